This design comes from an exercise in tuning for small area, a short achievable clock period and few clock cycles per item on the open sky130 flow, not from production work. RTL that was checked went through simulation tests only; none was proved equivalent to the original. Order is by start time. A run may have started before the one above it ended, and the first run may already hold edits. Some runs may be left out. An edit can pass the tests and still lose a function that they never use. Function not checked in runs 2 and 3: the RTL went through the layout flow alone.

--- design/flow/run.sh ---
#!/bin/bash
# synth_recipe.tcl (not shown) runs the flow's synth.tcl, then flattens the netlist and writes it again
# the make line also repeats each setting of config.mk as NAME=value (left out here)
make -C /OpenROAD-flow-scripts/flow DESIGN_CONFIG=/design/flow/config.mk WORK_HOME=/design/flow/orfs CLKGATE_MAP_FILE= SYNTH_SCRIPT=/design/flow/synth_recipe.tcl finish
--- design/flow/config.mk ---
export PLATFORM = sky130hd
export DESIGN_NAME = conv_top
export DESIGN_NICKNAME = conv_top
export VERILOG_FILES = /design/flow/design.v
export SDC_FILE = /design/flow/constraint.sdc
export NUM_CORES = 4
export LEC_CHECK = 0
export CAP_MARGIN = 20
export CORE_MARGIN = 2
export CORE_UTILIZATION = 40
export SLEW_MARGIN = 20
--- design/flow/constraint.sdc ---
create_clock -name core_clock -period 7.0 [get_ports {clk}]
set_input_delay 1.4000 -clock core_clock [delete_from_list [all_inputs] [get_ports {clk}]]
set_output_delay 1.4000 -clock core_clock [all_outputs]
set_load 0.01 [all_outputs]
--- design/flow/design.v ---
module and_gate (a, b, out); 
	input a, b;
	output out;
	assign out = a && b;
endmodule
module full_adder_module (a, b, cin, sum, cout);
	input a, b, cin;
	output sum, cout;
	reg sum, cout;
	always@(a or b or cin)
	begin
		{cout, sum} <= a + b + cin;
	end
endmodule
module d_flip_flop_module (d, clk, rst, q, q_bar);
	input d;
	input clk;  
	input rst;
	output q, q_bar;
	reg q, q_bar;	
	always@(posedge clk)
	begin
		if(rst == 1'b1)
		begin
		   q <= 1'b0;
	       q_bar <= 1'b1;
		end
		else
		begin
			q <= d;
			q_bar <= !d;		
		end
	end
endmodule
module pe_module(a, b, clk, rst, out, out_a, out_b);
	input [7:0] a, b;
	input clk;
	input rst;
	output [7:0] out, out_a, out_b;
	wire [35:0] and_out;
	wire [35:0] fa_out;
	wire [35:0] cout;
	wire [23:0] q_bar;	
	and_gate and_module_1(.a(a[0]), .b(b[0]), .out(and_out[0]));
	and_gate and_module_2(.a(a[1]), .b(b[0]), .out(and_out[1]));
	and_gate and_module_3(.a(a[2]), .b(b[0]), .out(and_out[2]));
	and_gate and_module_4(.a(a[3]), .b(b[0]), .out(and_out[3]));
	and_gate and_module_5(.a(a[4]), .b(b[0]), .out(and_out[4]));
	and_gate and_module_6(.a(a[5]), .b(b[0]), .out(and_out[5]));
	and_gate and_module_7(.a(a[6]), .b(b[0]), .out(and_out[6]));
	and_gate and_module_8(.a(a[7]), .b(b[0]), .out(and_out[7]));
	and_gate and_module_9(.a(a[0]), .b(b[1]), .out(and_out[8]));
	and_gate and_module_10(.a(a[1]), .b(b[1]), .out(and_out[9]));
	and_gate and_module_11(.a(a[2]), .b(b[1]), .out(and_out[10]));
	and_gate and_module_12(.a(a[3]), .b(b[1]), .out(and_out[11]));
	and_gate and_module_13(.a(a[4]), .b(b[1]), .out(and_out[12]));
	and_gate and_module_14(.a(a[5]), .b(b[1]), .out(and_out[13]));
	and_gate and_module_15(.a(a[6]), .b(b[1]), .out(and_out[14]));
	and_gate and_module_16(.a(a[0]), .b(b[2]), .out(and_out[15]));
	and_gate and_module_17(.a(a[1]), .b(b[2]), .out(and_out[16]));
	and_gate and_module_18(.a(a[2]), .b(b[2]), .out(and_out[17]));
	and_gate and_module_19(.a(a[3]), .b(b[2]), .out(and_out[18]));
	and_gate and_module_20(.a(a[4]), .b(b[2]), .out(and_out[19]));
	and_gate and_module_21(.a(a[5]), .b(b[2]), .out(and_out[20]));
	and_gate and_module_22(.a(a[0]), .b(b[3]), .out(and_out[21]));
	and_gate and_module_23(.a(a[1]), .b(b[3]), .out(and_out[22]));
	and_gate and_module_24(.a(a[2]), .b(b[3]), .out(and_out[23]));
	and_gate and_module_25(.a(a[3]), .b(b[3]), .out(and_out[24]));
	and_gate and_module_26(.a(a[4]), .b(b[3]), .out(and_out[25]));
	and_gate and_module_27(.a(a[0]), .b(b[4]), .out(and_out[26]));
	and_gate and_module_28(.a(a[1]), .b(b[4]), .out(and_out[27]));
	and_gate and_module_29(.a(a[2]), .b(b[4]), .out(and_out[28]));
	and_gate and_module_30(.a(a[3]), .b(b[4]), .out(and_out[29]));
	and_gate and_module_31(.a(a[0]), .b(b[5]), .out(and_out[30]));
	and_gate and_module_32(.a(a[1]), .b(b[5]), .out(and_out[31]));
	and_gate and_module_33(.a(a[2]), .b(b[5]), .out(and_out[32]));
	and_gate and_module_34(.a(a[0]), .b(b[6]), .out(and_out[33]));
	and_gate and_module_35(.a(a[1]), .b(b[6]), .out(and_out[34]));
	and_gate and_module_36(.a(a[0]), .b(b[7]), .out(and_out[35]));
	full_adder_module fa1(.a(and_out[1]), .b(and_out[8]), .cin(1'b0), .sum(fa_out[0]), .cout(cout[0]));  
	full_adder_module fa2(.a(and_out[2]), .b(and_out[9]), .cin(cout[0]), .sum(fa_out[1]), .cout(cout[1]));
	full_adder_module fa3(.a(and_out[3]), .b(and_out[10]), .cin(cout[1]), .sum(fa_out[2]), .cout(cout[2]));
	full_adder_module fa4(.a(and_out[4]), .b(and_out[11]), .cin(cout[2]), .sum(fa_out[3]), .cout(cout[3]));
	full_adder_module fa5(.a(and_out[5]), .b(and_out[12]), .cin(cout[3]), .sum(fa_out[4]), .cout(cout[4]));
	full_adder_module fa6(.a(and_out[6]), .b(and_out[13]), .cin(cout[4]), .sum(fa_out[5]), .cout(cout[5]));
	full_adder_module fa7(.a(and_out[7]), .b(and_out[14]), .cin(cout[5]), .sum(fa_out[6]), .cout(cout[6]));
	full_adder_module fa8(.a(fa_out[1]), .b(and_out[15]), .cin(1'b0), .sum(fa_out[7]), .cout(cout[7]));  
	full_adder_module fa9(.a(fa_out[2]), .b(and_out[16]), .cin(cout[7]), .sum(fa_out[8]), .cout(cout[8]));
	full_adder_module fa10(.a(fa_out[3]), .b(and_out[17]), .cin(cout[8]), .sum(fa_out[9]), .cout(cout[9]));
	full_adder_module fa11(.a(fa_out[4]), .b(and_out[18]), .cin(cout[9]), .sum(fa_out[10]), .cout(cout[10]));
	full_adder_module fa12(.a(fa_out[5]), .b(and_out[19]), .cin(cout[10]), .sum(fa_out[11]), .cout(cout[11]));
	full_adder_module fa13(.a(fa_out[6]), .b(and_out[20]), .cin(cout[11]), .sum(fa_out[12]), .cout(cout[12]));
	full_adder_module fa14(.a(fa_out[8]), .b(and_out[21]), .cin(1'b0), .sum(fa_out[13]), .cout(cout[13]));  
	full_adder_module fa15(.a(fa_out[9]), .b(and_out[22]), .cin(cout[13]), .sum(fa_out[14]), .cout(cout[14]));
	full_adder_module fa16(.a(fa_out[10]), .b(and_out[23]), .cin(cout[14]), .sum(fa_out[15]), .cout(cout[15]));
	full_adder_module fa17(.a(fa_out[11]), .b(and_out[24]), .cin(cout[15]), .sum(fa_out[16]), .cout(cout[16]));
	full_adder_module fa18(.a(fa_out[12]), .b(and_out[25]), .cin(cout[16]), .sum(fa_out[17]), .cout(cout[17]));
	full_adder_module fa19(.a(fa_out[14]), .b(and_out[26]), .cin(1'b0), .sum(fa_out[18]), .cout(cout[18]));  
	full_adder_module fa20(.a(fa_out[15]), .b(and_out[27]), .cin(cout[18]), .sum(fa_out[19]), .cout(cout[19]));
	full_adder_module fa21(.a(fa_out[16]), .b(and_out[28]), .cin(cout[19]), .sum(fa_out[20]), .cout(cout[20]));
	full_adder_module fa22(.a(fa_out[17]), .b(and_out[29]), .cin(cout[20]), .sum(fa_out[21]), .cout(cout[21]));
	full_adder_module fa23(.a(fa_out[19]), .b(and_out[30]), .cin(1'b0), .sum(fa_out[22]), .cout(cout[22]));  
	full_adder_module fa24(.a(fa_out[20]), .b(and_out[31]), .cin(cout[22]), .sum(fa_out[23]), .cout(cout[23]));
	full_adder_module fa25(.a(fa_out[21]), .b(and_out[32]), .cin(cout[23]), .sum(fa_out[24]), .cout(cout[24]));
	full_adder_module fa26(.a(fa_out[23]), .b(and_out[33]), .cin(1'b0), .sum(fa_out[25]), .cout(cout[25]));  
	full_adder_module fa27(.a(fa_out[24]), .b(and_out[34]), .cin(cout[25]), .sum(fa_out[26]), .cout(cout[26]));
	full_adder_module fa28(.a(fa_out[26]), .b(and_out[35]), .cin(1'b0), .sum(fa_out[27]), .cout(cout[27]));  
	full_adder_module fa29(.a(and_out[0]), .b(out[0]), .cin(1'b0), .sum(fa_out[28]), .cout(cout[28]));
	full_adder_module fa30(.a(fa_out[0]), .b(out[1]), .cin(cout[28]), .sum(fa_out[29]), .cout(cout[29]));
	full_adder_module fa31(.a(fa_out[7]), .b(out[2]), .cin(cout[29]), .sum(fa_out[30]), .cout(cout[30]));
	full_adder_module fa32(.a(fa_out[13]), .b(out[3]), .cin(cout[30]), .sum(fa_out[31]), .cout(cout[31]));
	full_adder_module fa33(.a(fa_out[18]), .b(out[4]), .cin(cout[31]), .sum(fa_out[32]), .cout(cout[32]));
	full_adder_module fa34(.a(fa_out[22]), .b(out[5]), .cin(cout[32]), .sum(fa_out[33]), .cout(cout[33]));
	full_adder_module fa35(.a(fa_out[25]), .b(out[6]), .cin(cout[33]), .sum(fa_out[34]), .cout(cout[34]));
	full_adder_module fa36(.a(fa_out[27]), .b(out[7]), .cin(cout[34]), .sum(fa_out[35]), .cout(cout[35]));
	d_flip_flop_module out_1(.d(fa_out[28]), .clk(clk), .rst(rst), .q(out[0]), .q_bar(q_bar[0]));	
	d_flip_flop_module out_2(.d(fa_out[29]), .clk(clk), .rst(rst), .q(out[1]), .q_bar(q_bar[1]));
	d_flip_flop_module out_3(.d(fa_out[30]), .clk(clk), .rst(rst), .q(out[2]), .q_bar(q_bar[2]));
	d_flip_flop_module out_4(.d(fa_out[31]), .clk(clk), .rst(rst), .q(out[3]), .q_bar(q_bar[3]));
	d_flip_flop_module out_5(.d(fa_out[32]), .clk(clk), .rst(rst), .q(out[4]), .q_bar(q_bar[4]));
	d_flip_flop_module out_6(.d(fa_out[33]), .clk(clk), .rst(rst), .q(out[5]), .q_bar(q_bar[5]));
	d_flip_flop_module out_7(.d(fa_out[34]), .clk(clk), .rst(rst), .q(out[6]), .q_bar(q_bar[6]));
	d_flip_flop_module out_8(.d(fa_out[35]), .clk(clk), .rst(rst), .q(out[7]), .q_bar(q_bar[7]));
	d_flip_flop_module out_a_9(.d(a[0]), .clk(clk), .rst(rst), .q(out_a[0]), .q_bar(q_bar[8]));	
	d_flip_flop_module out_a_10(.d(a[1]), .clk(clk), .rst(rst), .q(out_a[1]), .q_bar(q_bar[9]));
	d_flip_flop_module out_a_11(.d(a[2]), .clk(clk), .rst(rst), .q(out_a[2]), .q_bar(q_bar[10]));
	d_flip_flop_module out_a_12(.d(a[3]), .clk(clk), .rst(rst), .q(out_a[3]), .q_bar(q_bar[11]));
	d_flip_flop_module out_a_13(.d(a[4]), .clk(clk), .rst(rst), .q(out_a[4]), .q_bar(q_bar[12]));
	d_flip_flop_module out_a_14(.d(a[5]), .clk(clk), .rst(rst), .q(out_a[5]), .q_bar(q_bar[13]));
	d_flip_flop_module out_a_15(.d(a[6]), .clk(clk), .rst(rst), .q(out_a[6]), .q_bar(q_bar[14]));
	d_flip_flop_module out_a_16(.d(a[7]), .clk(clk), .rst(rst), .q(out_a[7]), .q_bar(q_bar[15]));
	d_flip_flop_module out_b_17(.d(b[0]), .clk(clk), .rst(rst), .q(out_b[0]), .q_bar(q_bar[16]));	
	d_flip_flop_module out_b_18(.d(b[1]), .clk(clk), .rst(rst), .q(out_b[1]), .q_bar(q_bar[17]));
	d_flip_flop_module out_b_19(.d(b[2]), .clk(clk), .rst(rst), .q(out_b[2]), .q_bar(q_bar[18]));
	d_flip_flop_module out_b_20(.d(b[3]), .clk(clk), .rst(rst), .q(out_b[3]), .q_bar(q_bar[19]));
	d_flip_flop_module out_b_21(.d(b[4]), .clk(clk), .rst(rst), .q(out_b[4]), .q_bar(q_bar[20]));
	d_flip_flop_module out_b_22(.d(b[5]), .clk(clk), .rst(rst), .q(out_b[5]), .q_bar(q_bar[21]));
	d_flip_flop_module out_b_23(.d(b[6]), .clk(clk), .rst(rst), .q(out_b[6]), .q_bar(q_bar[22]));
	d_flip_flop_module out_b_24(.d(b[7]), .clk(clk), .rst(rst), .q(out_b[7]), .q_bar(q_bar[23]));
endmodule 
module memory_module(input clk, input rst, input load, input control, 
                     input [7:0] arr_in0, arr_in1, arr_in2, arr_in3,
                     arr_in4, arr_in5, arr_in6, arr_in7,
                     arr_in8, arr_in9, arr_in10, arr_in11,
                     arr_in12, arr_in13, arr_in14, arr_in15,
                     output reg [7:0] arr_out0, arr_out1, arr_out2, arr_out3,
                     arr_out4, arr_out5, arr_out6, arr_out7,
                     arr_out8, arr_out9, arr_out10, arr_out11,
                     arr_out12, arr_out13, arr_out14, arr_out15);
  integer i;  
  reg [7:0] storage[15:0];
  reg [7:0] matrix[15:0];
  reg [7:0] filter[8:0];
  always @(posedge clk)
  begin  
    {storage[0], storage[1], storage[2], storage[3],
    storage[4], storage[5], storage[6], storage[7], 
    storage[8], storage[9], storage[10], storage[11], 
    storage[12], storage[13], storage[14], storage[15]} =  {arr_in0, arr_in1, arr_in2, arr_in3,
                                                            arr_in4, arr_in5, arr_in6, arr_in7,
                                                            arr_in8, arr_in9, arr_in10, arr_in11,
                                                            arr_in12, arr_in13, arr_in14, arr_in15}; 
    case (rst)
    1'b0:
    begin
      if (load)
      begin
        if(!control)         
        begin
          for (i = 0; i < 9; i = i + 1)
          begin
            filter[i] = storage[i];
          end
          {arr_out0, arr_out1, arr_out2, arr_out3} = {filter[0], filter[1], filter[2], filter[3]};
          {arr_out4, arr_out5, arr_out6, arr_out7} = {filter[4], filter[5], filter[6], filter[7]};
          {arr_out8, arr_out9, arr_out10, arr_out11} = {filter[8], 8'd0, 8'd0, 8'd0};
          {arr_out12, arr_out13, arr_out14, arr_out15} = {8'd0, 8'd0, 8'd0, 8'd0};
        end
        else
        begin
          for (i = 0; i < 16; i = i + 1)
          begin
            matrix[i] = storage[i];
          end
          {arr_out0, arr_out1, arr_out2, arr_out3} = {matrix[0], matrix[1], matrix[2], matrix[3]};
          {arr_out4, arr_out5, arr_out6, arr_out7} = {matrix[4], matrix[5], matrix[6], matrix[7]};
          {arr_out8, arr_out9, arr_out10, arr_out11} = {matrix[8], matrix[9], matrix[10], matrix[11]};
          {arr_out12, arr_out13, arr_out14, arr_out15} = {matrix[12], matrix[13], matrix[14], matrix[15]};
        end
      end
    end
    1'b1: 
    begin
      for (i = 0; i < 16; i = i + 1) 
      begin
        if (i < 9)
        begin           
          filter[i] = 8'd0;
        end
        matrix[i] = 8'd0;
      end
      {arr_out0, arr_out1, arr_out2, arr_out3} = {8'd0, 8'd0, 8'd0, 8'd0};
      {arr_out4, arr_out5, arr_out6, arr_out7} = {8'd0, 8'd0, 8'd0, 8'd0};
      {arr_out8, arr_out9, arr_out10, arr_out11} = {8'd0, 8'd0, 8'd0, 8'd0};
      {arr_out12, arr_out13, arr_out14, arr_out15} = {8'd0, 8'd0, 8'd0, 8'd0};
    end
   endcase
  end
endmodule
module systolic_three_by_three_module(
  input [7:0] input11, input12, input13, input14, input21, input22, input23,
  input24, input31, input32, input33, input34, input41, input42, input43, input44,
  input [7:0] filter11, filter12, filter13, filter21, filter22, filter23, filter31, filter32, filter33,
  input clk, rst, 
  output reg [7:0] result11, result12, result21, result22
  );
  parameter ZERO = 8'd0;  
  parameter NEEDED_CYCLES = 4'd11;  
  wire [7:0] in1[0:11], in2[0:11], in3[0:11], fil1[0:11], fil2[0:11], fil3[0:11];  
  reg [7:0] row_a, row_b, row_c, col_a, col_b, col_c;  
  wire [7:0] res_pe1, res_pe2, res_pe3, res_pe4;  
  wire [7:0] temp_row11, temp_row12, temp_row21, temp_row22, temp_row31, temp_row32, temp_col11, temp_col12, temp_col13, temp_col21, temp_col22, temp_col23;  
  reg [4:0] cnt;  
  assign in1[0] = input11; assign in1[1] = input12; assign in1[2] = input13; assign in1[3] = input21;
  assign in1[4] = input22; assign in1[5] = input23; assign in1[6] = input31; assign in1[7] = input32;
  assign in1[8] = input33; assign in1[9] = ZERO; assign in1[10] = ZERO; assign in1[11] = ZERO;
  assign in2[0] = ZERO; assign in2[1] = input12; assign in2[2] = input13; assign in2[3] = input14;
  assign in2[4] = input22; assign in2[5] = input23; assign in2[6] = input24; assign in2[7] = input32;
  assign in2[8] = input33; assign in2[9] = input34; assign in2[10] = ZERO; assign in2[11] = ZERO;
  assign in3[0] = ZERO; assign in3[1] = filter33; assign in3[2] = filter32; assign in3[3] = filter31;
  assign in3[4] = filter23; assign in3[5] = filter22; assign in3[6] = filter21; assign in3[7] = filter13;
  assign in3[8] = filter12; assign in3[9] = filter11; assign in3[10] = ZERO; assign in3[11] = ZERO;
  assign fil1[0] = filter33; assign fil1[1] = filter32; assign fil1[2] = filter31; assign fil1[3] = filter23;
  assign fil1[4] = filter22; assign fil1[5] = filter21; assign fil1[6] = filter13; assign fil1[7] = filter12;
  assign fil1[8] = filter11; assign fil1[9] = ZERO; assign fil1[10] = ZERO; assign fil1[11] = ZERO;
  assign fil2[0] = input21; assign fil2[1] = input22; assign fil2[2] = input23; assign fil2[3] = input31;
  assign fil2[4] = input32; assign fil2[5] = input33; assign fil2[6] = input41; assign fil2[7] = input42;
  assign fil2[8] = input43; assign fil2[9] = ZERO; assign fil2[10] = ZERO; assign fil2[11] = ZERO;
  assign fil3[0] = ZERO; assign fil3[1] = input22; assign fil3[2] = input23; assign fil3[3] = input24;
  assign fil3[4] = input32; assign fil3[5] = input33; assign fil3[6] = input34; assign fil3[7] = input42;
  assign fil3[8] = input43; assign fil3[9] = input44; assign fil3[10] = ZERO; assign fil3[11] = ZERO;
  pe_module PE1(.a(row_a), .b(col_a), .clk(clk), .rst(rst), .out(res_pe1), .out_a(temp_row11), .out_b(temp_col11));
  pe_module PE2(.a(temp_row11), .b(col_b), .clk(clk), .rst(rst), .out(), .out_a(temp_row12), .out_b(temp_col12));
  pe_module PE3(.a(temp_row12), .b(col_c), .clk(clk), .rst(rst), .out(), .out_a(), .out_b(temp_col13));
  pe_module PE4(.a(row_b), .b(temp_col11), .clk(clk), .rst(rst), .out(res_pe2), .out_a(temp_row21), .out_b(temp_col21));
  pe_module PE5(.a(temp_row21), .b(temp_col12), .clk(clk), .rst(rst), .out(), .out_a(temp_row22), .out_b(temp_col22));
  pe_module PE6(.a(temp_row22), .b(temp_col13), .clk(clk), .rst(rst), .out(), .out_a(), .out_b(temp_col23));
  pe_module PE7(.a(row_c), .b(temp_col21), .clk(clk), .rst(rst), .out(), .out_a(temp_row31), .out_b());
  pe_module PE8(.a(temp_row31), .b(temp_col22), .clk(clk), .rst(rst), .out(res_pe3), .out_a(temp_row32), .out_b());
  pe_module PE9(.a(temp_row32), .b(temp_col23), .clk(clk), .rst(rst), .out(res_pe4), .out_a(), .out_b());
  always @(posedge clk)
  begin
    if(rst)
      begin
        cnt <= ZERO;
        row_a <= ZERO;
        row_b <= ZERO;
        row_c <= ZERO;
        col_a <= ZERO;
        col_b <= ZERO;
        col_c <= ZERO;
      end
    else
    begin
      if (cnt <= NEEDED_CYCLES)
        begin
        cnt <= cnt + 1;
        row_a <= in1[cnt];
        row_b <= in2[cnt];
        row_c <= in3[cnt]; 
        col_a <= fil1[cnt];
        col_b <= fil2[cnt];
        col_c <= fil3[cnt];
        end
      else
        begin
        row_a <= ZERO;
        row_b <= ZERO;
        row_c <= ZERO;
        col_a <= ZERO;
        col_b <= ZERO;
        col_c <= ZERO;
        end
     end
  end
  always @(rst or res_pe1 or res_pe2 or res_pe3 or res_pe4)
  begin
    if(rst)
      begin
        result11 <= ZERO;
        result12 <= ZERO;
        result21<= ZERO;
        result22<= ZERO;
      end
    else
      begin
        result11 <= res_pe1;
        result12 <= res_pe2;
        result21 <= res_pe3;
        result22 <= res_pe4;
      end
  end
endmodule
module controller_module(input clk, input rst, input start,
output ready, output enable_memory, output enable_compute);
  reg state;
  reg [3:0] cnt;
  parameter IDLE = 1'b0, S1 = 1'b1;
  parameter COMPUTE_CYCLES = 4'd13;
  wire accept = start & (state == IDLE);
  assign ready = (state == IDLE);
  assign enable_memory = accept;
  assign enable_compute = accept;
  always @ (posedge clk)
  begin
    if(rst)
    begin
      state <= IDLE;
      cnt <= 4'd0;
    end
    else
    begin
      case(state)
        IDLE:
        begin
          cnt <= 4'd0;
          if (start)
            state <= S1;
        end
        S1:
        begin
          cnt <= cnt + 4'd1;
          if (cnt == COMPUTE_CYCLES - 4'd1)
            state <= IDLE;
        end
      endcase
    end
  end
endmodule
module conv_top(clk, rst, start, image, filter, ready, result);
  input clk, rst, start;
  input [127:0] image;
  input [71:0] filter;
  output ready;
  output [31:0] result;
  wire enable_memory;
  wire enable_compute;
  wire [7:0] a_mem[0:15];
  wire [7:0] f_mem[0:8];
  controller_module controller(.clk(clk), .rst(rst), .start(start), .ready(ready),
  .enable_memory(enable_memory), .enable_compute(enable_compute));
  memory_module memory_matrix(.clk(clk), .rst(rst), .load(enable_memory), .control(1'b1),
  .arr_in0(image[7:0]), .arr_in1(image[15:8]), .arr_in2(image[23:16]), .arr_in3(image[31:24]),
  .arr_in4(image[39:32]), .arr_in5(image[47:40]), .arr_in6(image[55:48]), .arr_in7(image[63:56]),
  .arr_in8(image[71:64]), .arr_in9(image[79:72]), .arr_in10(image[87:80]), .arr_in11(image[95:88]),
  .arr_in12(image[103:96]), .arr_in13(image[111:104]), .arr_in14(image[119:112]), .arr_in15(image[127:120]),
  .arr_out0(a_mem[0]), .arr_out1(a_mem[1]), .arr_out2(a_mem[2]), .arr_out3(a_mem[3]),
  .arr_out4(a_mem[4]), .arr_out5(a_mem[5]), .arr_out6(a_mem[6]), .arr_out7(a_mem[7]),
  .arr_out8(a_mem[8]), .arr_out9(a_mem[9]), .arr_out10(a_mem[10]), .arr_out11(a_mem[11]),
  .arr_out12(a_mem[12]), .arr_out13(a_mem[13]), .arr_out14(a_mem[14]), .arr_out15(a_mem[15]));
  memory_module memory_filter(.clk(clk), .rst(rst), .load(enable_memory), .control(1'b0),
  .arr_in0(filter[7:0]), .arr_in1(filter[15:8]), .arr_in2(filter[23:16]),
  .arr_in3(filter[31:24]), .arr_in4(filter[39:32]), .arr_in5(filter[47:40]),
  .arr_in6(filter[55:48]), .arr_in7(filter[63:56]), .arr_in8(filter[71:64]),
  .arr_in9(8'd0), .arr_in10(8'd0), .arr_in11(8'd0),
  .arr_in12(8'd0), .arr_in13(8'd0), .arr_in14(8'd0), .arr_in15(8'd0),
  .arr_out0(f_mem[0]), .arr_out1(f_mem[1]), .arr_out2(f_mem[2]),
  .arr_out3(f_mem[3]), .arr_out4(f_mem[4]), .arr_out5(f_mem[5]),
  .arr_out6(f_mem[6]), .arr_out7(f_mem[7]), .arr_out8(f_mem[8]),
  .arr_out9(), .arr_out10(), .arr_out11(),
  .arr_out12(), .arr_out13(), .arr_out14(),
  .arr_out15());
  systolic_three_by_three_module Systolic_3by3(
  .input11(a_mem[0]), .input12(a_mem[1]), .input13(a_mem[2]), .input14(a_mem[3]),
  .input21(a_mem[4]), .input22(a_mem[5]), .input23(a_mem[6]), .input24(a_mem[7]),
  .input31(a_mem[8]), .input32(a_mem[9]), .input33(a_mem[10]), .input34(a_mem[11]),
  .input41(a_mem[12]), .input42(a_mem[13]), .input43(a_mem[14]), .input44(a_mem[15]),
  .filter11(f_mem[0]), .filter12(f_mem[1]), .filter13(f_mem[2]),
  .filter21(f_mem[3]), .filter22(f_mem[4]), .filter23(f_mem[5]),
  .filter31(f_mem[6]), .filter32(f_mem[7]), .filter33(f_mem[8]),
  .clk(clk), .rst(rst | enable_compute),
  .result11(result[7:0]), .result12(result[15:8]), .result21(result[23:16]), .result22(result[31:24]));
endmodule
==> results by group, run 1 <==
Placed design
  – Cell Area, Placed: between 0.02 and 0.025 sq mm
  – Placed cell count: 2,309
  – PortBufs: 235
  – DPL Wire Length: 32.9 mm
  – Routability cong.: 0.870

Yosys
  – Most frequently used flop master after synthesis: edfxtp_1
  – Asr flop ratio synth: 0
  – Main combinational cell family by area after synthesis: simple AND/OR/NAND/NOR gates
  – XOR/XNOR share of the synthesized area: 0.0319
  – Synth top area cells: edfxtp_1 (34%), dfxtp_1 (17%), fa_1 (9.5%), nor2b_1 (7.4%), and2_1 (6.1%)
  – Post-synthesis sequential area ratio: 0.506
  – Syn avg cell area: 11.3 sq um
  – Post-synth EDFFs: 200
  – Synth Cell Area: 0.0176 sq mm
  – Total of warnings raised by yosys: 9
  – Area leader, netlist: edfxtp_1
  – Synth Area in Adders: 0.119
  – Syn Inst Count: roughly 1,600
  – Compound-Gate Fraction of Synth Area: 0.103
  – Fraction of synthesized area in multiplexers: 0.00184
  – Register bit total from synthesis: 346
  – Distinct cell type count of the synthesized netlist: 54
  – Post-synthesis simple-gate area fraction: 0.196
  – Share of Yosys cell area claimed by the top area cell type: 0.341
  – Syn nets: approximately 1,900

Drt
  – Final wirelength: around 45 mm
  – DRT iter0 DRCs: 1,046
  – Vias per cell: 5.09
  – TritonRoute pass-1 iters: 8
  – Antenna-violating nets left: 0
  – DRC Markers: 0
  – Routed wire per std cell: approximately 19 um
  – Via count: 12,100

Critical path
  – Critical Path Source Type: flip-flop
  – Critical Path RT: 7.48 ns
  – Critical path arrival: 7.14 ns
  – Setup CP Type: flip-flop to flip-flop
  – CP max FO: 9
  – Crit Reg-Reg Startpoint: Systolic_3by3.col_a[0]
  – CP startpoint: Systolic_3by3.col_a[0]
  – Crit path capture type: flip-flop

Finish
  – Fillers: 3,875
  – Final Cell Area: 0.0218 sq mm
  – Layout cells sized above 1: 0.0535
  – Nets: 2,086
  – Finished Layout Cells: between 2,000 and 2,500
  – Diodes inserted: 0
  – Layout area overhead: 23.5%

STA
  – Final setup vio count: 0
  – Tmin final: 6.65 ns
  – Max-slew headroom: 0.284
  – Max frequency: 0.150 GHz
  – Setup TNS: 0 ns
  – Period utilization: 0.951
  – RSZ-0062 raised after global routing: no
  – Clock skew: around 0.021 ns
  – Final slew viol count: 0
  – Hold Fails Final Rpt: 0
  – Worst Tran Pin Value: approximately 1.0 ns

Die
  – Die Wd: 214 um
  – Die area: 0.0458 sq mm
  – Die span in y: 214 um
  – CORE AREA: 0.0433 sq mm
  – Initial core utilization: 0.408
  – Io pins: roughly 240
  – Row count: 76

Global routing
  – First-pass GRT wire length: 71.0 mm
  – GR Overflow Total: 0
  – Tot GR Track Use: 0.198
  – Vias in the first global route: 12,500
  – Initial antenna violation count: 0
  – Largest net degree at the start of global routing: 146

CTS
  – Worst-path clk slew: 0.06 ns
  – Cts bufs inserted: 39
  – CTS Sinks: 346
  – Post-CTS setup buffers: 0
  – Post-CTS Resized: 0
  – Cts hold-fix bufs: 0
  – Max H-tree Level: 2
  – Later-pin clock latency in the skew report: 0.55 ns
  – CTS tree: built
  – Root buffer cell: clkbuf_16
  – CTS max path bufs: 3

Run
  – Maxcap violations: 0

Min path
  – HP Class: flip-flop to flip-flop
  – Min-delay src: Systolic_3by3.row_c[6]

Run status
  – Status: complete, no violations
==> worst paths after layout <==
path | endpoint | slack, ns | cells after the start
hold / removal | Systolic_3by3.PE7.out_a_15.q | 0.42 | 1
setup reg to reg | Systolic_3by3.PE1.out_8.q | 0.35 | 22
hold reg to reg | Systolic_3by3.PE7.out_a_15.q | 0.42 | 1
setup / recovery | Systolic_3by3.PE1.out_8.q | 0.35 | 22
==> cell families after synthesis <==
kind of cell             count (synthesis)
AO/OA/AOI/OAI                          220
XOR/XNOR                                58
adder cells (fa/ha/maj)                118
buffers and inverters                  180
flip-flops                             346
multiplexers                             3
AND/OR/NAND/NOR                        641
==> layout make-up <==
class	instances	area, sq um	area share
clock buffer	55	1080	0.0495
clock inverter	17	196	0.00902
inverter	85	327	0.0150
multi-input combinational	1040	8020	0.368
sequential	346	8930	0.410
tap	585	732	0.0336
timing repair buffer	253	2500	0.115
==> Yosys cell counts (all sizes together), types with 34 or more instances <==
master   number
nor2b       208
edfxtp      200
and2        175
dfxtp       146
nor2        114
inv          85
fa           84
nand2        82
clkbuf       62
a22oi        46
xnor2        45
nor3         42
a22o         39
a2111oi      36
ha           34
==> critical path, stage by stage (launching register included) <==
cell,delay [ns]
dfxtp_1,0.44
and2_1,0.17
ha_1,0.14
inv_1,0.05
fa_1,0.39
inv_1,0.08
fa_1,0.43
fa_1,0.44
fa_1,0.45
inv_1,0.09
fa_1,0.41
fa_1,0.51
inv_1,0.05
fa_1,0.42
fa_1,0.59
fa_1,0.43
ha_1,0.31
fa_1,0.40
xor2_1,0.16
xnor2_1,0.18
xnor2_1,0.15
xnor3_1,0.22
nor2_1,0.08
==> layout by cell type, fill, tap and decap left out, types with 39 or more instances in the layout <==
cell type	n
a22o_1	39
a22oi_1	46
and2_1	173
clkbuf_16	40
clkdlybuf4s50_1	234
dfxtp_1	145
edfxtp_1	200
fa_1	84
inv_1	84
nand2_1	82
nor2_1	114
nor2b_1	207
nor3_1	42
xnor2_1	45
==> metal layers <==
metal  share of wire  wire length, um  up-vias  global-route usage
li1                -                -     5772                   -
met1            0.45            20200     5851               0.273
met2            0.47            21200      422               0.322
met3           0.055             2490       77              0.0264
met4           0.025             1150        0              0.0690
met5               0                0        -                   0
==> through the flow <==
step	setup slack, ns	utilization	hold slack [ns]
floorplan	0.629	-	0.406
global placement	0.443	0.474	0.412
detailed placement	0.295	0.474	0.410
CTS	0.282	0.503	0.419
global route	0.00507	0.503	0.435
finish	0.345	0.503	0.419
Testbench counts, summed over its fixed seeds: cycles 14,336, items 1,024.
Power of run 1 is not shown: the default activity estimate is doubtful for this run.
==> run 2: changes to the inputs <==
==> design/flow/design.v (replaced) <==
module conv_top(clk, rst, start, image, filter, ready, result);
  input clk, rst, start;
  input [127:0] image;
  input [71:0] filter;
  output ready;
  output [31:0] result;
  reg [31:0] res_q;
  reg [7:0] acc [0:3];
  integer r, c, j, k;
  always @* begin
    for (r = 0; r < 2; r = r + 1)
      for (c = 0; c < 2; c = c + 1) begin
        acc[2*r+c] = 8'd0;
        for (j = 0; j < 3; j = j + 1)
          for (k = 0; k < 3; k = k + 1)
            acc[2*r+c] = acc[2*r+c] + image[8*((r+j)*4 + c + k) +: 8] * filter[8*((2-j)*3 + (2-k)) +: 8];
      end
  end
  always @(posedge clk)
    if (start && !rst)
      res_q <= {acc[3], acc[2], acc[1], acc[0]};
  assign ready = 1'b1;
  assign result = res_q;
endmodule
==> run 2 against run 1 <==
Compared with the run above: the layout now fails its checks (negative setup slack); utilization grew 3.2 points; first-iteration DRC count grew to 3.1 times the previous value; die area grew 110%; via count grew to 2.7 times the previous value; final cell count grew to 2.7 times the previous value; maximum frequency fell by 21%; critical path depth down 1; non-clock buffer count increased by 734; clock-buffer cell count down 48; hold slack improved by 1.6 ns; sequential share of layout area decreased by 39 points; critical path type is now input pin to flip-flop.
==> results by group, run 2 <==
Run status
  – Status: finished with violations (was complete, no violations)
  – Layout Check Fails: negative setup slack

Yosys
  – Share of Yosys cell area claimed by the top area cell type: 0.364 (was 0.341)
  – Distinct cell type count of the synthesized netlist: 19 (was 54)
  – Synth cell count leaders: inv_1 (946), fa_1 (688), nand2_1 (673), and2_1 (623), ha_1 (572) (was nor2b_1 (208), edfxtp_1 (200), and2_1 (173), dfxtp_1 (146), nor2_1 (114))
  – Synth Cell Area: 0.0379 sq mm (was 0.0176 sq mm)
  – Syn Inst Count: 4,308 (was 1,566)
  – Post-synth EDFFs: 32 (was 200)
  – Syn nets: 5,771 (was 1,887)
  – Register bit total from synthesis: 32 (was 346)
  – Synth top area cells: fa_1 (36%), ha_1 (19%), xnor2_1 (10%), and2_1 (10%), inv_1 (9.4%) (was edfxtp_1 (34%), dfxtp_1 (17%), fa_1 (9.5%), nor2b_1 (7.4%), and2_1 (6.1%))
  – Asr flop ratio synth: 0 (unchanged)
  – Area leader, netlist: fa_1 (was edfxtp_1)
  – Most frequently used flop master after synthesis: edfxtp_1 (unchanged)
  – Total of warnings raised by yosys: 2 (was 9)
  – Syn avg cell area: 8.79 sq um (was 11.3 sq um)
  – Most frequent cell after synthesis: inv_1 (was nor2b_1)
  – Post-synthesis sequential area ratio: 0.0254 (was 0.506)

Die
  – Io pins: 236 (unchanged)
  – Row count: 112 (was 76)
  – Die span in y: 312 um (was 214 um)
  – CORE AREA: 0.0936 sq mm (was 0.0433 sq mm)
  – Die Wd: 312 um (was 214 um)
  – Die area: 0.0972 sq mm (was 0.0458 sq mm)
  – Initial core utilization: 0.405 (was 0.408)

Critical path
  – Critical Path Source Type: input pin (was flip-flop)
  – CP max FO: 2 (was 9)
  – Crit path capture type: flip-flop (unchanged)
  – Crit-path cells: dlygate4sd2_1 > nand2_2 > fa_1 > inv_1 > fa_1 > inv_1 > fa_1 > fa_2 > fa_1 > fa_1 > fa_2 > fa_1 > fa_1 > fa_2 > xnor2_2 > xnor2_1 > xnor2_1 > xnor2_1 > xnor3_1 > xnor3_1 > xnor3_1 (was and2_1 > ha_1 > inv_1 > fa_1 > inv_1 > fa_1 > fa_1 > fa_1 > inv_1 > fa_1 > fa_1 > inv_1 > fa_1 > fa_1 > fa_1 > ha_1 > fa_1 > xor2_1 > xnor2_1 > xnor2_1 > xnor3_1 > nor2_1)
  – Crit-path slowest cell: fa_2 (was fa_1)
  – Crit path top cell by count: fa_1 (unchanged)
  – CP max stage delay: 0.63 ns (was 0.59 ns)
  – Setup CP Type: input pin to flip-flop (was flip-flop to flip-flop)
  – Critical path arrival: 8.53 ns (was 7.14 ns)
  – Critical Path RT: 7.08 ns (was 7.48 ns)

STA
  – Worst setup margin: -1.45 ns (was 0.345 ns)
  – Final setup vio count: 16 (was 0)
  – Period utilization: 1.21 (was 0.951)
  – Final slew viol count: 0 (unchanged)
  – Max frequency: 0.118 GHz (was 0.150 GHz)
  – Worst Tran Pin Value: 0.854 ns (was 1.05 ns)
  – Setup TNS: -13.01 ns (was 0 ns)
  – Hold Fails Final Rpt: 0 (unchanged)
  – Max-slew headroom: 0.426 (was 0.284)
  – Tmin final: 8.45 ns (was 6.65 ns)
  – RSZ-0062 raised after global routing: yes (was no)

Finish
  – Max FFs per register: 32
  – Fillers: 8,794 (was 3,875)
  – Layout area overhead: 32.3% (was 23.5%)
  – Most common cell after layout, fill and taps aside: inv_1 (was clkdlybuf4s50_1)
  – Most frequent cells in the layout: inv_1 (856), nand2_1 (637), fa_1 (633) (was clkdlybuf4s50_1 (234), nor2b_1 (207), edfxtp_1 (200))
  – Nets: 6,572 (was 2,086)
  – Layout cells sized above 1: 0.224 (was 0.0535)
  – Top flop regs: res_q: 32 flops
  – Final Cell Area: 0.0501 sq mm (was 0.0218 sq mm)
  – Most flops, register: res_q

Min path
  – Hold Crit Depth: 6 (was 1)
  – Hold Path End: res_q[16] (was Systolic_3by3.PE7.out_a_15.q)
  – Min-delay src: filter[8] (was Systolic_3by3.row_c[6])
  – HP Class: input pin to flip-flop (was flip-flop to flip-flop)

CTS
  – Worst-path clk slew: 0.08 ns (was 0.06 ns)
  – Cts bufs inserted: 5 (was 39)
  – CTS max path bufs: 2 (was 3)
  – CTS tree: built (unchanged)
  – CTS Sinks: 32 (was 346)
  – Max H-tree Level: 2 (unchanged)
  – Cts hold-fix bufs: 0 (unchanged)
  – Root buffer cell: clkbuf_16 (unchanged)

Drt
  – Routed wire per std cell: 26.4 um (was 18.9 um)
  – Antenna-violating nets left: 0 (unchanged)
  – TritonRoute pass-1 iters: 6 (was 8)
  – Via count: 32,600 (was 12,100)
  – DRT iter0 DRCs: 3,246 (was 1,046)
  – Vias per cell: 5.11 (was 5.09)
  – DRC Markers: 0 (unchanged)
  – Final wirelength: 168 mm (was 45.1 mm)

Global routing
  – Vias in the first global route: 34,400 (was 12,500)
  – Tot GR Track Use: 0.347 (was 0.198)
  – First-pass GRT wire length: 240 mm (was 71.0 mm)
  – Gr busiest metal: met2 (unchanged)
  – GRT met2 Usage: 0.515 (was 0.322)
  – Met1 Use GR: 0.474 (was 0.273)
  – M3 GR Usage: 0.0853 (was 0.0264)
  – Largest net degree at the start of global routing: 33 (was 146)
  – GR Overflow Total: 0 (unchanged)
  – Initial antenna violation count: 12 (was 0)

Placed design
  – PortBufs: 234 (was 235)
  – Routability cong.: 1.04 (was 0.870)
  – DPL Wire Length: 139 mm (was 32.9 mm)
  – Cell Area, Placed: 0.0463 sq mm (was 0.0205 sq mm)

Run
  – Maxcap violations: 0 (unchanged)
run 2: layout make-up:
class / instances / area [sq um] / share of cell area
Multi-Input combinational cell: 3137 / 33900 / 0.677
Clock buffer: 7 / 133 / 0.00265
Antenna cell: 3 / 7.51 / 0.000150
Inverter: 946 / 3550 / 0.0709
Sequential cell: 32 / 961 / 0.0192
Timing Repair Buffer: 987 / 9970 / 0.199
Clock inverter: 1 / 3.75 / 0.0000749
Tap cell: 1254 / 1570 / 0.0313
run 2: how the worst max path moves through the flow:
stage,startpoint,end,cells past startpoint
global placement,filter[16],res_q[15],20
floorplan,image[49],res_q[15],26
finish,image[78],res_q[15],21
detailed placement,filter[16],res_q[15],21
CTS,image[42],res_q[7],27
global route,filter[12],res_q[15],27
run 2: logic make-up after synthesis:
kind of cell,Yosys count,synth area share
xor+xnor,563,0.135
other cells,1,0.0000990
simple gates,1297,0.170
fa+ha+maj,1260,0.552
compound gates,16,0.00264
flops,32,0.0254
buf+inv,1139,0.115
run 2: layer usage:
metal | up-vias | part of all wire
met2 | 1843 | 0.42
met3 | 453 | 0.11
met1 | 16200 | 0.41
li1 | 14100 | -
met5 | - | 0.00036
met4 | 10 | 0.063
run 2: critical path: cells and delay by family:
family | cells | cell delay, ns
adder cells (fa/ha/maj) | 10 | 5.05
XOR/XNOR | 7 | 1.49
buffers and inverters | 3 | 0.44
AND/OR/NAND/NOR | 1 | 0.16
run 2: metrics by stage:
| stage | worst slack (ns) | cells | hold WS [ns] | util |
|---|---|---|---|---|
| global placement | -2.15 | 6148 | 2.21 | 0.495 |
| CTS | -1.57 | 6335 | 2.02 | 0.527 |
| detailed placement | -2.26 | 6148 | 2.21 | 0.495 |
| floorplan | -1.27 | 4308 | 1.75 | - |
| finish | -1.45 | 6367 | 2.02 | 0.535 |
| global route | -1.67 | 6366 | 2.06 | 0.535 |
run 2: what timing repair did:
item,4_1_cts,5_1_grt
endpoints found under the setup margin,20,20
gates cloned,12,2
setup buffers,170,36
resized for setup,604,254
pin swaps,258,182
Power of run 2 is left out: the tool's default activity adds up to more than one toggle a clock period on the data nets, which glitch-free logic cannot reach.
==> run 3: too many edits to list; what changed since run 2 <==
design/flow/design.v: 24 -> 3405 lines; modules unchanged: 0
  pp_sel3: new, 5 lines
  full_adder_module: new, 6 lines
  xor_cell: new, 5 lines
  conv_top: edited, 24 -> 3389 lines, shown in part
==> module pp_sel3 as of run 3 <==
module pp_sel3(s1, a, s2, b, s3, c, y);
  input s1, a, s2, b, s3, c;
  output y;
  assign y = ~((s1 & a) | (s2 & b) | (s3 & c));
endmodule
==> module full_adder_module as of run 3 <==
module full_adder_module(a, b, cin, sum, cout);
  input a, b, cin;
  output sum, cout;
  assign sum = a ^ b ^ cin;
  assign cout = (a & b) | (a & cin) | (b & cin);
endmodule
==> module xor_cell as of run 3 <==
module xor_cell(a, b, y);
  input a, b;
  output y;
  assign y = a ^ b;
endmodule
==> module conv_top, changes in run 3, first 50 of 3398 lines <==
@@ -5,20 +5,3385 @@
   output ready;
   output [31:0] result;
   reg [31:0] res_q;
-  reg [7:0] acc [0:3];
-  integer r, c, j, k;
-  always @* begin
-    for (r = 0; r < 2; r = r + 1)
-      for (c = 0; c < 2; c = c + 1) begin
-        acc[2*r+c] = 8'd0;
-        for (j = 0; j < 3; j = j + 1)
-          for (k = 0; k < 3; k = k + 1)
-            acc[2*r+c] = acc[2*r+c] + image[8*((r+j)*4 + c + k) +: 8] * filter[8*((2-j)*3 + (2-k)) +: 8];
-      end
-  end
+  wire t0_g0 = filter[1] & filter[0];
+  wire t0_p7 = filter[1] ^ filter[0];
+  wire t0_g1 = filter[2] & filter[1];
+  wire t0_p8 = filter[2] ^ filter[1];
+  wire t0_g2 = filter[3] & filter[2];
+  wire t0_p9 = filter[3] ^ filter[2];
+  wire t0_g3 = filter[4] & filter[3];
+  wire t0_p10 = filter[4] ^ filter[3];
+  wire t0_g4 = filter[5] & filter[4];
+  wire t0_p11 = filter[5] ^ filter[4];
+  wire t0_g5 = filter[6] & filter[5];
+  wire t0_p12 = filter[6] ^ filter[5];
+  wire t0_g6 = filter[7] & filter[6];
+  wire t0_p13 = filter[7] ^ filter[6];
+  wire t0_G14 = t0_g1 | (t0_p8 & t0_g0);
+  wire t0_P15 = t0_p8 & t0_p7;
+  wire t0_G16 = t0_g3 | (t0_p10 & t0_g2);
+  wire t0_P17 = t0_p10 & t0_p9;
+  wire t0_G18 = t0_g5 | (t0_p12 & t0_g4);
+  wire t0_P19 = t0_p12 & t0_p11;
+  wire t0_G20 = t0_g2 | (t0_p9 & t0_G14);
+  wire t0_P21 = t0_p9 & t0_P15;
+  wire t0_G22 = t0_G16 | (t0_P17 & t0_G14);
+  wire t0_P23 = t0_P17 & t0_P15;
+  wire t0_G24 = t0_g6 | (t0_p13 & t0_G18);
+  wire t0_P25 = t0_p13 & t0_P19;
+  wire t0_G26 = t0_g4 | (t0_p11 & t0_G22);
+  wire t0_P27 = t0_p11 & t0_P23;
+  wire t0_G28 = t0_G18 | (t0_P19 & t0_G22);
+  wire t0_P29 = t0_P19 & t0_P23;
+  wire t0_G30 = t0_G24 | (t0_P25 & t0_G22);
+  wire t0_P31 = t0_P25 & t0_P23;
+  wire t0_s32 = t0_p7;
+  wire t0_s33 = t0_p8 ^ t0_g0;
+  wire t0_s34 = t0_p9 ^ t0_G14;
--- a/design/flow/config.mk
+++ b/design/flow/config.mk
@@ -9,3 +9,4 @@
 export CORE_MARGIN = 2
 export CORE_UTILIZATION = 40
 export SLEW_MARGIN = 20
+export SYNTH_HIERARCHICAL = 1
==> run 3 against run 2 <==
Compared with the run above: the layout still fails its checks (negative setup slack); cell area decreased by 37%; final cell count shrank 44%; worst setup slack improved by 1.4 ns; wire length down 19%; critical path depth is 8 lower; utilization up 4.4 points.
==> results by group, run 3 <==
Yosys
  – Most frequent cell after synthesis: a222oi_1 (was inv_1)
  – Post-synthesis sequential area ratio: 0.0437 (was 0.0254)
  – Asr flop ratio synth: 0 (unchanged)
  – Post-synth EDFFs: 32 (unchanged)
  – Distinct cell type count of the synthesized netlist: 27 (was 19)
  – Area leader, netlist: fa_1 (unchanged)
  – Syn nets: 2,670 (was 5,771)
  – Synth cell count leaders: a222oi_1 (576), fa_1 (455), xor2_1 (270), nand2_1 (164), nor2b_1 (137) (was inv_1 (946), fa_1 (688), nand2_1 (673), and2_1 (623), ha_1 (572))
  – Register bit total from synthesis: 32 (unchanged)
  – Syn Inst Count: 1,955 (was 4,308)
  – Total of warnings raised by yosys: 7 (was 2)
  – Synth Cell Area: 0.0220 sq mm (was 0.0379 sq mm)
  – Most frequently used flop master after synthesis: edfxtp_1 (unchanged)
  – Share of Yosys cell area claimed by the top area cell type: 0.414 (was 0.364)
  – Syn avg cell area: 11.3 sq um (was 8.79 sq um)
  – Synth top area cells: fa_1 (41%), a222oi_1 (26%), xor2_1 (11%), edfxtp_1 (4.4%), nor2b_1 (3.9%) (was fa_1 (36%), ha_1 (19%), xnor2_1 (10%), and2_1 (10%), inv_1 (9.4%))

Critical path
  – WP buf/inv: 2 (was 3)
  – Crit path capture type: flip-flop (unchanged)
  – Crit-path cells: clkdlybuf4s50_1 > buf_12 > nor2b_1 > a222oi_1 > fa_1 > fa_1 > fa_1 > fa_1 > fa_1 > fa_2 > fa_2 > nor2_2 > xnor2_1 (was dlygate4sd2_1 > nand2_2 > fa_1 > inv_1 > fa_1 > inv_1 > fa_1 > fa_2 > fa_1 > fa_1 > fa_2 > fa_1 > fa_1 > fa_2 > xnor2_2 > xnor2_1 > xnor2_1 > xnor2_1 > xnor3_1 > xnor3_1 > xnor3_1)
  – Critical Path RT: 7.06 ns (was 7.08 ns)
  – Critical path arrival: 7.10 ns (was 8.53 ns)
  – CP max FO: 12 (was 2)
  – Setup CP Type: input pin to flip-flop (unchanged)
  – Crit path top cell by count: fa_1 (unchanged)
  – CP max stage delay: 0.84 ns (was 0.63 ns)
  – Crit-path slowest cell: nor2b_1 (was fa_2)
  – Crit path max-delay family: adder cells (unchanged)
  – Total stage count of the critical path: 13 (was 21)
  – Critical Path Source Type: input pin (unchanged)

Placed design
  – Routability cong.: 1.12 (was 1.04)
  – PortBufs: 234 (unchanged)
  – DPL Wire Length: 108 mm (was 139 mm)

Drt
  – Routed wire per std cell: 38.3 um (was 26.4 um)
  – DRC Markers: 0 (unchanged)
  – Final wirelength: 136 mm (was 168 mm)
  – DRT iter0 DRCs: 8,181 (was 3,246)
  – Antenna-violating nets left: 0 (unchanged)
  – TritonRoute pass-1 iters: 17 (was 6)
  – Via count: 26,500 (was 32,600)
  – Vias per cell: 7.49 (was 5.11)

CTS
  – Cts bufs inserted: 5 (unchanged)
  – CTS tree: built (unchanged)
  – Cts hold-fix bufs: 0 (unchanged)
  – CTS max path bufs: 2 (unchanged)
  – Root buffer cell: clkbuf_16 (unchanged)
  – Max H-tree Level: 2 (unchanged)
  – CTS Sinks: 32 (unchanged)
  – Worst-path clk slew: 0.06 ns (was 0.08 ns)

Finish
  – Layout area overhead: 42.5% (was 32.3%)
  – Most flops, register: res_q (unchanged)
  – Fillers: 4,790 (was 8,794)
  – Layout cells sized above 1: 0.302 (was 0.224)
  – Nets: 3,553 (was 6,572)
  – Most common cell after layout, fill and taps aside: buf_4 (was inv_1)
  – Most frequent cells in the layout: buf_4 (608), a222oi_1 (576), fa_1 (379) (was inv_1 (856), nand2_1 (637), fa_1 (633))
  – End-of-flow core utilization: 0.579 (was 0.535)
  – Max FFs per register: 32 (unchanged)
  – Top flop regs: res_q: 32 flops (unchanged)

Global routing
  – Vias in the first global route: 25,900 (was 34,400)
  – M3 GR Usage: 0.166 (was 0.0853)
  – GRT met2 Usage: 0.682 (was 0.515)
  – GR Overflow Total: 0 (unchanged)
  – Met1 Use GR: 0.595 (was 0.474)
  – Tot GR Track Use: 0.467 (was 0.347)
  – Gr busiest metal: met2 (unchanged)
  – First-pass GRT wire length: 187 mm (was 240 mm)
  – Initial antenna violation count: 5 (was 12)
  – Largest net degree at the start of global routing: 33 (unchanged)

STA
  – Max frequency: 0.142 GHz (was 0.118 GHz)
  – Worst setup margin: -0.0483 ns (was -1.45 ns)
  – Final slew viol count: 0 (unchanged)
  – Final setup vio count: 2 (was 16)
  – Tmin final: 7.05 ns (was 8.45 ns)
  – Max-slew headroom: 0.285 (was 0.426)
  – RSZ-0062 raised after global routing: yes (unchanged)
  – Period utilization: 1.01 (was 1.21)
  – Hold Fails Final Rpt: 0 (unchanged)
  – Worst Tran Pin Value: 1.07 ns (was 0.854 ns)

Run status
  – Status: finished with violations (unchanged)
  – Layout Check Fails: negative setup slack (unchanged)

Die
  – CORE AREA: 0.0541 sq mm (was 0.0936 sq mm)
  – Initial core utilization: 0.407 (was 0.405)
  – Die Wd: 239 um (was 312 um)
  – Die area: 0.0569 sq mm (was 0.0972 sq mm)
  – Io pins: 236 (unchanged)
  – Row count: 85 (was 112)
  – Die span in y: 239 um (was 312 um)

Min path
  – Hold Crit Depth: 3 (was 6)
  – HP Class: input pin to flip-flop (unchanged)

Run
  – Maxcap violations: 0 (unchanged)
run 3: cell count changes in the layout (fill, tap and decap cells not counted), moves of 118 or more:
cell      change
a222oi_1    +576
and2_1      -508
fa_1        -254
ha_1        -458
inv_1       -803
nand2_1     -473
nor2b_1     +118
xnor2_1     -430
xor2_1      +164
run 3: worst paths after layout:
path	to	startpoint	slack [ns]
max	res_q[23]	image[42]	-0.05
min	res_q[13]	start	2.15
run 3: cell type report:
class                           count  area (sq um)  share of cell area
Clock buffer                        7           133             0.00423
Sequential cell                    32           961              0.0306
Timing Repair Buffer              895          7770               0.248
Multi-Input combinational cell   1828         21300               0.679
Tap cell                          696           871              0.0278
Clock inverter                      1          3.75            0.000120
Antenna cell                        2          5.00            0.000160
Inverter                           76           315              0.0101
run 3: logic make-up (layout without fill, tap and decap cells):
family          count (synthesis)  in the layout  synth area share
flops                          32             32            0.0437
compound gates                622            622             0.280
other cells                     1              3          0.000170
simple gates                  397            397            0.0928
buf+inv                        95            979            0.0164
xor+xnor                      296            296             0.121
fa+ha+maj                     512            512             0.446
run 3: stage by stage:
step                      std cells  worst slack [ns]  TNS, ns  cell area [sq um]  hold WS, ns
after floorplan                1955             0.307        0              22000         1.75
after global placement         3506            -0.936    -9.47              30400         2.22
after detailed placement       3506            -0.942    -9.78              30400         2.22
after CTS                      3533            -0.149   -0.378              31100         2.11
after global routing           3537           -0.0882   -0.196              31400         2.16
final                          3537           -0.0483  -0.0510              31400         2.15
run 3: layer usage:
metal	vias up	part of all wire
met4	0	0.080
met2	2749	0.41
met5	-	0
li1	10100	-
met3	557	0.16
met1	13100	0.35
run 3: modules after synthesis, one instance, submodules excluded:
module | cells | cell area (sq um) | copies in the design | flops+latches
full_adder_module | 1 | 20.0 | 428 | 0
pp_sel3 | 1 | 10.0 | 576 | 0
conv_top | 695 | 5430 | 1 | 32
xor_cell | 1 | 8.76 | 256 | 0
run 3: timing repair:
item                                   4_1_cts  5_1_grt
gates cloned                                 0        0
setup endpoints to repair                   12        8
setup buffers                               20        3
resized for setup                          210       98
endpoints found under the hold margin        0        0
pin swaps                                  149      132
Power of run 3 is not shown: the default activity estimate is doubtful for this run.
==> run 4: too many edits to list; what changed since run 3 <==
design/flow/design.v: 3405 -> 3608 lines; modules unchanged: 3
  ao21_cell: new, 5 lines
  conv_top: edited, 3389 -> 3587 lines, shown in part
==> module ao21_cell as of run 4 <==
module ao21_cell(a, b, c, y);
  input a, b, c;
  output y;
  assign y = a | (b & c);
endmodule
==> module conv_top, changes in run 4, first 48 of 6303 lines <==
@@ -4,367 +4,565 @@
   input [71:0] filter;
   output ready;
   output [31:0] result;
-  reg [31:0] res_q;
+  reg [119:0] st_q;
   wire t0_g0 = filter[1] & filter[0];
-  wire t0_p7 = filter[1] ^ filter[0];
+  wire t0_p7;
+  xor_cell ut0_p7(.a(filter[1]), .b(filter[0]), .y(t0_p7));
   wire t0_g1 = filter[2] & filter[1];
-  wire t0_p8 = filter[2] ^ filter[1];
+  wire t0_p8;
+  xor_cell ut0_p8(.a(filter[2]), .b(filter[1]), .y(t0_p8));
   wire t0_g2 = filter[3] & filter[2];
-  wire t0_p9 = filter[3] ^ filter[2];
+  wire t0_p9;
+  xor_cell ut0_p9(.a(filter[3]), .b(filter[2]), .y(t0_p9));
   wire t0_g3 = filter[4] & filter[3];
-  wire t0_p10 = filter[4] ^ filter[3];
+  wire t0_p10;
+  xor_cell ut0_p10(.a(filter[4]), .b(filter[3]), .y(t0_p10));
   wire t0_g4 = filter[5] & filter[4];
-  wire t0_p11 = filter[5] ^ filter[4];
+  wire t0_p11;
+  xor_cell ut0_p11(.a(filter[5]), .b(filter[4]), .y(t0_p11));
   wire t0_g5 = filter[6] & filter[5];
-  wire t0_p12 = filter[6] ^ filter[5];
+  wire t0_p12;
+  xor_cell ut0_p12(.a(filter[6]), .b(filter[5]), .y(t0_p12));
   wire t0_g6 = filter[7] & filter[6];
-  wire t0_p13 = filter[7] ^ filter[6];
-  wire t0_G14 = t0_g1 | (t0_p8 & t0_g0);
+  wire t0_p13;
+  xor_cell ut0_p13(.a(filter[7]), .b(filter[6]), .y(t0_p13));
+  wire ao16;
+  ao21_cell uao16(.a(t0_g1), .b(t0_p8), .c(t0_g0), .y(ao16));
   wire t0_P15 = t0_p8 & t0_p7;
-  wire t0_G16 = t0_g3 | (t0_p10 & t0_g2);
-  wire t0_P17 = t0_p10 & t0_p9;
-  wire t0_G18 = t0_g5 | (t0_p12 & t0_g4);
-  wire t0_P19 = t0_p12 & t0_p11;
-  wire t0_G20 = t0_g2 | (t0_p9 & t0_G14);
-  wire t0_P21 = t0_p9 & t0_P15;
-  wire t0_G22 = t0_G16 | (t0_P17 & t0_G14);
-  wire t0_P23 = t0_P17 & t0_P15;
-  wire t0_G24 = t0_g6 | (t0_p13 & t0_G18);
-  wire t0_P25 = t0_p13 & t0_P19;
removed: design/flow/run.sh
==> design/flow/flow/run.sh (new file) <==
#!/bin/bash
# Own flow: the standard layout (standard.sh), except that the port
# buffers use sky130_fd_sc_hd__buf_2 instead of the resizer's default delay
# buffer. Every input and output port still gets its own buffer.
set -euo pipefail
export BUFFER_PORTS_ARGS="-buffer_cell sky130_fd_sc_hd__buf_2"
bash standard.sh > standard.log 2>&1
==> design/flow/standard.sh (new file) <==
#!/bin/bash
# synth_recipe.tcl (not shown) runs the flow's synth.tcl, then flattens the netlist and writes it again
# the make line also repeats each setting of config.mk as NAME=value (left out here)
make -C /OpenROAD-flow-scripts/flow DESIGN_CONFIG=/design/flow/config.mk WORK_HOME=/design/flow/orfs CLKGATE_MAP_FILE= SYNTH_SCRIPT=/design/flow/synth_recipe.tcl "${@:-finish}"
--- a/design/flow/config.mk
+++ b/design/flow/config.mk
@@ -6,7 +6,11 @@
 export NUM_CORES = 4
 export LEC_CHECK = 0
 export CAP_MARGIN = 20
+export CELL_PAD_IN_SITES_GLOBAL_PLACEMENT = 1
 export CORE_MARGIN = 2
-export CORE_UTILIZATION = 40
+export CORE_UTILIZATION = 35
+export GPL_TIMING_DRIVEN = 0
+export PLACE_DENSITY = 0.5
+export SETUP_SLACK_MARGIN = 2.5
 export SLEW_MARGIN = 20
 export SYNTH_HIERARCHICAL = 1
==> run 4 against run 3 <==
Compared with the run above: the run now finishes clean; worst setup slack better by 2.0 ns; sequential cell count up 88; clock-buffer cell count grew 10; via count decreased by 1.5%; critical path depth up 2; final cell count fell by 1.8%; critical endpoint is now st_q[29]; largest cell class unchanged.
==> results by group, run 4 <==
Drt
  – DRT iter0 DRCs: 8,041 (was 8,181)
  – TritonRoute pass-1 iters: 22 (was 17)
  – Routed wire per std cell: 45.5 um (was 38.3 um)
  – DRC Markers: 0 (unchanged)
  – Final wirelength: 158 mm (was 136 mm)
  – Vias per cell: 7.51 (was 7.49)
  – Antenna-violating nets left: 0 (unchanged)
  – Via count: 26,100 (was 26,500)

CTS
  – Worst-path clk slew: 0.07 ns (was 0.06 ns)
  – Root buffer cell: clkbuf_16 (unchanged)
  – CTS max path bufs: 2 (unchanged)
  – Max H-tree Level: 4 (was 2)
  – Cts bufs inserted: 17 (was 5)
  – CTS Sinks: 120 (was 32)
  – Cts hold-fix bufs: 0 (unchanged)
  – CTS tree: built (unchanged)

STA
  – Final setup vio count: 0 (was 2)
  – Worst hold slack: 1.32 ns (was 2.15 ns)
  – Max frequency: 0.196 GHz (was 0.142 GHz)
  – Max-slew headroom: 0.143 (was 0.285)
  – Hold Fails Final Rpt: 0 (unchanged)
  – RSZ-0062 raised after global routing: yes (unchanged)
  – Final slew viol count: 0 (unchanged)
  – Period utilization: 0.728 (was 1.01)
  – Worst Tran Pin Value: 1.29 ns (was 1.07 ns)
  – Tmin final: 5.09 ns (was 7.05 ns)

Yosys
  – Asr flop ratio synth: 0 (unchanged)
  – Syn Inst Count: 2,073 (was 1,955)
  – Most frequent cell after synthesis: a222oi_1 (unchanged)
  – Total of warnings raised by yosys: 7 (unchanged)
  – Syn nets: 2,716 (was 2,670)
  – Share of Yosys cell area claimed by the top area cell type: 0.348 (was 0.414)
  – Synth top area cells: fa_1 (35%), a222oi_1 (23%), edfxtp_1 (15%), xor2_1 (13%), and2_1 (3.5%) (was fa_1 (41%), a222oi_1 (26%), xor2_1 (11%), edfxtp_1 (4.4%), nor2b_1 (3.9%))
  – Syn avg cell area: 11.9 sq um (was 11.3 sq um)
  – Post-synthesis sequential area ratio: 0.146 (was 0.0437)
  – Synth cell count leaders: a222oi_1 (576), fa_1 (428), xor2_1 (373), nand2_1 (144), and2_1 (136) (was a222oi_1 (576), fa_1 (455), xor2_1 (270), nand2_1 (164), nor2b_1 (137))
  – Distinct cell type count of the synthesized netlist: 16 (was 27)
  – Synth Cell Area: 0.0246 sq mm (was 0.0220 sq mm)
  – Area leader, netlist: fa_1 (unchanged)
  – Post-synth EDFFs: 120 (was 32)
  – Register bit total from synthesis: 120 (was 32)
  – Most frequently used flop master after synthesis: edfxtp_1 (unchanged)

Die
  – Io pins: 236 (unchanged)
  – Row count: 97 (was 85)
  – Die Wd: 269 um (was 239 um)
  – Initial core utilization: 0.353 (was 0.407)
  – Die span in y: 269 um (was 239 um)
  – CORE AREA: 0.0698 sq mm (was 0.0541 sq mm)
  – Die area: 0.0725 sq mm (was 0.0569 sq mm)

Critical path
  – CP max FO: 3 (was 12)
  – Critical Path Source Type: input pin (unchanged)
  – Critical Path RT: 7.33 ns (was 7.06 ns)
  – Critical path arrival: 5.42 ns (was 7.10 ns)
  – Crit path top cell by count: xor2_1 (was fa_1)
  – CP max stage delay: 0.67 ns (was 0.84 ns)
  – Crit-path slowest cell: a222oi_1 (was nor2b_1)
  – Crit path capture type: flip-flop (unchanged)
  – Setup CP Type: input pin to flip-flop (unchanged)
  – Crit-path cells: buf_16 > buf_8 > and2_4 > a21o_4 > a21o_4 > a21o_4 > xor2_4 > a222oi_1 > xor2_1 > xor2_1 > xor2_1 > xor2_1 > xor2_2 > xor2_1 > xor2_1 (was clkdlybuf4s50_1 > buf_12 > nor2b_1 > a222oi_1 > fa_1 > fa_1 > fa_1 > fa_1 > fa_1 > fa_2 > fa_2 > nor2_2 > xnor2_1)

Finish
  – Nets: 3,161 (was 3,553)
  – Max FFs per register: 120 (was 32)
  – Most common cell after layout, fill and taps aside: a222oi_1 (was buf_4)
  – Layout area overhead: 34.0% (was 42.5%)
  – Most frequent cells in the layout: a222oi_1 (576), fa_1 (354), xor2_1 (268) (was buf_4 (608), a222oi_1 (576), fa_1 (379))
  – Most flops, register: st_q (was res_q)
  – Layout cells sized above 1: 0.303 (was 0.302)
  – Top flop regs: st_q: 120 flops (was res_q: 32 flops)

Run
  – Maxcap violations: 0 (unchanged)

Global routing
  – First-pass GRT wire length: 208 mm (was 187 mm)
  – Vias in the first global route: 25,500 (was 25,900)
  – Largest net degree at the start of global routing: 33 (unchanged)
  – Tot GR Track Use: 0.416 (was 0.467)
  – GR Overflow Total: 0 (unchanged)
  – Initial antenna violation count: 10 (was 5)

Placed design
  – DPL Wire Length: 108 mm (about the same)
  – PortBufs: 234 (unchanged)
  – Routability cong.: 0.972 (was 1.12)

Run status
  – Status: complete, no violations (was finished with violations)

Min path
  – Hold Crit Depth: 2 (was 3)
  – HP Class: input pin to flip-flop (unchanged)
[run 4: cell types whose count changed in the layout (fill, tap and decap cells not counted), sizes merged, moves of 10 or more]
cell	change
inv	-48
and2	+72
a21o	+61
edfxtp	+88
ha	-45
nand2	-20
buf	-216
dlymetal6s2s	-10
fa	-27
clkdlybuf4s50	-195
xor2	+95
[run 4: repair_timing]
item	in CTS	in global routing
setup buffers	78	67
cloned	5	7
setup endpoints to repair	124	63
resized for setup	398	119
pin swaps	144	156
[run 4: area by class of cell]
| type | count | area (sq um) |
|---|---|---|
| Multi-Input combinational cell | 1883 | 22700 |
| Fill cell | 6428 | 36800 |
| Buffer | 47 | 534 |
| Antenna cell | 3 | 7.51 |
| Tap cell | 940 | 1180 |
| Clock inverter | 15 | 160 |
| Inverter | 24 | 90.1 |
| Timing Repair Buffer | 425 | 4290 |
| Clock buffer | 17 | 425 |
| Sequential cell | 120 | 3600 |
[run 4: per-layer routing]
| layer | up-vias | wire (um) | global-route usage |
|---|---|---|---|
| met2 | 2516 | 65600 | 0.602 |
| met3 | 528 | 25500 | 0.176 |
| met1 | 13500 | 56200 | 0.530 |
| met4 | 16 | 10600 | 0.212 |
| met5 | - | 261 | 0.00789 |
| li1 | 9540 | - | - |
[run 4: critical path, delay by kind of cell]
kind                   cells  cell delay [ns]
AO/OA/AOI/OAI              4             1.34
XOR/XNOR                   8             2.31
buffers and inverters      2             0.23
AND/OR/NAND/NOR            1             0.13
[run 4: cells by family (layout without fill, tap and decap cells)]
kind of cell | after synthesis | count (layout) | synth area share
flops | 120 | 120 | 0.146
simple gates | 417 | 418 | 0.0929
buf+inv | 71 | 528 | 0.0162
other cells | 1 | 4 | 0.000152
fa+ha+maj | 440 | 440 | 0.354
compound gates | 639 | 639 | 0.253
xor+xnor | 385 | 385 | 0.137
[run 4: metrics by stage]
step	TNS, ns	setup WS, ns	utilization	area (sq um)	instances
after CTS	0	2.09	0.454	31700	3397
after detailed placement	0	0.500	0.406	28400	3282
after global routing	0	1.99	0.473	33000	3471
after global placement	-0.490	-0.174	0.387	27000	3247
after floorplan	0	2.49	-	24700	2073
final	0	1.91	0.473	33000	3474
[run 4: per-module statistics from Yosys (local to each module, per instance)]
module	cells inside	cell area [sq um]	copies in the design
xor_cell	1	8.76	373
pp_sel3	1	10.0	576
full_adder_module	1	20.0	428
conv_top	633	6550	1
ao21_cell	1	7.51	63
[run 4: final timing paths]
check                   from        to  slack [ns]
setup / recovery  filter[64]  st_q[29]        1.91
hold / removal           rst  st_q[61]        1.32
Testbench counts for the RTL of run 4, summed over its fixed seeds: cycles 1,024, items 1,024.
Power of run 4 is not shown: the default activity estimate is doubtful for this run.
==> run 5: changes to the inputs <==
==> design/flow/run.sh (new file) <==
#!/bin/bash
# synth_recipe.tcl (not shown) runs the flow's synth.tcl, then flattens the netlist and writes it again
# the make line also repeats each setting of config.mk as NAME=value (left out here)
make -C /OpenROAD-flow-scripts/flow DESIGN_CONFIG=/design/flow/config.mk WORK_HOME=/design/flow/orfs CLKGATE_MAP_FILE= SYNTH_SCRIPT=/design/flow/synth_recipe.tcl finish
--- a/design/flow/config.mk
+++ b/design/flow/config.mk
@@ -11,6 +11,6 @@
 export CORE_UTILIZATION = 35
 export GPL_TIMING_DRIVEN = 0
 export PLACE_DENSITY = 0.5
-export SETUP_SLACK_MARGIN = 2.5
+export SETUP_SLACK_MARGIN = 2.0
 export SLEW_MARGIN = 20
 export SYNTH_HIERARCHICAL = 1
removed: design/flow/flow/run.sh
removed: design/flow/standard.sh
==> run 5 against run 4 <==
Compared with the run above: maximum frequency shrank 1.4%; die area is the same; global-route usage shrank 2.0 points; cell area shrank 3.4%; via count shrank 3.7%; worst setup slack lost 0.072 ns; wire length shrank 6.4%; synthesized cell count is the same; clock-buffer cell count is the same; sequential cell count is the same; utilization shrank 1.6 points; hold slack gained 0.37 ns.
==> results by group, run 5 <==
Placed design
  – PortBufs: 234 (unchanged)
  – Setup Slack @ Placement: 0.255 ns (was 0.500 ns)
  – Routability cong.: 1.01 (was 0.972)
  – DPL Wire Length: 109 mm (was 108 mm)

Global routing
  – GR Overflow Total: 0 (unchanged)
  – M3 GR Usage: 0.165 (was 0.176)
  – Met1 Use GR: 0.510 (was 0.530)
  – Initial antenna violation count: 4 (was 10)
  – Vias in the first global route: 25,100 (was 25,500)
  – Tot GR Track Use: 0.397 (was 0.416)
  – GRT met2 Usage: 0.570 (was 0.602)
  – First-pass GRT wire length: 199 mm (was 208 mm)
  – Largest net degree at the start of global routing: 29 (was 33)
  – Gr busiest metal: met2 (unchanged)

Yosys
  – Share of Yosys cell area claimed by the top area cell type: 0.348 (unchanged)
  – Synth top area cells: fa_1 (35%), a222oi_1 (23%), edfxtp_1 (15%), xor2_1 (13%), and2_1 (3.5%) (unchanged)
  – Most frequently used flop master after synthesis: edfxtp_1 (unchanged)
  – Syn avg cell area: 11.9 sq um (unchanged)
  – Register bit total from synthesis: 120 (unchanged)
  – Most frequent cell after synthesis: a222oi_1 (unchanged)
  – Distinct cell type count of the synthesized netlist: 16 (unchanged)
  – Area leader, netlist: fa_1 (unchanged)
  – Syn nets: 2,716 (unchanged)
  – Total of warnings raised by yosys: 7 (unchanged)
  – XOR/XNOR share of the synthesized area: 0.137 (unchanged)
  – Synth Area in Adders: 0.354 (unchanged)
  – Syn Inst Count: 2,073 (unchanged)
  – Post-synth EDFFs: 120 (unchanged)
  – Compound-Gate Fraction of Synth Area: 0.253 (unchanged)
  – Synth cell count leaders: a222oi_1 (576), fa_1 (428), xor2_1 (373), nand2_1 (144), and2_1 (136) (unchanged)
  – Post-synthesis simple-gate area fraction: 0.0929 (unchanged)
  – Post-synthesis sequential area ratio: 0.146 (unchanged)
  – Asr flop ratio synth: 0 (unchanged)
  – Main combinational cell family by area after synthesis: adder cells (unchanged)
  – Fraction of synthesized area in multiplexers: 0 (unchanged)
  – Synth Cell Area: 0.0246 sq mm (unchanged)

Run
  – Maxcap violations: 0 (unchanged)

STA
  – Final slew viol count: 0 (unchanged)
  – Worst setup margin: 1.83 ns (was 1.91 ns)
  – Tmin final: 5.17 ns (was 5.09 ns)
  – RSZ-0062 raised after global routing: yes (unchanged)
  – Final setup vio count: 0 (unchanged)
  – Max-slew headroom: 0.0944 (was 0.143)
  – Worst Tran Pin Value: 1.36 ns (was 1.29 ns)
  – Max frequency: 0.194 GHz (was 0.196 GHz)
  – Hold Fails Final Rpt: 0 (unchanged)
  – Period utilization: 0.738 (was 0.728)

Critical path
  – Crit path capture type: flip-flop (unchanged)
  – Critical path arrival: 5.40 ns (was 5.42 ns)
  – Setup CP Type: input pin to flip-flop (unchanged)
  – Critical Path RT: 7.23 ns (was 7.33 ns)
  – CP max FO: 10 (was 3)
  – Critical Path Source Type: input pin (unchanged)

CTS
  – Worst-path clk slew: 0.06 ns (was 0.07 ns)
  – CTS max path bufs: 2 (unchanged)
  – Max H-tree Level: 4 (unchanged)
  – Cts hold-fix bufs: 0 (unchanged)
  – CTS Sinks: 120 (unchanged)
  – CTS tree: built (unchanged)
  – Cts bufs inserted: 17 (unchanged)
  – Root buffer cell: clkbuf_16 (unchanged)

Drt
  – TritonRoute pass-1 iters: 15 (was 22)
  – DRC Markers: 0 (unchanged)
  – Routed wire per std cell: 43.9 um (was 45.5 um)
  – Vias per cell: 7.45 (was 7.51)
  – Via count: 25,100 (was 26,100)
  – Final wirelength: 148 mm (was 158 mm)
  – Antenna-violating nets left: 0 (unchanged)
  – DRT iter0 DRCs: 7,640 (was 8,041)

Die
  – Die area: 0.0725 sq mm (unchanged)
  – CORE AREA: 0.0698 sq mm (unchanged)
  – Die span in y: 269 um (unchanged)
  – Row count: 97 (unchanged)
  – Die Wd: 269 um (unchanged)
  – Io pins: 236 (unchanged)
  – Initial core utilization: 0.353 (unchanged)

Finish
  – Top flop regs: st_q: 120 flops (unchanged)
  – Layout cells sized above 1: 0.172 (was 0.303)
  – Most frequent cells in the layout: a222oi_1 (576), fa_1 (413), xor2_1 (267) (was a222oi_1 (576), fa_1 (354), xor2_1 (268))
  – Most flops, register: st_q (unchanged)
  – Most common cell after layout, fill and taps aside: a222oi_1 (unchanged)
  – Layout area overhead: 29.5% (was 34.0%)
  – Max FFs per register: 120 (unchanged)
  – Nets: 3,060 (was 3,161)

Min path
  – HP Class: input pin to flip-flop (unchanged)

Run status
  – Status: complete, no violations (unchanged)
-- run 5: cell count changes in the layout (fill, tap and decap cells not counted), moves of 12 or more --
cell,before,now
buf_2,186,15
clkdlybuf4s50_1,0,163
fa_2,74,15
xor2_4,61,44
buf_6,47,27
xor2_2,44,62
buf_12,36,24
buf_16,38,23
fa_1,354,413
buf_4,135,72
-- run 5: metrics by stage --
stage | hold WS, ns | std cells | area [sq um] | util | setup TNS, ns
finish | 1.69 | 3373 | 31900 | 0.457 | 0
global route | 1.71 | 3370 | 31900 | 0.457 | 0
global placement | 2.31 | 3247 | 28100 | 0.403 | -64.88
floorplan | 1.85 | 2073 | 24600 | - | 0
CTS | 1.67 | 3340 | 31100 | 0.446 | 0
detailed placement | 2.19 | 3298 | 29700 | 0.425 | 0
-- run 5: layout make-up --
cell class              instances  area [sq um]
fillers                      6488         37900
multi-input cells            1883         22200
repair buffers                324          3750
flip-flops and latches        120          3600
well taps                     940          1180
clock buffers                  17           425
plain buffers                  47           419
clock inverters                15           178
inverters                      24          90.1
diodes                          3          7.51
-- run 5: worst max-delay path, cell delays in order --
cell             delay [ns]
clkdlybuf4s50_1        0.60
nor2b_1                0.96
a222oi_1               0.53
fa_2                   0.49
fa_1                   0.44
xor2_2                 0.47
xor2_1                 0.21
xor2_1                 0.19
xor2_1                 0.09
-- run 5: kinds of logic after synthesis --
family	after synthesis
flip-flops	120
XOR/XNOR	385
AND/OR/NAND/NOR	417
buffers and inverters	71
AO/OA/AOI/OAI	639
adder cells (fa/ha/maj)	440
other	1
-- run 5: final timing paths --
check	depth (start not counted)	slack [ns]	end	from
setup / recovery	9	1.83	st_q[89]	image[34]
hold / removal	2	1.69	st_q[62]	start
-- run 5: repair_timing --
action	4_1_cts	5_1_grt
setup buffers	9	28
hold endpoints to repair	0	0
gates cloned	1	1
endpoints found under the setup margin	112	34
resized for setup	206	124
pin swaps	35	65
-- run 5: modules after synthesis, one instance, submodules excluded --
module	flip-flops and latches	cells	copies in the design
conv_top	120	633	1
full_adder_module	0	1	428
pp_sel3	0	1	576
xor_cell	0	1	373
ao21_cell	0	1	63
-- run 5: routing by layer --
layer  part of all wire  vias up
met5           0.000088        -
met4              0.061        2
met3               0.16      414
met2               0.42     2379
met1               0.37    13000
li1                   -     9330
Power of run 5 is not shown: the default activity estimate is doubtful for this run.
==> run 6: changes to the inputs <==
==> design/flow/flow/run.sh (new file) <==
#!/bin/bash
# Own flow: the standard layout (standard.sh), except that the port
# buffers use sky130_fd_sc_hd__buf_2 instead of the resizer's default delay
# buffer. Every input and output port still gets its own buffer.
set -euo pipefail
export BUFFER_PORTS_ARGS="-buffer_cell sky130_fd_sc_hd__buf_2"
bash standard.sh > standard.log 2>&1
==> design/flow/standard.sh (new file) <==
#!/bin/bash
# synth_recipe.tcl (not shown) runs the flow's synth.tcl, then flattens the netlist and writes it again
# the make line also repeats each setting of config.mk as NAME=value (left out here)
make -C /OpenROAD-flow-scripts/flow DESIGN_CONFIG=/design/flow/config.mk WORK_HOME=/design/flow/orfs CLKGATE_MAP_FILE= SYNTH_SCRIPT=/design/flow/synth_recipe.tcl "${@:-finish}"
--- a/design/flow/config.mk
+++ b/design/flow/config.mk
@@ -9,7 +9,7 @@
 export CELL_PAD_IN_SITES_GLOBAL_PLACEMENT = 1
 export CORE_MARGIN = 2
 export CORE_UTILIZATION = 35
-export GPL_TIMING_DRIVEN = 0
+export GPL_TIMING_DRIVEN = 1
 export PLACE_DENSITY = 0.5
 export SETUP_SLACK_MARGIN = 2.0
 export SLEW_MARGIN = 20
removed: design/flow/run.sh
==> run 6 against run 5 <==
Compared with the run above: non-clock buffer count is 5 higher; still clean; synthesized cell count unchanged; utilization down 4.4 points; critical path type unchanged; area after synthesis stayed put; sequential cell count is the same; largest cell class unchanged; final cell count rose by 0.12%; critical endpoint is now st_q[115]; wire length rose by 1.5%; first-iteration DRC count shrank 0.81%.
==> results by group, run 6 <==
Placed design
  – Cell Area, Placed: 0.0279 sq mm (was 0.0297 sq mm)
  – Routability cong.: 0.990 (was 1.01)
  – PortBufs: 234 (unchanged)
  – DPL Wire Length: 113 mm (was 109 mm)

Die
  – CORE AREA: 0.0698 sq mm (unchanged)
  – Io pins: 236 (unchanged)
  – Die Wd: 269 um (unchanged)
  – Row count: 97 (unchanged)
  – Die area: 0.0725 sq mm (unchanged)
  – Die span in y: 269 um (unchanged)
  – Initial core utilization: 0.353 (unchanged)

STA
  – Max-slew headroom: 0.219 (was 0.0944)
  – Period utilization: 0.734 (was 0.738)
  – Final setup vio count: 0 (unchanged)
  – Setup TNS: 0 ns (unchanged)
  – RSZ-0062 raised after global routing: yes (unchanged)
  – Worst Tran Pin Value: 1.17 ns (was 1.36 ns)
  – Tmin final: 5.14 ns (was 5.17 ns)
  – Max frequency: 0.195 GHz (was 0.194 GHz)
  – Hold Fails Final Rpt: 0 (unchanged)
  – Final slew viol count: 0 (unchanged)

Finish
  – Max FFs per register: 120 (unchanged)
  – Nets: 3,064 (was 3,060)
  – Most flops, register: st_q (unchanged)
  – Seq. cell area: 0.00360 sq mm (unchanged)
  – Most common cell after layout, fill and taps aside: a222oi_1 (unchanged)
  – Layout cells sized above 1: 0.191 (was 0.172)
  – Multi-input logic area: 0.0210 sq mm (was 0.0222 sq mm)
  – End-of-flow core utilization: 0.413 (was 0.457)
  – Top flop regs: st_q: 120 flops (unchanged)
  – Most frequent cells in the layout: a222oi_1 (576), fa_1 (425), xor2_1 (336) (was a222oi_1 (576), fa_1 (413), xor2_1 (267))
  – Fillers: 6,795 (was 6,488)
  – Final Cell Area: 0.0288 sq mm (was 0.0319 sq mm)
  – Layout area overhead: 17.0% (was 29.5%)

Drt
  – DRC Markers: 0 (unchanged)
  – Metal1 wirelength: 55.8 mm (was 54.2 mm)
  – Highest Signal Layer: met5 (unchanged)
  – DR WL met3: 22.5 mm (was 23.2 mm)
  – DR WL met2: 63.4 mm (was 61.5 mm)
  – Via count: 25,300 (was 25,100)
  – DRT iter0 DRCs: 7,578 (was 7,640)
  – Vias per cell: 7.49 (was 7.45)
  – Antenna-violating nets left: 0 (unchanged)
  – TritonRoute pass-1 iters: 17 (was 15)
  – Routed wire per std cell: 44.5 um (was 43.9 um)
  – Final wirelength: 150 mm (was 148 mm)

Yosys
  – Post-synth EDFFs: 120 (unchanged)
  – Syn nets: 2,716 (unchanged)
  – Share of Yosys cell area claimed by the top area cell type: 0.348 (unchanged)
  – Most frequently used flop master after synthesis: edfxtp_1 (unchanged)
  – Asr flop ratio synth: 0 (unchanged)
  – Register bit total from synthesis: 120 (unchanged)
  – Total of warnings raised by yosys: 7 (unchanged)
  – Most frequent cell after synthesis: a222oi_1 (unchanged)
  – Distinct cell type count of the synthesized netlist: 16 (unchanged)
  – Synth cell count leaders: a222oi_1 (576), fa_1 (428), xor2_1 (373), nand2_1 (144), and2_1 (136) (unchanged)
  – Synth Cell Area: 0.0246 sq mm (unchanged)
  – Syn Inst Count: 2,073 (unchanged)
  – Post-synthesis sequential area ratio: 0.146 (unchanged)
  – Syn avg cell area: 11.9 sq um (unchanged)
  – Area leader, netlist: fa_1 (unchanged)
  – Synth top area cells: fa_1 (35%), a222oi_1 (23%), edfxtp_1 (15%), xor2_1 (13%), and2_1 (3.5%) (unchanged)

Run
  – Maxcap violations: 0 (unchanged)

Critical path
  – Crit path capture type: flip-flop (unchanged)
  – Critical Path RT: 7.21 ns (was 7.23 ns)
  – CP max FO: 12 (was 10)
  – Critical path arrival: 5.35 ns (was 5.40 ns)
  – Critical Path Source Type: input pin (unchanged)
  – Crit path to: st_q[115] (was st_q[89])
  – Setup CP Type: input pin to flip-flop (unchanged)
  – CP startpoint: filter[41] (was image[34])

Min path
  – HP Class: input pin to flip-flop (unchanged)
  – Min-delay src: rst (was start)

Global routing
  – Tot GR Track Use: 0.402 (was 0.397)
  – Vias in the first global route: 24,700 (was 25,100)
  – First-pass GRT wire length: 203 mm (was 199 mm)
  – Largest net degree at the start of global routing: 121 (was 29)
  – GR Overflow Total: 0 (unchanged)
  – Initial antenna violation count: 11 (was 4)

CTS
  – CTS tree: built (unchanged)
  – Cts bufs inserted: 17 (unchanged)
  – Root buffer cell: clkbuf_16 (unchanged)
  – Max H-tree Level: 4 (unchanged)
  – Cts hold-fix bufs: 0 (unchanged)
  – CTS Sinks: 120 (unchanged)
  – CTS max path bufs: 2 (unchanged)
  – Worst-path clk slew: 0.07 ns (was 0.06 ns)

Run status
  – Status: complete, no violations (unchanged)
[run 6: cell counts after synthesis]
Identical to the previous run, type by type.
[run 6: what timing repair did]
action,CTS,global route
pin swaps,2,12
setup endpoints to repair,35,25
hold endpoints to repair,0,0
resized for setup,13,35
buffers inserted,0,5
[run 6: per-layer routing]
layer  track usage  up-vias
li1              -     9364
met1         0.528    13100
met2         0.589     2389
met3         0.147      422
met4         0.182        8
met5             0        -
[run 6: cells by family after synthesis]
family	count (synthesis)	synth area share
compound gates	639	0.253
xor+xnor	385	0.137
fa+ha+maj	440	0.354
buf+inv	71	0.0162
flops	120	0.146
other cells	1	0.000152
simple gates	417	0.0929
[run 6: cell type report]
class / count / area share
antenna: 3 / 0.000261
clock buffer: 17 / 0.0148
clock inverter: 15 / 0.00612
inverter: 24 / 0.00313
multi-input combinational: 1882 / 0.729
sequential: 120 / 0.125
tap: 940 / 0.0408
timing repair buffer: 376 / 0.0805
[run 6: critical path: stages]
cell,delay (ns)
buf_2,0.37
and2_2,0.41
a21o_1,0.35
a21o_1,0.22
a21o_1,0.17
xor2_2,0.41
a222oi_1,0.21
fa_1,0.56
fa_1,0.73
fa_1,0.49
[run 6: stage by stage]
step | hold WS (ns) | setup WS (ns) | std cells
floorplan | 1.85 | 2.03 | 2073
global placement | 1.85 | 1.32 | 3336
detailed placement | 1.85 | 1.25 | 3337
CTS | 1.55 | 2.01 | 3369
global route | 1.57 | 1.92 | 3374
finish | 1.52 | 1.86 | 3377
[run 6: how the worst min path moves through the flow]
| stage | end | cells after the start |
|---|---|---|
| after floorplan | result[0] | 2 |
| after global placement | result[24] | 2 |
| after detailed placement | result[8] | 2 |
| after CTS | st_q[60] | 4 |
| after global routing | st_q[62] | 3 |
| final | st_q[63] | 3 |
[run 6: Yosys stat by module (local to each module, per instance)]
module | copies in the design | cells inside | flip-flops and latches
conv_top | 1 | 633 | 120
full_adder_module | 428 | 1 | 0
ao21_cell | 63 | 1 | 0
xor_cell | 373 | 1 | 0
pp_sel3 | 576 | 1 | 0
Power of run 6 is not shown: the default activity estimate is doubtful for this run.
==> run 7: changes to the inputs <==
--- a/design/flow/config.mk
+++ b/design/flow/config.mk
@@ -11,6 +11,6 @@
 export CORE_UTILIZATION = 35
 export GPL_TIMING_DRIVEN = 1
 export PLACE_DENSITY = 0.5
-export SETUP_SLACK_MARGIN = 2.0
+export SETUP_SLACK_MARGIN = 2.25
 export SLEW_MARGIN = 20
 export SYNTH_HIERARCHICAL = 1
==> run 7 against run 6 <==
Compared with the run above: global-route usage is 0.28 points lower; sequential share of layout area shrank 0.31 points; non-clock buffer count rose by 12; maximum frequency up 5.7%; first-iteration DRC count decreased by 12%; area after synthesis unchanged; sequential cell count did not move; clock-buffer cell count unchanged; highest routed layer unchanged; die area unchanged.
==> results by group, run 7 <==
Global routing
  – Largest net degree at the start of global routing: 62 (was 121)
  – Initial antenna violation count: 3 (was 11)
  – Tot GR Track Use: 0.399 (was 0.402)
  – First-pass GRT wire length: 202 mm (was 203 mm)
  – GR Overflow Total: 0 (unchanged)
  – Vias in the first global route: 24,800 (was 24,700)

Die
  – Initial core utilization: 0.353 (unchanged)
  – Io pins: 236 (unchanged)
  – CORE AREA: 0.0698 sq mm (unchanged)
  – Die area: 0.0725 sq mm (unchanged)
  – Die Wd: 269 um (unchanged)
  – Die span in y: 269 um (unchanged)
  – Row count: 97 (unchanged)

Yosys
  – Post-synth EDFFs: 120 (unchanged)
  – Distinct cell type count of the synthesized netlist: 16 (unchanged)
  – Share of Yosys cell area claimed by the top area cell type: 0.348 (unchanged)
  – Synth cell count leaders: a222oi_1 (576), fa_1 (428), xor2_1 (373), nand2_1 (144), and2_1 (136) (unchanged)
  – Post-synthesis sequential area ratio: 0.146 (unchanged)
  – Syn Inst Count: 2,073 (unchanged)
  – Syn avg cell area: 11.9 sq um (unchanged)
  – Asr flop ratio synth: 0 (unchanged)
  – Synth Cell Area: 0.0246 sq mm (unchanged)
  – Syn nets: 2,716 (unchanged)
  – Synth top area cells: fa_1 (35%), a222oi_1 (23%), edfxtp_1 (15%), xor2_1 (13%), and2_1 (3.5%) (unchanged)
  – Most frequent cell after synthesis: a222oi_1 (unchanged)
  – Total of warnings raised by yosys: 7 (unchanged)
  – Most frequently used flop master after synthesis: edfxtp_1 (unchanged)
  – Area leader, netlist: fa_1 (unchanged)
  – Register bit total from synthesis: 120 (unchanged)

Finish
  – Layout area overhead: 20.0% (was 17.0%)
  – Max FFs per register: 120 (unchanged)
  – Layout cells sized above 1: 0.220 (was 0.191)
  – Top flop regs: st_q: 120 flops (unchanged)
  – Most flops, register: st_q (unchanged)
  – Most common cell after layout, fill and taps aside: a222oi_1 (unchanged)
  – Most frequent cells in the layout: a222oi_1 (576), fa_1 (401), xor2_1 (311) (was a222oi_1 (576), fa_1 (425), xor2_1 (336))
  – Nets: 3,076 (was 3,064)
  – Fillers: 6,789 (was 6,795)

Min path
  – Min-delay src: rst (unchanged)
  – Hold Path End: st_q[61] (was st_q[63])
  – Hold Crit Depth: 2 (was 3)
  – HP Class: input pin to flip-flop (unchanged)

CTS
  – CTS max path bufs: 2 (unchanged)
  – Root buffer cell: clkbuf_16 (unchanged)
  – Cts bufs inserted: 17 (unchanged)
  – Cts hold-fix bufs: 0 (unchanged)
  – CTS tree: built (unchanged)
  – Max H-tree Level: 4 (unchanged)
  – CTS Sinks: 120 (unchanged)
  – Worst-path clk slew: 0.07 ns (about the same)

STA
  – Final slew viol count: 0 (unchanged)
  – Final setup vio count: 0 (unchanged)
  – Period utilization: 0.695 (was 0.734)
  – Hold Fails Final Rpt: 0 (unchanged)
  – Worst Tran Pin Value: 1.24 ns (was 1.17 ns)
  – Max-slew headroom: 0.169 (was 0.219)
  – RSZ-0062 raised after global routing: yes (unchanged)
  – Tmin final: 4.86 ns (was 5.14 ns)
  – Setup TNS: 0 ns (unchanged)
  – Max frequency: 0.206 GHz (was 0.195 GHz)

Critical path
  – CP max FO: 7 (was 12)
  – Critical path arrival: 5.09 ns (was 5.35 ns)
  – Setup CP Type: input pin to flip-flop (unchanged)
  – Critical Path RT: 7.22 ns (was 7.21 ns)
  – Critical Path Source Type: input pin (unchanged)
  – Crit path capture type: flip-flop (unchanged)

Drt
  – Final wirelength: 149 mm (was 150 mm)
  – Routed wire per std cell: 44.0 um (was 44.5 um)
  – DRC Markers: 0 (unchanged)
  – DRT iter0 DRCs: 6,670 (was 7,578)
  – Vias per cell: 7.39 (was 7.49)
  – TritonRoute pass-1 iters: 22 (was 17)
  – Antenna-violating nets left: 0 (unchanged)
  – Via count: 25,000 (was 25,300)

Run status
  – Status: complete, no violations (unchanged)

Placed design
  – PortBufs: 234 (unchanged)
  – DPL Wire Length: 111 mm (was 113 mm)
  – Routability cong.: 1.01 (was 0.990)

Run
  – Maxcap violations: 0 (unchanged)
## run 7: worst max-delay path, cell delays in order
cell,delay (ns)
buf_16,0.13
xor2_4,0.18
a21o_1,0.20
a21o_1,0.22
xor2_1,0.18
buf_4,0.17
buf_4,0.16
a222oi_1,0.78
fa_1,0.57
fa_1,0.41
fa_1,0.50
xor2_1,0.19
## run 7: worst max path at each step
stage / slack [ns] / start / cells past startpoint / endpoint
final: 2.14 / filter[66] / 12 / st_q[119]
after global routing: 2.09 / st_q[103] / 7 / result[31]
after CTS: 2.14 / st_q[106] / 7 / result[31]
after detailed placement: 1.06 / filter[34] / 13 / st_q[89]
after global placement: 1.13 / filter[34] / 13 / st_q[89]
after floorplan: 2.26 / image[40] / 6 / st_q[93]
## run 7: stage by stage
| step | instances | setup slack (ns) | hold WS, ns | utilization | cell area (sq um) |
|---|---|---|---|---|---|
| detailed placement | 3336 | 1.06 | 1.76 | 0.399 | 27900 |
| global route | 3386 | 2.09 | 1.26 | 0.423 | 29500 |
| finish | 3387 | 2.14 | 1.27 | 0.423 | 29500 |
| floorplan | 2073 | 2.26 | 1.85 | - | 24600 |
| global placement | 3335 | 1.13 | 1.76 | 0.399 | 27900 |
| CTS | 3375 | 2.14 | 1.24 | 0.414 | 28900 |
## run 7: cells by family (layout without fill, tap and decap cells)
group / Yosys count / count (layout) / synth area share
AOI/OAI and AO/OA: 639 / 639 / 0.253
xor gates and xnor gates: 385 / 385 / 0.137
DFF: 120 / 120 / 0.146
buffers and inverters: 71 / 444 / 0.0162
and+or+nand+nor: 417 / 417 / 0.0929
other: 1 / 2 / 0.000152
adders and majority gates: 440 / 440 / 0.354
## run 7: layout make-up
type / instances / area, sq um / area share
flip-flops and latches: 120 / 3600 / 0.122
multi-input cells: 1882 / 21400 / 0.725
diodes: 1 / 2.50 / 0.0000847
repair buffers: 388 / 2630 / 0.0892
clock inverters: 15 / 201 / 0.00682
well taps: 940 / 1180 / 0.0398
inverters: 24 / 90.1 / 0.00305
clock buffers: 17 / 425 / 0.0144
## run 7: per-layer routing
metal,track usage,up-vias,part of all wire,routed length (um)
met2,0.589,2204,0.42,62600
li1,-,9359,-,-
met3,0.151,406,0.15,21600
met1,0.516,13100,0.37,55400
met4,0.187,4,0.062,9170
met5,0,-,0.00071,106
## run 7: Yosys stat by module (local to each module, per instance)
module	times used	cells inside
conv_top	1	633
full_adder_module	428	1
pp_sel3	576	1
xor_cell	373	1
ao21_cell	63	1
## run 7: what timing repair did
action                                  CTS  global route
buffers inserted                          6            10
gates resized for setup                  75           108
endpoints found under the setup margin   80            39
gates cloned                              1             1
pin swaps                                22            53
Power of run 7 is not shown: the default activity estimate is doubtful for this run.
--- run 8: outline of the changes from run 7 ---
design/flow/design.v: 3608 -> 3608 lines; modules unchanged: 4
  conv_top: edited, 3587 -> 3587 lines, shown in part
==> module conv_top, changes in run 8, first 37 of 2062 lines <==
@@ -4,7 +4,7 @@
   input [71:0] filter;
   output ready;
   output [31:0] result;
-  reg [119:0] st_q;
+  reg [111:0] st_q;
   wire t0_g0 = filter[1] & filter[0];
   wire t0_p7;
   xor_cell ut0_p7(.a(filter[1]), .b(filter[0]), .y(t0_p7));
@@ -1090,13 +1090,13 @@
   wire s620, c621;
   full_adder_module us620(.a(c613), .b(c615), .cin(c617), .sum(s620), .cout(c621));
   wire s622, c623;
-  full_adder_module us622(.a(p433), .b(p453), .cin(p473), .sum(s622), .cout(c623));
+  full_adder_module us622(.a(c619), .b(s620), .cin(p433), .sum(s622), .cout(c623));
   wire s624, c625;
-  full_adder_module us624(.a(p493), .b(p513), .cin(p533), .sum(s624), .cout(c625));
+  full_adder_module us624(.a(p453), .b(p473), .cin(p493), .sum(s624), .cout(c625));
   wire s626, c627;
-  full_adder_module us626(.a(p553), .b(p573), .cin(p593), .sum(s626), .cout(c627));
+  full_adder_module us626(.a(p513), .b(p533), .cin(p553), .sum(s626), .cout(c627));
   wire s628, c629;
-  full_adder_module us628(.a(c619), .b(s620), .cin(s622), .sum(s628), .cout(c629));
+  full_adder_module us628(.a(p573), .b(p593), .cin(s622), .sum(s628), .cout(c629));
   wire s630, c631;
   full_adder_module us630(.a(s624), .b(s626), .cin(s628), .sum(s630), .cout(c631));
   wire s632, c633;
@@ -1108,29 +1108,29 @@
   wire s638, c639;
   full_adder_module us638(.a(s632), .b(s634), .cin(s636), .sum(s638), .cout(c639));
   wire s640, c641;
-  full_adder_module us640(.a(c621), .b(p434), .cin(p454), .sum(s640), .cout(c641));
+  full_adder_module us640(.a(c621), .b(s638), .cin(p434), .sum(s640), .cout(c641));
   wire s642, c643;
-  full_adder_module us642(.a(p474), .b(p494), .cin(p514), .sum(s642), .cout(c643));
+  full_adder_module us642(.a(p454), .b(p474), .cin(p494), .sum(s642), .cout(c643));
   wire s644, c645;
--- a/design/flow/config.mk
+++ b/design/flow/config.mk
@@ -11,6 +11,6 @@
 export CORE_UTILIZATION = 35
 export GPL_TIMING_DRIVEN = 1
 export PLACE_DENSITY = 0.5
-export SETUP_SLACK_MARGIN = 2.25
+export SETUP_SLACK_MARGIN = 2.0
 export SLEW_MARGIN = 20
 export SYNTH_HIERARCHICAL = 1
==> run 8 against run 7 <==
Compared with the run above: synthesized cell count down 0.39%; utilization decreased by 1.4 points; wire length is 1.3% higher; critical path depth is the same; sequential share of layout area shrank 0.25 points; largest cell class unchanged; die area fell by 0.96%; sequential cell count down 8; non-clock buffer count shrank 10; maximum frequency fell by 5.4%; via count is 1.4% higher; final cell count shrank 1.3%; worst setup slack worse by 0.28 ns.
==> results by group, run 8 <==
Run status
  – Status: complete, no violations (unchanged)

Die
  – Die Wd: 268 um (was 269 um)
  – Row count: 96 (was 97)
  – Io pins: 236 (unchanged)
  – Die span in y: 268 um (was 269 um)
  – CORE AREA: 0.0688 sq mm (was 0.0698 sq mm)
  – Initial core utilization: 0.354 (was 0.353)
  – Die area: 0.0718 sq mm (was 0.0725 sq mm)

Finish
  – Layout cells sized above 1: 0.180 (was 0.220)
  – Top flop regs: st_q: 112 flops (was st_q: 120 flops)
  – Nets: 3,050 (was 3,076)
  – Most common cell after layout, fill and taps aside: a222oi_1 (unchanged)
  – Most frequent cells in the layout: a222oi_1 (576), fa_1 (423), xor2_1 (355) (was a222oi_1 (576), fa_1 (401), xor2_1 (311))
  – End-of-flow core utilization: 0.409 (was 0.423)
  – Max FFs per register: 112 (was 120)
  – Layout area overhead: 15.4% (was 20.0%)
  – Fillers: 6,765 (was 6,789)
  – Most flops, register: st_q (unchanged)

Critical path
  – Critical Path RT: 7.21 ns (was 7.22 ns)
  – Critical Path Source Type: input pin (unchanged)
  – CP startpoint: filter[20] (was filter[66])
  – Crit-path cells: clkbuf_4 > xor2_1 > and2_1 > a21o_1 > a21o_1 > xor2_1 > a222oi_1 > xor2_1 > xor2_1 > xor2_1 > xor2_1 > xor2_1 (was buf_16 > xor2_4 > a21o_1 > a21o_1 > xor2_1 > buf_4 > buf_4 > a222oi_1 > fa_1 > fa_1 > fa_1 > xor2_1)
  – Total stage count of the critical path: 12 (unchanged)
  – Crit path to: st_q[50] (was st_q[119])
  – CP max stage delay: 0.59 ns (was 0.78 ns)
  – Crit path capture type: flip-flop (unchanged)
  – Crit-path slowest cell: xor2_1 (was a222oi_1)
  – CP max FO: 20 (was 7)
  – Crit path max-delay family: XOR/XNOR gates (was adder cells)
  – Setup CP Type: input pin to flip-flop (unchanged)
  – Critical path arrival: 5.35 ns (was 5.09 ns)
  – WP buf/inv: 1 (was 3)
  – Crit path top cell by count: xor2_1 (was fa_1)

Global routing
  – GR Overflow Total: 0 (unchanged)
  – First-pass GRT wire length: 200 mm (was 202 mm)
  – Largest net degree at the start of global routing: 57 (was 62)
  – Vias in the first global route: 24,700 (was 24,800)
  – Tot GR Track Use: 0.409 (was 0.399)
  – Initial antenna violation count: 8 (was 3)

Drt
  – DRC Markers: 0 (unchanged)
  – TritonRoute pass-1 iters: 17 (was 22)
  – Vias per cell: 7.59 (was 7.39)
  – Final wirelength: 151 mm (was 149 mm)
  – Antenna-violating nets left: 0 (unchanged)
  – Via count: 25,400 (was 25,000)
  – DRT iter0 DRCs: 7,658 (was 6,670)
  – Routed wire per std cell: 45.1 um (was 44.0 um)

STA
  – Final setup vio count: 0 (unchanged)
  – Worst setup margin: 1.86 ns (was 2.14 ns)
  – Setup TNS: 0 ns (unchanged)
  – RSZ-0062 raised after global routing: yes (unchanged)
  – Hold Fails Final Rpt: 0 (unchanged)
  – Max-slew headroom: 0.0986 (was 0.169)
  – Worst Tran Pin Value: 1.35 ns (was 1.24 ns)
  – Period utilization: 0.734 (was 0.695)
  – Tmin final: 5.14 ns (was 4.86 ns)
  – Final slew viol count: 0 (unchanged)
  – Max frequency: 0.195 GHz (was 0.206 GHz)

Yosys
  – Most frequently used flop master after synthesis: edfxtp_1 (unchanged)
  – Share of Yosys cell area claimed by the top area cell type: 0.351 (was 0.348)
  – Synth Cell Area: 0.0244 sq mm (was 0.0246 sq mm)
  – Synth cell count leaders: a222oi_1 (576), fa_1 (428), xor2_1 (373), nand2_1 (144), and2_1 (136) (unchanged)
  – Syn nets: 2,708 (was 2,716)
  – Distinct cell type count of the synthesized netlist: 16 (unchanged)
  – Post-synth EDFFs: 112 (was 120)
  – Synth top area cells: fa_1 (35%), a222oi_1 (24%), edfxtp_1 (14%), xor2_1 (13%), and2_1 (3.5%) (was fa_1 (35%), a222oi_1 (23%), edfxtp_1 (15%), xor2_1 (13%), and2_1 (3.5%))
  – Asr flop ratio synth: 0 (unchanged)
  – Most frequent cell after synthesis: a222oi_1 (unchanged)
  – Syn avg cell area: 11.8 sq um (was 11.9 sq um)
  – Register bit total from synthesis: 112 (was 120)
  – Post-synthesis sequential area ratio: 0.138 (was 0.146)
  – Area leader, netlist: fa_1 (unchanged)
  – Syn Inst Count: 2,065 (was 2,073)
  – Total of warnings raised by yosys: 7 (unchanged)

CTS
  – CTS max path bufs: 2 (unchanged)
  – Cts hold-fix bufs: 0 (unchanged)
  – Cts bufs inserted: 9 (was 17)
  – CTS tree: built (unchanged)
  – Worst-path clk slew: 0.09 ns (was 0.07 ns)
  – Max H-tree Level: 3 (was 4)
  – Root buffer cell: clkbuf_16 (unchanged)
  – CTS Sinks: 112 (was 120)

Placed design
  – DPL Wire Length: 113 mm (was 111 mm)
  – Setup Slack @ Placement: 1.17 ns (was 1.06 ns)
  – Routability cong.: 1.02 (was 1.01)
  – PortBufs: 234 (unchanged)

Min path
  – HP Class: input pin to flip-flop (unchanged)

Run
  – Maxcap violations: 0 (unchanged)
==> run 8: changes by cell type after synthesis, sizes merged <==
cell and change:
edfxtp -8
==> run 8: stage by stage <==
stage / cells / instance area (sq um) / hold WS (ns)
global route: 3343 / 28100 / 1.37
detailed placement: 3324 / 27600 / 1.80
CTS: 3340 / 28000 / 1.37
floorplan: 2065 / 24400 / 1.85
finish: 3344 / 28100 / 1.37
global placement: 3324 / 27600 / 1.81
==> run 8: per-module statistics from Yosys (local to each module, per instance) <==
module | cells | times used | flops+latches
xor_cell | 1 | 373 | 0
pp_sel3 | 1 | 576 | 0
full_adder_module | 1 | 428 | 0
ao21_cell | 1 | 63 | 0
conv_top | 625 | 1 | 112
==> run 8: layer usage <==
layer,global-route usage,vias to the layer above,part of all wire
met3,0.143,489,0.15
met4,0.209,4,0.067
met5,0.00203,-,0.00018
li1,-,9333,-
met2,0.596,2505,0.41
met1,0.536,13100,0.37
==> run 8: final cells by class <==
type,instances,area (sq um),share of cell area
well taps,931,1160,0.0414
repair buffers,378,2410,0.0856
diodes,1,2.50,0.0000889
clock inverters,7,53.8,0.00191
inverters,24,90.1,0.00320
flip-flops and latches,112,3360,0.120
clock buffers,9,225,0.00800
multi-input cells,1882,20800,0.740
==> run 8: cell families (layout without fill, tap and decap cells) <==
kind of cell | count (synthesis) | in the layout | share of synthesized area
AO/OA/AOI/OAI | 639 | 639 | 0.256
XOR/XNOR | 385 | 385 | 0.138
adder cells (fa/ha/maj) | 440 | 440 | 0.358
buffers and inverters | 71 | 418 | 0.0163
flip-flops | 112 | 112 | 0.138
other | 1 | 2 | 0.000154
AND/OR/NAND/NOR | 417 | 417 | 0.0939
==> run 8: timing repair <==
action | in CTS | in global routing
pin swaps | 0 | 8
endpoints found under the setup margin | 75 | 39
setup buffers | 0 | 2
gates resized for setup | 25 | 26
cloned | 0 | 1
==> run 8: worst min path at each step <==
stage,slack (ns),cells past startpoint,from,to
3_3_place_gp,1.81,2,rst,st_q[67]
6_report,1.37,2,rst,st_q[68]
2_1_floorplan,1.85,2,st_q[0],result[0]
5_1_grt,1.37,2,rst,st_q[68]
3_5_place_dp,1.80,2,rst,st_q[68]
4_1_cts,1.37,2,rst,st_q[68]
Testbench counts for the RTL of run 8, summed over its fixed seeds: cycles 1,024, items 1,024.
Power of run 8 is not shown: the default activity estimate is doubtful for this run.
==> run 9: changes to the inputs <==
--- a/design/flow/config.mk
+++ b/design/flow/config.mk
@@ -11,6 +11,6 @@
 export CORE_UTILIZATION = 35
 export GPL_TIMING_DRIVEN = 1
 export PLACE_DENSITY = 0.5
-export SETUP_SLACK_MARGIN = 2.0
+export SETUP_SLACK_MARGIN = 2.25
 export SLEW_MARGIN = 20
 export SYNTH_HIERARCHICAL = 1
==> run 9 against run 8 <==
Compared with the run above: still clean on timing, DRC and antenna; non-clock buffer count grew 41; utilization grew 2.2 points; cell area grew 5.3%; area after synthesis is the same; final cell count grew 1.2%; first-iteration DRC count grew 5.7%.
==> results by group, run 9 <==
Run status
  – Status: complete, no violations (unchanged)

Finish
  – Diodes inserted: 0 (was 1)
  – Nets: 3,091 (was 3,050)
  – Top flop regs: st_q: 112 flops (unchanged)
  – Layout cells sized above 1: 0.234 (was 0.180)
  – Most common cell after layout, fill and taps aside: a222oi_1 (unchanged)
  – Most flops, register: st_q (unchanged)
  – Most frequent cells in the layout: a222oi_1 (576), fa_1 (375), xor2_1 (327) (was a222oi_1 (576), fa_1 (423), xor2_1 (355))
  – Max FFs per register: 112 (unchanged)
  – Layout area overhead: 21.5% (was 15.4%)
  – Fillers: 6,679 (was 6,765)

Critical path
  – Critical Path RT: 7.14 ns (was 7.21 ns)
  – Critical Path Source Type: input pin (unchanged)
  – Crit path top cell by count: fa_1 (was xor2_1)
  – CP max FO: 19 (was 20)
  – Crit-path cells: buf_2 > and2_1 > a222oi_1 > fa_1 > fa_1 > fa_1 > fa_1 (was clkbuf_4 > xor2_1 > and2_1 > a21o_1 > a21o_1 > xor2_1 > a222oi_1 > xor2_1 > xor2_1 > xor2_1 > xor2_1 > xor2_1)
  – Setup CP Type: input pin to flip-flop (unchanged)
  – Crit path capture type: flip-flop (unchanged)
  – CP startpoint: image[40] (was filter[20])
  – Crit path to: st_q[87] (was st_q[50])
  – Crit-path slowest cell: and2_1 (was xor2_1)
  – CP max stage delay: 0.93 ns (was 0.59 ns)
  – Critical path arrival: 5.01 ns (was 5.35 ns)

Yosys
  – Post-synthesis sequential area ratio: 0.138 (unchanged)
  – Most frequent cell after synthesis: a222oi_1 (unchanged)
  – Synth Cell Area: 0.0244 sq mm (unchanged)
  – Register bit total from synthesis: 112 (unchanged)
  – Syn nets: 2,708 (unchanged)
  – Area leader, netlist: fa_1 (unchanged)
  – Synth cell count leaders: a222oi_1 (576), fa_1 (428), xor2_1 (373), nand2_1 (144), and2_1 (136) (unchanged)
  – Distinct cell type count of the synthesized netlist: 16 (unchanged)
  – Syn avg cell area: 11.8 sq um (unchanged)
  – Post-synth EDFFs: 112 (unchanged)
  – Synth top area cells: fa_1 (35%), a222oi_1 (24%), edfxtp_1 (14%), xor2_1 (13%), and2_1 (3.5%) (unchanged)
  – Most frequently used flop master after synthesis: edfxtp_1 (unchanged)
  – Share of Yosys cell area claimed by the top area cell type: 0.351 (unchanged)
  – Asr flop ratio synth: 0 (unchanged)
  – Total of warnings raised by yosys: 7 (unchanged)
  – Syn Inst Count: 2,065 (unchanged)

Die
  – Die Wd: 268 um (unchanged)
  – Die span in y: 268 um (unchanged)
  – Io pins: 236 (unchanged)
  – Die area: 0.0718 sq mm (unchanged)
  – Initial core utilization: 0.354 (unchanged)
  – Row count: 96 (unchanged)
  – CORE AREA: 0.0688 sq mm (unchanged)

Run
  – Maxcap violations: 0 (unchanged)

STA
  – Final setup vio count: 0 (unchanged)
  – Max frequency: 0.206 GHz (was 0.195 GHz)
  – Hold Fails Final Rpt: 0 (unchanged)
  – Final slew viol count: 0 (unchanged)
  – Tmin final: 4.86 ns (was 5.14 ns)
  – Period utilization: 0.695 (was 0.734)
  – Setup TNS: 0 ns (unchanged)
  – Max-slew headroom: 0.216 (was 0.0986)
  – RSZ-0062 raised after global routing: yes (unchanged)
  – Worst Tran Pin Value: 1.17 ns (was 1.35 ns)

Global routing
  – First-pass GRT wire length: 198 mm (was 200 mm)
  – Tot GR Track Use: 0.406 (was 0.409)
  – Initial antenna violation count: 3 (was 8)
  – GR Overflow Total: 0 (unchanged)
  – Largest net degree at the start of global routing: 63 (was 57)
  – Vias in the first global route: 24,400 (was 24,700)

Drt
  – DRT iter0 DRCs: 8,093 (was 7,658)
  – Antenna-violating nets left: 0 (unchanged)
  – Final wirelength: 152 mm (was 151 mm)
  – Vias per cell: 7.50 (was 7.59)
  – Via count: 25,400 (about the same)
  – Routed wire per std cell: 44.9 um (was 45.1 um)
  – TritonRoute pass-1 iters: 17 (unchanged)
  – DRC Markers: 0 (unchanged)

CTS
  – Worst-path clk slew: 0.09 ns (about the same)
  – Max H-tree Level: 3 (unchanged)
  – Cts bufs inserted: 9 (unchanged)
  – CTS tree: built (unchanged)
  – Root buffer cell: clkbuf_16 (unchanged)
  – CTS max path bufs: 2 (unchanged)
  – CTS Sinks: 112 (unchanged)
  – Cts hold-fix bufs: 0 (unchanged)

Placed design
  – PortBufs: 234 (unchanged)
  – DPL Wire Length: 113 mm (about the same)
  – Routability cong.: 0.999 (was 1.02)

Min path
  – HP Class: input pin to flip-flop (unchanged)
[run 9: changes by cell type in the layout (fill, tap and decap cells not counted), moves of 10 or more]
cell     delta
fa_1       -48
fa_2       +48
xor2_1     -28
buf_2      -22
buf_4      +22
xor2_2     +18
buf_12     +12
buf_16     +10
nand2_1    -10
xor2_4     +10
[run 9: layout make-up]
| cell class | instances | area, sq um | share of cell area |
|---|---|---|---|
| clock inverters | 7 | 80.1 | 0.00270 |
| repair buffers | 419 | 3340 | 0.113 |
| flip-flops and latches | 112 | 3360 | 0.114 |
| well taps | 931 | 1160 | 0.0393 |
| inverters | 24 | 90.1 | 0.00304 |
| clock buffers | 9 | 225 | 0.00760 |
| multi-input cells | 1882 | 21400 | 0.721 |
[run 9: cells by family (layout without fill, tap and decap cells)]
group                      count (synthesis)  after routing  synth area share
buffers and inverters                     71            459            0.0163
adders and majority gates                440            440             0.358
AOI/OAI and AO/OA                        639            639             0.256
DFF                                      112            112             0.138
and+or+nand+nor                          417            417            0.0939
other                                      1              1          0.000154
xor gates and xnor gates                 385            385             0.138
[run 9: per-module statistics from Yosys (local to each module, per instance)]
module             cell area, sq um  copies in the design  flops+latches
conv_top                       6310                     1            112
full_adder_module              20.0                   428              0
xor_cell                       8.76                   373              0
ao21_cell                      7.51                    63              0
pp_sel3                        10.0                   576              0
[run 9: worst max-delay path: cells and delay by family]
family	cells	cell delay [ns]
AOI/OAI and AO/OA	1	0.41
buffers and inverters	1	0.27
adders and majority gates	4	1.99
and+or+nand+nor	1	0.93
[run 9: routing by layer]
layer  vias up  track usage  routed length, um  share of wire
met4         4        0.166               8820          0.058
met5         -      0.00541                128        0.00084
met2      2569        0.597              62800           0.41
li1       9390            -                  -              -
met3       470        0.140              22800           0.15
met1     13000        0.546              57500           0.38
[run 9: worst min path at each step]
stage | from | to | slack [ns] | cells after the start
final | rst | st_q[57] | 1.72 | 3
after global routing | rst | st_q[57] | 1.75 | 3
after CTS | rst | st_q[57] | 1.73 | 3
after detailed placement | st_q[29] | result[9] | 1.86 | 2
after global placement | st_q[1] | result[1] | 1.86 | 2
after floorplan | st_q[0] | result[0] | 1.85 | 2
[run 9: metrics by stage]
stage | cells | hold WS, ns | worst slack [ns] | util | instance area [sq um]
3_3_place_gp | 3321 | 1.86 | 1.15 | 0.401 | 27600
2_1_floorplan | 2065 | 1.85 | 2.24 | - | 24600
3_5_place_dp | 3321 | 1.86 | 1.13 | 0.401 | 27600
4_1_cts | 3344 | 1.73 | 2.18 | 0.414 | 28500
6_report | 3384 | 1.72 | 2.14 | 0.431 | 29600
5_1_grt | 3384 | 1.75 | 2.14 | 0.431 | 29600
[run 9: repair_timing]
| action | CTS | global route |
|---|---|---|
| resized for setup | 126 | 134 |
| pin swaps | 22 | 95 |
| gates cloned | 0 | 9 |
| setup endpoints to repair | 105 | 56 |
| setup buffers | 7 | 31 |
Power of run 9 is not shown: the default activity estimate is doubtful for this run.
==> run 10: changes to the inputs <==
--- a/design/flow/config.mk
+++ b/design/flow/config.mk
@@ -11,6 +11,6 @@
 export CORE_UTILIZATION = 35
 export GPL_TIMING_DRIVEN = 1
 export PLACE_DENSITY = 0.5
-export SETUP_SLACK_MARGIN = 2.25
+export SETUP_SLACK_MARGIN = 2.5
 export SLEW_MARGIN = 20
 export SYNTH_HIERARCHICAL = 1
==> run 10 against run 9 <==
Compared with the run above: sequential cell count unchanged; first-iteration DRC count decreased by 6.4%; global-route usage increased by 2.5 points; worst setup slack got worse by 0.016 ns; critical path depth increased by 3; clock-buffer cell count unchanged; area after synthesis unchanged; still clean; cell area increased by 6.7%; final cell count increased by 1.8%; sequential share of layout area decreased by 0.71 points; maximum frequency decreased by 0.33%.
==> results by group, run 10 <==
Run status
  – Status: complete, no violations (unchanged)

STA
  – Max frequency: 0.205 GHz (was 0.206 GHz)
  – Tmin final: 4.88 ns (was 4.86 ns)
  – Final setup vio count: 0 (unchanged)
  – Max-slew headroom: 0.186 (was 0.216)
  – Setup TNS: 0 ns (unchanged)
  – Worst Tran Pin Value: 1.22 ns (was 1.17 ns)
  – Final slew viol count: 0 (unchanged)
  – Period utilization: 0.697 (was 0.695)
  – RSZ-0062 raised after global routing: yes (unchanged)
  – Hold Fails Final Rpt: 0 (unchanged)

Die
  – Io pins: 236 (unchanged)
  – Die area: 0.0718 sq mm (unchanged)
  – Initial core utilization: 0.354 (unchanged)
  – CORE AREA: 0.0688 sq mm (unchanged)
  – Row count: 96 (unchanged)
  – Die Wd: 268 um (unchanged)
  – Die span in y: 268 um (unchanged)

CTS
  – Cts bufs inserted: 9 (unchanged)
  – Cts hold-fix bufs: 0 (unchanged)
  – Root buffer cell: clkbuf_16 (unchanged)
  – Max H-tree Level: 3 (unchanged)
  – Worst-path clk slew: 0.09 ns (about the same)
  – CTS max path bufs: 2 (unchanged)
  – CTS tree: built (unchanged)
  – CTS Sinks: 112 (unchanged)

Yosys
  – Syn nets: 2,708 (unchanged)
  – Most frequent cell after synthesis: a222oi_1 (unchanged)
  – Register bit total from synthesis: 112 (unchanged)
  – Compound-Gate Fraction of Synth Area: 0.256 (unchanged)
  – Syn Inst Count: 2,065 (unchanged)
  – Most frequently used flop master after synthesis: edfxtp_1 (unchanged)
  – Post-synth EDFFs: 112 (unchanged)
  – Fraction of synthesized area in multiplexers: 0 (unchanged)
  – Share of Yosys cell area claimed by the top area cell type: 0.351 (unchanged)
  – Total of warnings raised by yosys: 7 (unchanged)
  – Synth Area in Adders: 0.358 (unchanged)
  – XOR/XNOR share of the synthesized area: 0.138 (unchanged)
  – Asr flop ratio synth: 0 (unchanged)
  – Syn avg cell area: 11.8 sq um (unchanged)
  – Synth Cell Area: 0.0244 sq mm (unchanged)
  – Distinct cell type count of the synthesized netlist: 16 (unchanged)
  – Post-synthesis sequential area ratio: 0.138 (unchanged)
  – Main combinational cell family by area after synthesis: adder cells (unchanged)
  – Post-synthesis simple-gate area fraction: 0.0939 (unchanged)
  – Area leader, netlist: fa_1 (unchanged)
  – Synth cell count leaders: a222oi_1 (576), fa_1 (428), xor2_1 (373), nand2_1 (144), and2_1 (136) (unchanged)
  – Synth top area cells: fa_1 (35%), a222oi_1 (24%), edfxtp_1 (14%), xor2_1 (13%), and2_1 (3.5%) (unchanged)

Critical path
  – Critical Path RT: 7.15 ns (was 7.14 ns)
  – Crit path top cell by count: fa_2 (was fa_1)
  – CP max FO: 4 (was 19)
  – Crit-path cells: buf_8 > and2_4 > a21o_4 > a21o_1 > a21o_1 > xor2_4 > a222oi_1 > fa_2 > fa_2 > fa_2 (was buf_2 > and2_1 > a222oi_1 > fa_1 > fa_1 > fa_1 > fa_1)
  – Setup CP Type: input pin to flip-flop (unchanged)
  – Critical Path Source Type: input pin (unchanged)
  – Crit path to: st_q[20] (was st_q[87])
  – Critical path arrival: 5.04 ns (was 5.01 ns)
  – CP max stage delay: 0.83 ns (was 0.93 ns)
  – CP startpoint: filter[56] (was image[40])
  – Crit-path slowest cell: a222oi_1 (was and2_1)
  – Crit path capture type: flip-flop (unchanged)

Finish
  – Most flops, register: st_q (unchanged)
  – Most frequent cells in the layout: a222oi_1 (576), xor2_1 (286), fa_1 (230) (was a222oi_1 (576), fa_1 (375), xor2_1 (327))
  – Seq. cell area: 0.00336 sq mm (unchanged)
  – Multi-input logic area: 0.0225 sq mm (was 0.0214 sq mm)
  – Fillers: 6,449 (was 6,679)
  – Finished Layout Cells: 3,444 (was 3,384)
  – Layout cells sized above 1: 0.341 (was 0.234)
  – Most common cell after layout, fill and taps aside: a222oi_1 (unchanged)
  – Nets: 3,149 (was 3,091)
  – Layout area overhead: 29.6% (was 21.5%)
  – Top flop regs: st_q: 112 flops (unchanged)
  – Max FFs per register: 112 (unchanged)

Global routing
  – Initial antenna violation count: 8 (was 3)
  – First-pass GRT wire length: 210 mm (was 198 mm)
  – GR Overflow Total: 0 (unchanged)
  – Tot GR Track Use: 0.431 (was 0.406)
  – Largest net degree at the start of global routing: 62 (was 63)
  – Vias in the first global route: 25,600 (was 24,400)

Placed design
  – Placed cell count: 3,321 (unchanged)
  – PortBufs: 234 (unchanged)
  – DPL Wire Length: 116 mm (was 113 mm)
  – Routability cong.: 1.02 (was 0.999)

Min path
  – HP Class: input pin to flip-flop (unchanged)

Drt
  – Routed wire per std cell: 46.0 um (was 44.9 um)
  – Vias per cell: 7.53 (was 7.50)
  – DRT iter0 DRCs: 7,579 (was 8,093)
  – Antenna-violating nets left: 0 (unchanged)
  – Final wirelength: 158 mm (was 152 mm)
  – DRC Markers: 0 (unchanged)
  – Via count: 25,900 (was 25,400)
  – TritonRoute pass-1 iters: 20 (was 17)

Run
  – Maxcap violations: 0 (unchanged)
[run 10: cell type report]
| type | instances | area share |
|---|---|---|
| clock buffers | 9 | 0.00713 |
| repair buffers | 477 | 0.133 |
| flip-flops and latches | 112 | 0.106 |
| multi-input cells | 1882 | 0.711 |
| clock inverters | 7 | 0.00253 |
| well taps | 931 | 0.0369 |
| diodes | 2 | 0.000158 |
| inverters | 24 | 0.00285 |
[run 10: timing repair]
item	4_1_cts	5_1_grt
pin swaps	194	146
gates cloned	8	2
endpoints found under the setup margin	112	92
buffers inserted	85	10
gates resized for setup	375	97
[run 10: kinds of logic (layout without fill, tap and decap cells)]
kind of cell             after synthesis  count (layout)
AND/OR/NAND/NOR                      417             417
adder cells (fa/ha/maj)              440             440
flip-flops                           112             112
XOR/XNOR                             385             385
AO/OA/AOI/OAI                        639             639
buffers and inverters                 71             517
other                                  1               3
[run 10: through the flow]
stage | hold slack, ns | utilization | instance area (sq um) | setup WS, ns
2_1_floorplan | 1.85 | - | 25000 | 2.26
3_3_place_gp | 1.77 | 0.406 | 28000 | 1.24
3_5_place_dp | 1.77 | 0.406 | 28000 | 1.20
4_1_cts | 1.34 | 0.450 | 31000 | 2.09
5_1_grt | 1.34 | 0.459 | 31600 | 2.18
6_report | 1.35 | 0.459 | 31600 | 2.12
[run 10: how the worst min path moves through the flow]
stage               slack (ns)        end  startpoint  cells after the start
floorplan                 1.85  result[0]     st_q[0]                      2
global placement          1.77   st_q[61]         rst                      2
detailed placement        1.77   st_q[58]         rst                      2
CTS                       1.34   st_q[61]         rst                      2
global route              1.34   st_q[70]         rst                      2
finish                    1.35   st_q[61]         rst                      2
[run 10: per-layer routing]
metal | up-vias | routed length [um] | track usage
met3 | 577 | 24400 | 0.173
met2 | 2618 | 64400 | 0.625
met5 | - | 161 | 0.00405
met1 | 13300 | 58000 | 0.558
met4 | 8 | 11400 | 0.208
li1 | 9490 | - | -
[run 10: modules after synthesis, one instance, submodules excluded]
| module | cells | cell area, sq um |
|---|---|---|
| conv_top | 625 | 6310 |
| ao21_cell | 1 | 7.51 |
| full_adder_module | 1 | 20.0 |
| pp_sel3 | 1 | 10.0 |
| xor_cell | 1 | 8.76 |
[run 10: critical path, delay by kind of cell]
| family | cells | cell delay [ns] |
|---|---|---|
| adder cells (fa/ha/maj) | 3 | 1.60 |
| AO/OA/AOI/OAI | 4 | 1.51 |
| XOR/XNOR | 1 | 0.22 |
| AND/OR/NAND/NOR | 1 | 0.18 |
| buffers and inverters | 1 | 0.12 |
Power of run 10 is not shown: the default activity estimate is doubtful for this run.

==> separate check: timing with driven ports <==
The flow's constraints put no driver on any port. The routed layouts listed below were extracted and timed again, unchanged, in two steps.
Step 1, drivers: a clkbuf_16 drives clk and a buf_2 each remaining input, both assumed.
Step 2 adds t to the input delays and takes it off the output delays; t is the mean of the earliest and latest rising clock arrival at the registers after step 1. Input paths then give back, and output paths get back, about the clock's delay inside the block.
Three values: ideal ports, drivers, drivers and shift; two values: the first two.
| run | t (ns) | slack for setup (ns) | pins driven straight from the clock port |
|---|---|---|---|
| run 1 | 0.599 | 0.345 / 0.345 / 0.345 | 1 |
| run 2 | 0.384 | -1.452 / -1.488 / -1.872 | 1 |
| run 3 | 0.364 | -0.048 / -0.061 / -0.425 | 1 |
| run 4 | 0.556 | 1.906 / 1.800 / 1.244 | 1 |
| run 5 | 0.556 | 1.834 / 1.865 / 1.308 | 1 |
| run 6 | 0.548 | 1.859 / 1.895 / 1.347 | 1 |
| run 7 | 0.548 | 2.137 / 2.061 / 1.513 | 1 |
| run 8 | 0.466 | 1.859 / 1.895 / 1.430 | 1 |
| run 9 | 0.467 | 2.136 / 2.110 / 1.643 | 1 |
| run 10 | 0.467 | 2.120 / 2.106 / 1.640 | 1 |
For run 4, which loses most, drivers alone change the setup slack by -0.106 ns; drivers and shift together by -0.662 ns.
